This is an optimization exercise on Yosys and OpenROAD, whose aim is small area, not a production implementation. In this exercise RTL edits were held to simulation tests only and were not proved equivalent to the original. Order is by start time. A run may have started before the one above it ended, and the first run may already hold edits. Not every run is shown, and edits may drop behaviour that the tests do not exercise. Power figures rest on the tool's default switching activity, not on a simulated workload.

==> flow/design.v <==
module twin_77_ad_sign_43(
  input CLK,
  input rst,
  input PSW0,
  output LED0,
  output LED1,
  output LED2,
  output trans1,
  output trans2,
  output trans3,
  output trans4,
  output trans5,
  output trans6,
  output trans7,
  output trans8,
  output trans9,
  output trans10,
  output trans11,
  output trans12,
  output trans13,
  output trans14,
  output trans15,
  output trans16,
  output trans17,
  output trans18,
  output trans19,
  output trans20,
  output trans21,
  output trans22,
  output trans23,
  output trans24,
  output trans25,
  output trans26,
  output trans27,
  output trans28,
  output trans29,
  output trans30,
  output trans31,
  output trans32,
  output trans33,
  output trans34,
  output trans35,
  output trans36,
  output trans37,
  output trans38,
  output trans39,
  output trans40,
  output trans41,
  output trans42,
  output trans43,
  output trans44,
  output trans45,
  output trans46,
  output trans47,
  output trans48,
  output trans49
);
  reg [10:0] base;
  reg        first;
  wire       wrap = base[10] & base[7] & base[6] & base[5] & base[0];  
  always @(posedge CLK) begin
    if (rst) begin
      base  <= 11'd0;
      first <= 1'b1;
    end else begin
      base <= wrap ? 11'd0 : base + 11'd1;
      if (wrap) first <= 1'b0;
    end
  end
  reg [1:0]  psw0_reg;
  reg [19:0] lfsr;
  reg [2:0]  psw0_smp_reg;
  reg        psw0_filt_reg;
  reg [6:0]  sel;
  wire smp_pulse = (lfsr == 20'h36dff);
  wire psw0_filt = (psw0_smp_reg[0] & psw0_smp_reg[1]) | (psw0_smp_reg[0] & psw0_smp_reg[2]) |
                   (psw0_smp_reg[1] & psw0_smp_reg[2]);
  always @(posedge CLK) begin
    if (rst) begin
      psw0_reg      <= 2'd0;
      lfsr          <= 20'h6dbff;
      psw0_smp_reg  <= 3'd0;
      psw0_filt_reg <= 1'b0;
      sel           <= 7'd0;
    end else begin
      psw0_reg <= {psw0_reg[0], PSW0};
      lfsr <= {lfsr[18:0], ~(lfsr[19] ^ lfsr[16]) ^ smp_pulse};
      if (smp_pulse) psw0_smp_reg <= {psw0_smp_reg[1:0], psw0_reg[1]};
      psw0_filt_reg <= psw0_filt;
      if (psw0_filt & ~psw0_filt_reg) sel <= sel + 7'd1;
    end
  end
  wire s0 = (sel == 7'd0);
  wire s1 = (sel == 7'd1);
  wire s2 = (sel == 7'd2);
  wire s3 = ~(s0 | s1 | s2);
  assign LED0 = s0;
  assign LED1 = s1 | (sel == 7'd3);
  assign LED2 = s2;
  wire [4:0] H = base[10:6];
  wire [5:0] L = base[5:0];
  wire heq0 = H == 5'd0;
  wire heq1 = H == 5'd1;
  wire heq2 = H == 5'd2;
  wire heq3 = H == 5'd3;
  wire heq4 = H == 5'd4;
  wire heq5 = H == 5'd5;
  wire heq6 = H == 5'd6;
  wire heq7 = H == 5'd7;
  wire heq8 = H == 5'd8;
  wire heq9 = H == 5'd9;
  wire heq10 = H == 5'd10;
  wire heq11 = H == 5'd11;
  wire heq12 = H == 5'd12;
  wire heq13 = H == 5'd13;
  wire heq14 = H == 5'd14;
  wire heq15 = H == 5'd15;
  wire heq16 = H == 5'd16;
  wire heq17 = H == 5'd17;
  wire heq18 = H == 5'd18;
  wire heq19 = H == 5'd19;
  wire hgt0 = H > 5'd0;
  wire hgt1 = H > 5'd1;
  wire hgt2 = H > 5'd2;
  wire hgt3 = H > 5'd3;
  wire hgt4 = H > 5'd4;
  wire hgt5 = H > 5'd5;
  wire hgt6 = H > 5'd6;
  wire hgt7 = H > 5'd7;
  wire hgt8 = H > 5'd8;
  wire hgt9 = H > 5'd9;
  wire hgt10 = H > 5'd10;
  wire hgt11 = H > 5'd11;
  wire hgt12 = H > 5'd12;
  wire hgt13 = H > 5'd13;
  wire hgt14 = H > 5'd14;
  wire hgt15 = H > 5'd15;
  wire hgt16 = H > 5'd16;
  wire hgt17 = H > 5'd17;
  wire hgt18 = H > 5'd18;
  wire hgt19 = H > 5'd19;
  wire lgt0 = L > 6'd0;
  wire lgt1 = L > 6'd1;
  wire lgt2 = L > 6'd2;
  wire lgt3 = L > 6'd3;
  wire lgt4 = L > 6'd4;
  wire lgt5 = L > 6'd5;
  wire lgt6 = L > 6'd6;
  wire lgt7 = L > 6'd7;
  wire lgt8 = L > 6'd8;
  wire lgt9 = L > 6'd9;
  wire lgt10 = L > 6'd10;
  wire lgt11 = L > 6'd11;
  wire lgt12 = L > 6'd12;
  wire lgt13 = L > 6'd13;
  wire lgt14 = L > 6'd14;
  wire lgt15 = L > 6'd15;
  wire lgt16 = L > 6'd16;
  wire lgt17 = L > 6'd17;
  wire lgt18 = L > 6'd18;
  wire lgt19 = L > 6'd19;
  wire lgt20 = L > 6'd20;
  wire lgt21 = L > 6'd21;
  wire lgt22 = L > 6'd22;
  wire lgt23 = L > 6'd23;
  wire lgt24 = L > 6'd24;
  wire lgt25 = L > 6'd25;
  wire lgt26 = L > 6'd26;
  wire lgt27 = L > 6'd27;
  wire lgt28 = L > 6'd28;
  wire lgt29 = L > 6'd29;
  wire lgt30 = L > 6'd30;
  wire lgt31 = L > 6'd31;
  wire lgt32 = L > 6'd32;
  wire lgt33 = L > 6'd33;
  wire lgt34 = L > 6'd34;
  wire lgt35 = L > 6'd35;
  wire lgt36 = L > 6'd36;
  wire lgt37 = L > 6'd37;
  wire lgt38 = L > 6'd38;
  wire lgt39 = L > 6'd39;
  wire lgt40 = L > 6'd40;
  wire lgt41 = L > 6'd41;
  wire lgt42 = L > 6'd42;
  wire lgt43 = L > 6'd43;
  wire lgt44 = L > 6'd44;
  wire lgt45 = L > 6'd45;
  wire lgt46 = L > 6'd46;
  wire lgt47 = L > 6'd47;
  wire lgt48 = L > 6'd48;
  wire lgt49 = L > 6'd49;
  wire lgt50 = L > 6'd50;
  wire lgt51 = L > 6'd51;
  wire lgt52 = L > 6'd52;
  wire lgt53 = L > 6'd53;
  wire lgt54 = L > 6'd54;
  wire lgt55 = L > 6'd55;
  wire lgt56 = L > 6'd56;
  wire lgt57 = L > 6'd57;
  wire lgt58 = L > 6'd58;
  wire lgt59 = L > 6'd59;
  wire lgt60 = L > 6'd60;
  wire lgt61 = L > 6'd61;
  wire lgt62 = L > 6'd62;
  wire fd170 = first & ~((hgt2 | (heq2 & lgt41)));  
  wire fd185 = first & ~((hgt2 | (heq2 & lgt56)));  
  wire fd197 = first & ~((hgt3 | (heq3 & lgt4)));  
  wire fd205 = first & ~((hgt3 | (heq3 & lgt12)));  
  wire fd220 = first & ~((hgt3 | (heq3 & lgt27)));  
  wire fd237 = first & ~((hgt3 | (heq3 & lgt44)));  
  wire fd264 = first & ~((hgt4 | (heq4 & lgt7)));  
  wire fd319 = first & ~((hgt4 | (heq4 & lgt62)));  
  wire fd362 = first & ~((hgt5 | (heq5 & lgt41)));  
  wire fd463 = first & ~((hgt7 | (heq7 & lgt14)));  
  wire fd624 = first & ~((hgt9 | (heq9 & lgt47)));  
  wire p1_1 = (hgt11 | (heq11 & lgt48)) & ~(hgt15 | (heq15 & lgt56));
  wire p1_2 = (hgt9 | (heq9 & lgt57)) & ~(hgt14 | (heq14 & lgt1));
  wire p1_3 = (hgt4 | (heq4 & lgt56)) & ~(hgt9 | (heq9 & lgt0));
  wire p1_4 = (hgt5 | (heq5 & lgt0)) & ~(hgt9 | (heq9 & lgt8));
  assign trans1 = (s0 ? p1_1 : s1 ? p1_2 : s2 ? p1_3 : p1_4) | fd264;
  wire p2_1 = (hgt2 | (heq2 & lgt0)) & ~(hgt6 | (heq6 & lgt8));
  wire p2_2 = (hgt0 | (heq0 & lgt54)) & ~(hgt4 | (heq4 & lgt62));
  wire p2_3 = (hgt16 | (heq16 & lgt2)) | ~(hgt0 | (heq0 & lgt40));
  wire p2_4 = (hgt13 | (heq13 & lgt41)) & ~(hgt17 | (heq17 & lgt49));
  assign trans2 = (s0 ? p2_1 : s1 ? p2_2 : s2 ? p2_3 : p2_4) | fd264;
  wire p3_1 = (hgt8 | (heq8 & lgt37)) & ~(hgt12 | (heq12 & lgt45));
  wire p3_2 = (hgt8 | (heq8 & lgt18)) & ~(hgt12 | (heq12 & lgt26));
  wire p3_3 = (hgt4 | (heq4 & lgt48)) & ~(hgt8 | (heq8 & lgt56));
  wire p3_4 = (hgt6 | (heq6 & lgt52)) & ~(hgt10 | (heq10 & lgt60));
  assign trans3 = (s0 ? p3_1 : s1 ? p3_2 : s2 ? p3_3 : p3_4) | fd264;
  wire p4_1 = (hgt11 | (heq11 & lgt4)) & ~(hgt16 | (heq16 & lgt3));
  wire p4_2 = (hgt11 | (heq11 & lgt46)) & ~(hgt16 | (heq16 & lgt45));
  wire p4_3 = (hgt9 | (heq9 & lgt8)) & ~(hgt14 | (heq14 & lgt7));
  wire p4_4 = (hgt8 | (heq8 & lgt37)) & ~(hgt13 | (heq13 & lgt36));
  assign trans4 = (s0 ? p4_1 : s1 ? p4_2 : s2 ? p4_3 : p4_4) | fd319;
  wire p5_1 = (hgt0 | (heq0 & lgt0)) & ~(hgt5 | (heq5 & lgt42));
  wire p5_2 = (hgt1 | (heq1 & lgt40)) & ~(hgt7 | (heq7 & lgt18));
  wire p5_3 = (hgt0 | (heq0 & lgt0)) & ~(hgt5 | (heq5 & lgt42));
  wire p5_4 = (hgt2 | (heq2 & lgt48)) & ~(hgt8 | (heq8 & lgt26));
  assign trans5 = (s0 ? p5_1 : s1 ? p5_2 : s2 ? p5_3 : p5_4) | fd362;
  wire p6_1 = (hgt15 | (heq15 & lgt3)) | ~(hgt0 | (heq0 & lgt32));
  wire p6_2 = (hgt17 | (heq17 & lgt39)) | ~(hgt3 | (heq3 & lgt4));
  wire p6_3 = (hgt16 | (heq16 & lgt60)) | ~(hgt2 | (heq2 & lgt25));
  wire p6_4 = (hgt0 | (heq0 & lgt29)) & ~(hgt5 | (heq5 & lgt28));
  assign trans6 = (s0 ? p6_1 : s1 ? p6_2 : s2 ? p6_3 : p6_4) | fd319;
  wire p7_1 = (hgt7 | (heq7 & lgt49)) & ~(hgt10 | (heq10 & lgt54));
  wire p7_2 = (hgt11 | (heq11 & lgt8)) & ~(hgt14 | (heq14 & lgt13));
  wire p7_3 = (hgt11 | (heq11 & lgt21)) & ~(hgt14 | (heq14 & lgt26));
  wire p7_4 = (hgt14 | (heq14 & lgt2)) & ~(hgt17 | (heq17 & lgt7));
  assign trans7 = (s0 ? p7_1 : s1 ? p7_2 : s2 ? p7_3 : p7_4) | fd197;
  wire p8_1 = (hgt1 | (heq1 & lgt19)) & ~(hgt5 | (heq5 & lgt0));
  wire p8_2 = (hgt18 | (heq18 & lgt50)) | ~(hgt2 | (heq2 & lgt61));
  wire p8_3 = (hgt13 | (heq13 & lgt39)) & ~(hgt17 | (heq17 & lgt20));
  wire p8_4 = (hgt9 | (heq9 & lgt57)) & ~(hgt13 | (heq13 & lgt38));
  assign trans8 = (s0 ? p8_1 : s1 ? p8_2 : s2 ? p8_3 : p8_4) | fd237;
  wire p9_1 = (hgt9 | (heq9 & lgt60)) & ~(hgt17 | (heq17 & lgt11));
  wire p9_2 = (hgt8 | (heq8 & lgt41)) & ~(hgt15 | (heq15 & lgt56));
  wire p9_3 = (hgt4 | (heq4 & lgt9)) & ~(hgt11 | (heq11 & lgt24));
  wire p9_4 = (hgt5 | (heq5 & lgt16)) & ~(hgt12 | (heq12 & lgt31));
  assign trans9 = (s0 ? p9_1 : s1 ? p9_2 : s2 ? p9_3 : p9_4) | fd463;
  wire p10_1 = (hgt18 | (heq18 & lgt9)) | ~(hgt3 | (heq3 & lgt38));
  wire p10_2 = (hgt17 | (heq17 & lgt47)) | ~(hgt3 | (heq3 & lgt12));
  wire p10_3 = (hgt14 | (heq14 & lgt6)) & ~(hgt19 | (heq19 & lgt5));
  wire p10_4 = (hgt11 | (heq11 & lgt14)) & ~(hgt16 | (heq16 & lgt13));
  assign trans10 = (s0 ? p10_1 : s1 ? p10_2 : s2 ? p10_3 : p10_4) | fd319;
  wire p11_1 = (hgt2 | (heq2 & lgt42)) & ~(hgt5 | (heq5 & lgt55));
  wire p11_2 = (hgt3 | (heq3 & lgt18)) & ~(hgt6 | (heq6 & lgt31));
  wire p11_3 = (hgt0 | (heq0 & lgt40)) & ~(hgt3 | (heq3 & lgt53));
  wire p11_4 = (hgt1 | (heq1 & lgt39)) & ~(hgt4 | (heq4 & lgt52));
  assign trans11 = (s0 ? p11_1 : s1 ? p11_2 : s2 ? p11_3 : p11_4) | fd205;
  wire p12_1 = (hgt10 | (heq10 & lgt58)) & ~(hgt15 | (heq15 & lgt2));
  wire p12_2 = (hgt12 | (heq12 & lgt38)) & ~(hgt16 | (heq16 & lgt46));
  wire p12_3 = (hgt11 | (heq11 & lgt0)) & ~(hgt15 | (heq15 & lgt8));
  wire p12_4 = (hgt11 | (heq11 & lgt8)) & ~(hgt15 | (heq15 & lgt16));
  assign trans12 = (s0 ? p12_1 : s1 ? p12_2 : s2 ? p12_3 : p12_4) | fd264;
  wire p13_1 = (hgt6 | (heq6 & lgt5)) & ~(hgt9 | (heq9 & lgt33));
  wire p13_2 = (hgt8 | (heq8 & lgt47)) & ~(hgt12 | (heq12 & lgt11));
  wire p13_3 = (hgt8 | (heq8 & lgt12)) & ~(hgt11 | (heq11 & lgt40));
  wire p13_4 = (hgt9 | (heq9 & lgt25)) & ~(hgt12 | (heq12 & lgt53));
  assign trans13 = (s0 ? p13_1 : s1 ? p13_2 : s2 ? p13_3 : p13_4) | fd220;
  wire p14_1 = (hgt16 | (heq16 & lgt0)) | ~(hgt1 | (heq1 & lgt29));
  wire p14_2 = (hgt0 | (heq0 & lgt0)) & ~hgt4;
  wire p14_3 = (hgt0 | (heq0 & lgt21)) & ~(hgt5 | (heq5 & lgt20));
  wire p14_4 = (hgt5 | (heq5 & lgt25)) & ~(hgt10 | (heq10 & lgt24));
  assign trans14 = (s0 ? p14_1 : s1 ? p14_2 : s2 ? p14_3 : p14_4) | fd319;
  wire p15_1 = (hgt7 | (heq7 & lgt1)) & ~(hgt10 | (heq10 & lgt29));
  wire p15_2 = (hgt4 | (heq4 & lgt54)) & ~(hgt8 | (heq8 & lgt18));
  wire p15_3 = (hgt19 | (heq19 & lgt5)) | ~hgt2;
  wire p15_4 = (hgt14 | (heq14 & lgt45)) & ~(hgt18 | (heq18 & lgt9));
  assign trans15 = (s0 ? p15_1 : s1 ? p15_2 : s2 ? p15_3 : p15_4) | fd220;
  wire p16_1 = (hgt18 | (heq18 & lgt0)) | ~(hgt1 | (heq1 & lgt43));
  wire p16_2 = (hgt16 | (heq16 & lgt38)) | ~(hgt0 | (heq0 & lgt17));
  wire p16_3 = hgt11 & ~(hgt15 | (heq15 & lgt12));
  wire p16_4 = (hgt9 | (heq9 & lgt30)) & ~(hgt12 | (heq12 & lgt43));
  assign trans16 = (s0 ? p16_1 : s1 ? p16_2 : s2 ? p16_3 : p16_4) | fd205;
  wire p17_1 = (hgt6 | (heq6 & lgt12)) & ~(hgt8 | (heq8 & lgt54));
  wire p17_2 = (hgt5 | (heq5 & lgt44)) & ~(hgt8 | (heq8 & lgt22));
  wire p17_3 = (hgt1 | (heq1 & lgt62)) & ~(hgt4 | (heq4 & lgt40));
  wire p17_4 = (hgt1 | (heq1 & lgt56)) & ~(hgt4 | (heq4 & lgt34));
  assign trans17 = (s0 ? p17_1 : s1 ? p17_2 : s2 ? p17_3 : p17_4) | fd170;
  wire p18_1 = (hgt9 | (heq9 & lgt8)) & ~(hgt12 | (heq12 & lgt36));
  wire p18_2 = (hgt9 | (heq9 & lgt45)) & ~(hgt13 | (heq13 & lgt9));
  wire p18_3 = (hgt7 | (heq7 & lgt2)) & ~(hgt10 | (heq10 & lgt30));
  wire p18_4 = (hgt7 | (heq7 & lgt17)) & ~(hgt10 | (heq10 & lgt45));
  assign trans18 = (s0 ? p18_1 : s1 ? p18_2 : s2 ? p18_3 : p18_4) | fd220;
  wire p19_1 = (hgt17 | (heq17 & lgt49)) | ~(hgt1 | (heq1 & lgt43));
  wire p19_2 = (hgt19 | (heq19 & lgt30)) | ~(hgt3 | (heq3 & lgt24));
  wire p19_3 = (hgt17 | (heq17 & lgt59)) | ~(hgt1 | (heq1 & lgt53));
  wire p19_4 = (hgt0 | (heq0 & lgt49)) & ~(hgt4 | (heq4 & lgt13));
  assign trans19 = (s0 ? p19_1 : s1 ? p19_2 : s2 ? p19_3 : p19_4) | fd220;
  wire p20_1 = (hgt11 | (heq11 & lgt34)) & ~(hgt16 | (heq16 & lgt33));
  wire p20_2 = (hgt14 | (heq14 & lgt19)) & ~(hgt19 | (heq19 & lgt18));
  wire p20_3 = (hgt13 | (heq13 & lgt52)) & ~(hgt18 | (heq18 & lgt51));
  wire p20_4 = (hgt14 | (heq14 & lgt14)) & ~(hgt19 | (heq19 & lgt13));
  assign trans20 = (s0 ? p20_1 : s1 ? p20_2 : s2 ? p20_3 : p20_4) | fd319;
  wire p21_1 = (hgt2 | (heq2 & lgt61)) & ~(hgt6 | (heq6 & lgt42));
  wire p21_2 = (hgt6 | (heq6 & lgt37)) & ~(hgt10 | (heq10 & lgt18));
  wire p21_3 = (hgt7 | (heq7 & lgt2)) & ~(hgt10 | (heq10 & lgt47));
  wire p21_4 = (hgt9 | (heq9 & lgt17)) & ~(hgt12 | (heq12 & lgt62));
  assign trans21 = (s0 ? p21_1 : s1 ? p21_2 : s2 ? p21_3 : p21_4) | fd237;
  wire p22_1 = (hgt8 | (heq8 & lgt51)) & ~(hgt12 | (heq12 & lgt32));
  wire p22_2 = (hgt6 | (heq6 & lgt38)) & ~(hgt10 | (heq10 & lgt19));
  wire p22_3 = (hgt1 | (heq1 & lgt16)) & ~(hgt4 | (heq4 & lgt61));
  wire p22_4 = (hgt16 | (heq16 & lgt23)) | ~(hgt0 | (heq0 & lgt34));
  assign trans22 = (s0 ? p22_1 : s1 ? p22_2 : s2 ? p22_3 : p22_4) | fd237;
  wire p23_1 = (hgt0 | (heq0 & lgt45)) & ~(hgt3 | (heq3 & lgt38));
  wire p23_2 = (hgt18 | (heq18 & lgt50)) | ~(hgt2 | (heq2 & lgt9));
  wire p23_3 = (hgt14 | (heq14 & lgt8)) & ~(hgt17 | (heq17 & lgt1));
  wire p23_4 = (hgt11 | (heq11 & lgt34)) & ~(hgt14 | (heq14 & lgt27));
  assign trans23 = (s0 ? p23_1 : s1 ? p23_2 : s2 ? p23_3 : p23_4) | fd185;
  wire p24_1 = (hgt8 | (heq8 & lgt0)) & ~(hgt11 | (heq11 & lgt28));
  wire p24_2 = (hgt7 | (heq7 & lgt30)) & ~(hgt10 | (heq10 & lgt58));
  wire p24_3 = (hgt3 | (heq3 & lgt47)) & ~(hgt7 | (heq7 & lgt11));
  wire p24_4 = (hgt5 | (heq5 & lgt13)) & ~(hgt8 | (heq8 & lgt41));
  assign trans24 = (s0 ? p24_1 : s1 ? p24_2 : s2 ? p24_3 : p24_4) | fd220;
  wire p25_1 = (hgt11 | (heq11 & lgt37)) & ~(hgt14 | (heq14 & lgt42));
  wire p25_2 = (hgt12 | (heq12 & lgt10)) & ~(hgt15 | (heq15 & lgt15));
  wire p25_3 = (hgt9 | (heq9 & lgt30)) & ~(hgt12 | (heq12 & lgt35));
  wire p25_4 = (hgt8 | (heq8 & lgt31)) & ~(hgt11 | (heq11 & lgt36));
  assign trans25 = (s0 ? p25_1 : s1 ? p25_2 : s2 ? p25_3 : p25_4) | fd197;
  wire p26_1 = (hgt0 | (heq0 & lgt31)) & ~(hgt3 | (heq3 & lgt59));
  wire p26_2 = (hgt2 | (heq2 & lgt13)) & ~(hgt5 | (heq5 & lgt41));
  wire p26_3 = (hgt0 | (heq0 & lgt42)) & ~(hgt4 | (heq4 & lgt6));
  wire p26_4 = (hgt1 | (heq1 & lgt44)) & ~(hgt5 | (heq5 & lgt8));
  assign trans26 = (s0 ? p26_1 : s1 ? p26_2 : s2 ? p26_3 : p26_4) | fd220;
  wire p27_1 = (hgt13 | (heq13 & lgt44)) & ~(hgt18 | (heq18 & lgt43));
  wire p27_2 = (hgt16 | (heq16 & lgt30)) | ~(hgt1 | (heq1 & lgt59));
  wire p27_3 = (hgt16 | (heq16 & lgt1)) | ~(hgt1 | (heq1 & lgt30));
  wire p27_4 = (hgt0 | (heq0 & lgt0)) & ~hgt4;
  assign trans27 = (s0 ? p27_1 : s1 ? p27_2 : s2 ? p27_3 : p27_4) | fd319;
  wire p28_1 = (hgt4 | (heq4 & lgt19)) & ~(hgt9 | (heq9 & lgt18));
  wire p28_2 = (hgt7 | (heq7 & lgt62)) & ~(hgt12 | (heq12 & lgt61));
  wire p28_3 = (hgt8 | (heq8 & lgt29)) & ~(hgt13 | (heq13 & lgt28));
  wire p28_4 = (hgt10 | (heq10 & lgt44)) & ~(hgt15 | (heq15 & lgt43));
  assign trans28 = (s0 ? p28_1 : s1 ? p28_2 : s2 ? p28_3 : p28_4) | fd319;
  wire p29_1 = (hgt6 | (heq6 & lgt57)) & ~(hgt10 | (heq10 & lgt38));
  wire p29_2 = (hgt4 | (heq4 & lgt46)) & ~(hgt8 | (heq8 & lgt27));
  wire p29_3 = (hgt18 | (heq18 & lgt61)) | ~(hgt3 | (heq3 & lgt8));
  wire p29_4 = (hgt14 | (heq14 & lgt37)) & ~(hgt18 | (heq18 & lgt18));
  assign trans29 = (s0 ? p29_1 : s1 ? p29_2 : s2 ? p29_3 : p29_4) | fd237;
  wire p30_1 = (hgt17 | (heq17 & lgt49)) | ~(hgt1 | (heq1 & lgt60));
  wire p30_2 = (hgt16 | (heq16 & lgt22)) | ~(hgt0 | (heq0 & lgt33));
  wire p30_3 = (hgt11 | (heq11 & lgt48)) & ~(hgt15 | (heq15 & lgt29));
  wire p30_4 = (hgt9 | (heq9 & lgt14)) & ~(hgt12 | (heq12 & lgt59));
  assign trans30 = (s0 ? p30_1 : s1 ? p30_2 : s2 ? p30_3 : p30_4) | fd237;
  wire p31_1 = (hgt6 | (heq6 & lgt4)) & ~(hgt8 | (heq8 & lgt61));
  wire p31_2 = (hgt5 | (heq5 & lgt37)) & ~(hgt8 | (heq8 & lgt30));
  wire p31_3 = (hgt1 | (heq1 & lgt54)) & ~(hgt4 | (heq4 & lgt47));
  wire p31_4 = (hgt1 | (heq1 & lgt49)) & ~(hgt4 | (heq4 & lgt42));
  assign trans31 = (s0 ? p31_1 : s1 ? p31_2 : s2 ? p31_3 : p31_4) | fd185;
  wire p32_1 = (hgt8 | (heq8 & lgt22)) & ~(hgt13 | (heq13 & lgt21));
  wire p32_2 = (hgt8 | (heq8 & lgt60)) & ~(hgt13 | (heq13 & lgt59));
  wire p32_3 = (hgt6 | (heq6 & lgt16)) & ~(hgt11 | (heq11 & lgt15));
  wire p32_4 = (hgt6 | (heq6 & lgt32)) & ~(hgt11 | (heq11 & lgt31));
  assign trans32 = (s0 ? p32_1 : s1 ? p32_2 : s2 ? p32_3 : p32_4) | fd319;
  wire p33_1 = (hgt18 | (heq18 & lgt10)) | ~(hgt1 | (heq1 & lgt18));
  wire p33_2 = (hgt0 | (heq0 & lgt21)) & ~hgt2;
  wire p33_3 = (hgt18 | (heq18 & lgt20)) | ~(hgt1 | (heq1 & lgt28));
  wire p33_4 = (hgt1 | (heq1 & lgt10)) & ~(hgt3 | (heq3 & lgt52));
  assign trans33 = (s0 ? p33_1 : s1 ? p33_2 : s2 ? p33_3 : p33_4) | fd170;
  wire p34_1 = (hgt11 | (heq11 & lgt34)) & ~(hgt16 | (heq16 & lgt33));
  wire p34_2 = (hgt14 | (heq14 & lgt19)) & ~(hgt19 | (heq19 & lgt18));
  wire p34_3 = (hgt13 | (heq13 & lgt52)) & ~(hgt18 | (heq18 & lgt51));
  wire p34_4 = (hgt14 | (heq14 & lgt14)) & ~(hgt19 | (heq19 & lgt13));
  assign trans34 = (s0 ? p34_1 : s1 ? p34_2 : s2 ? p34_3 : p34_4) | fd319;
  wire p35_1 = (hgt2 | (heq2 & lgt47)) & ~(hgt6 | (heq6 & lgt55));
  wire p35_2 = (hgt6 | (heq6 & lgt24)) & ~(hgt10 | (heq10 & lgt32));
  wire p35_3 = (hgt6 | (heq6 & lgt52)) & ~(hgt10 | (heq10 & lgt60));
  wire p35_4 = (hgt9 | (heq9 & lgt4)) & ~(hgt13 | (heq13 & lgt12));
  assign trans35 = (s0 ? p35_1 : s1 ? p35_2 : s2 ? p35_3 : p35_4) | fd264;
  wire p36_1 = (hgt0 | (heq0 & lgt20)) & ~(hgt5 | (heq5 & lgt62));
  wire p36_2 = (hgt17 | (heq17 & lgt52)) | ~(hgt3 | (heq3 & lgt60));
  wire p36_3 = (hgt12 | (heq12 & lgt40)) & ~(hgt18 | (heq18 & lgt18));
  wire p36_4 = (hgt8 | (heq8 & lgt59)) & ~(hgt14 | (heq14 & lgt37));
  assign trans36 = (s0 ? p36_1 : s1 ? p36_2 : s2 ? p36_3 : p36_4) | fd362;
  wire p37_1 = (hgt11 | (heq11 & lgt32)) & ~(hgt15 | (heq15 & lgt40));
  wire p37_2 = (hgt10 | (heq10 & lgt13)) & ~(hgt14 | (heq14 & lgt21));
  wire p37_3 = (hgt5 | (heq5 & lgt45)) & ~(hgt9 | (heq9 & lgt53));
  wire p37_4 = (hgt6 | (heq6 & lgt52)) & ~(hgt10 | (heq10 & lgt60));
  assign trans37 = (s0 ? p37_1 : s1 ? p37_2 : s2 ? p37_3 : p37_4) | fd264;
  wire p38_1 = (hgt18 | (heq18 & lgt51)) | ~(hgt2 | (heq2 & lgt62));
  wire p38_2 = (hgt18 | (heq18 & lgt24)) | ~(hgt2 | (heq2 & lgt35));
  wire p38_3 = (hgt14 | (heq14 & lgt48)) & ~(hgt18 | (heq18 & lgt29));
  wire p38_4 = (hgt11 | (heq11 & lgt55)) & ~(hgt15 | (heq15 & lgt36));
  assign trans38 = (s0 ? p38_1 : s1 ? p38_2 : s2 ? p38_3 : p38_4) | fd237;
  wire p39_1 = (hgt2 | (heq2 & lgt47)) & ~(hgt5 | (heq5 & lgt52));
  wire p39_2 = (hgt3 | (heq3 & lgt22)) & ~(hgt6 | (heq6 & lgt27));
  wire p39_3 = (hgt0 | (heq0 & lgt45)) & ~(hgt3 | (heq3 & lgt50));
  wire p39_4 = (hgt1 | (heq1 & lgt43)) & ~(hgt4 | (heq4 & lgt48));
  assign trans39 = (s0 ? p39_1 : s1 ? p39_2 : s2 ? p39_3 : p39_4) | fd197;
  wire p40_1 = (hgt11 | (heq11 & lgt16)) & ~(hgt14 | (heq14 & lgt44));
  wire p40_2 = (hgt12 | (heq12 & lgt59)) & ~(hgt16 | (heq16 & lgt23));
  wire p40_3 = (hgt11 | (heq11 & lgt22)) & ~(hgt14 | (heq14 & lgt50));
  wire p40_4 = (hgt11 | (heq11 & lgt29)) & ~(hgt14 | (heq14 & lgt57));
  assign trans40 = (s0 ? p40_1 : s1 ? p40_2 : s2 ? p40_3 : p40_4) | fd220;
  wire p41_1 = (hgt6 | (heq6 & lgt12)) & ~(hgt9 | (heq9 & lgt25));
  wire p41_2 = (hgt8 | (heq8 & lgt55)) & ~(hgt12 | (heq12 & lgt4));
  wire p41_3 = (hgt8 | (heq8 & lgt19)) & ~(hgt11 | (heq11 & lgt32));
  wire p41_4 = (hgt9 | (heq9 & lgt33)) & ~(hgt12 | (heq12 & lgt46));
  assign trans41 = (s0 ? p41_1 : s1 ? p41_2 : s2 ? p41_3 : p41_4) | fd205;
  wire p42_1 = (hgt16 | (heq16 & lgt28)) | ~(hgt1 | (heq1 & lgt2));
  wire p42_2 = (hgt0 | (heq0 & lgt28)) & ~(hgt4 | (heq4 & lgt36));
  wire p42_3 = (hgt0 | (heq0 & lgt49)) & ~(hgt4 | (heq4 & lgt57));
  wire p42_4 = (hgt5 | (heq5 & lgt53)) & ~(hgt9 | (heq9 & lgt61));
  assign trans42 = (s0 ? p42_1 : s1 ? p42_2 : s2 ? p42_3 : p42_4) | fd264;
  wire p43_1 = (hgt8 | (heq8 & lgt60)) & ~(hgt18 | (heq18 & lgt44));
  wire p43_2 = (hgt7 | (heq7 & lgt5)) & ~(hgt16 | (heq16 & lgt53));
  wire p43_3 = (hgt2 | (heq2 & lgt4)) & ~(hgt11 | (heq11 & lgt52));
  wire p43_4 = (hgt2 | (heq2 & lgt12)) & ~(hgt11 | (heq11 & lgt60));
  assign trans43 = (s0 ? p43_1 : s1 ? p43_2 : s2 ? p43_3 : p43_4) | fd624;
  wire p44_1 = (hgt2 | (heq2 & lgt29)) & ~(hgt5 | (heq5 & lgt42));
  wire p44_2 = (hgt1 | (heq1 & lgt19)) & ~(hgt4 | (heq4 & lgt32));
  wire p44_3 = (hgt16 | (heq16 & lgt31)) | ~(hgt0 | (heq0 & lgt10));
  wire p44_4 = (hgt14 | (heq14 & lgt6)) & ~(hgt17 | (heq17 & lgt19));
  assign trans44 = (s0 ? p44_1 : s1 ? p44_2 : s2 ? p44_3 : p44_4) | fd205;
  wire p45_1 = (hgt8 | (heq8 & lgt51)) & ~(hgt12 | (heq12 & lgt32));
  wire p45_2 = (hgt8 | (heq8 & lgt31)) & ~(hgt12 | (heq12 & lgt12));
  wire p45_3 = (hgt4 | (heq4 & lgt62)) & ~(hgt8 | (heq8 & lgt43));
  wire p45_4 = (hgt7 | (heq7 & lgt1)) & ~(hgt10 | (heq10 & lgt46));
  assign trans45 = (s0 ? p45_1 : s1 ? p45_2 : s2 ? p45_3 : p45_4) | fd237;
  wire p46_1 = (hgt12 | (heq12 & lgt7)) & ~(hgt15 | (heq15 & lgt0));
  wire p46_2 = (hgt12 | (heq12 & lgt49)) & ~(hgt15 | (heq15 & lgt42));
  wire p46_3 = (hgt10 | (heq10 & lgt11)) & ~(hgt13 | (heq13 & lgt4));
  wire p46_4 = (hgt9 | (heq9 & lgt40)) & ~(hgt12 | (heq12 & lgt33));
  assign trans46 = (s0 ? p46_1 : s1 ? p46_2 : s2 ? p46_3 : p46_4) | fd185;
  wire p47_1 = (hgt1 | (heq1 & lgt7)) & ~(hgt4 | (heq4 & lgt35));
  wire p47_2 = (hgt2 | (heq2 & lgt46)) & ~(hgt6 | (heq6 & lgt10));
  wire p47_3 = (hgt1 | (heq1 & lgt7)) & ~(hgt4 | (heq4 & lgt35));
  wire p47_4 = (hgt3 | (heq3 & lgt54)) & ~(hgt7 | (heq7 & lgt18));
  assign trans47 = (s0 ? p47_1 : s1 ? p47_2 : s2 ? p47_3 : p47_4) | fd220;
  wire p48_1 = (hgt15 | (heq15 & lgt53)) & ~(hgt19 | (heq19 & lgt17));
  wire p48_2 = (hgt18 | (heq18 & lgt24)) | ~(hgt2 | (heq2 & lgt18));
  wire p48_3 = (hgt17 | (heq17 & lgt46)) | ~(hgt1 | (heq1 & lgt40));
  wire p48_4 = (hgt1 | (heq1 & lgt14)) & ~(hgt4 | (heq4 & lgt42));
  assign trans48 = (s0 ? p48_1 : s1 ? p48_2 : s2 ? p48_3 : p48_4) | fd220;
  wire p49_1 = (hgt7 | (heq7 & lgt37)) & ~(hgt11 | (heq11 & lgt1));
  wire p49_2 = (hgt10 | (heq10 & lgt60)) & ~(hgt14 | (heq14 & lgt24));
  wire p49_3 = (hgt11 | (heq11 & lgt9)) & ~(hgt14 | (heq14 & lgt37));
  wire p49_4 = (hgt13 | (heq13 & lgt54)) & ~(hgt17 | (heq17 & lgt18));
  assign trans49 = (s0 ? p49_1 : s1 ? p49_2 : s2 ? p49_3 : p49_4) | fd220;
endmodule
==> flow/flow/area.script <==
strash
&get -n
&st
&deepsyn -T 60
&dch -f
&nf -R 1000
&put
==> flow/flow/reabc.ys <==
# Re-map the combinational logic of the standard synthesis netlist with an area-oriented
# ABC script. Flip-flop cells are kept as they are (same instances, names and cell types).
read_liberty -ignore_miss_func {LIB}
read_verilog {IN}
hierarchy -top {TOP}
setattr -mod -set keep_hierarchy 1 sky130_fd_sc_hd__df* sky130_fd_sc_hd__sdf* sky130_fd_sc_hd__edf*
flatten
rename -hide w:*.*
opt -purge
tee -o {OUTDIR}/reabc_before.txt stat -liberty {LIB}
abc -script {SCRIPT} -liberty {LIB} -dont_use *probe* -dont_use *lpflow*
setundef -zero
splitnets
opt_clean -purge
hilomap -singleton -hicell sky130_fd_sc_hd__conb_1 HI -locell sky130_fd_sc_hd__conb_1 LO
insbuf -buf sky130_fd_sc_hd__buf_4 A X
opt_clean -purge
check
blackbox sky130_fd_sc_hd__*
tee -o {OUTDIR}/reabc_after.txt stat -liberty {LIB}

write_verilog -noattr -nohex -nodec {OUT}
==> flow/standard.sh <==
#!/bin/bash
# synth_recipe.tcl (not shown) runs the flow's synth.tcl, then flattens the netlist and writes it again
# the make line also repeats each setting of config.mk as NAME=value (left out here)
make -C /OpenROAD-flow-scripts/flow DESIGN_CONFIG=/design/flow/config.mk WORK_HOME=/design/flow/orfs CLKGATE_MAP_FILE= SYNTH_SCRIPT=/design/flow/synth_recipe.tcl "${@:-finish}"
==> flow/constraint.sdc <==
create_clock -name core_clock -period 10.0 [get_ports {CLK}]
set_input_delay 2.0000 -clock core_clock [delete_from_list [all_inputs] [get_ports {CLK}]]
set_output_delay 2.0000 -clock core_clock [all_outputs]
set_load 0.01 [all_outputs]
==> flow/config.mk <==
export PLATFORM = sky130hd
export DESIGN_NAME = twin_77_ad_sign_43
export DESIGN_NICKNAME = twin_77_ad_sign_43
export VERILOG_FILES = /design/flow/design.v
export SDC_FILE = /design/flow/constraint.sdc
export NUM_CORES = 4
export LEC_CHECK = 0
export CAP_MARGIN = 20
export CORE_MARGIN = 2
export CORE_UTILIZATION = 60
export SLEW_MARGIN = 20
==> flow/flow/run.sh <==
#!/bin/bash
# Standard synthesis, then an area-oriented ABC re-mapping of its combinational logic (the
# registers stay exactly as the standard synthesis made them), then the standard layout steps.
set -euo pipefail
W=$(pwd)
R=$W/orfs/results/$FLOW_PLATFORM/twin_77_ad_sign_43/base
LIB=$FLOW_HOME/platforms/$FLOW_PLATFORM/lib/sky130_fd_sc_hd__tt_025C_1v80.lib

bash standard.sh synth > $W/log_1_standard_synth.txt 2>&1

cp $R/1_2_yosys.v $W/std_1_2_yosys.v
sed -e "s#{LIB}#$LIB#g" -e "s#{IN}#$W/std_1_2_yosys.v#g" -e "s#{TOP}#$FLOW_TOP#g" \
    -e "s#{SCRIPT}#$W/flow/area.script#g" -e "s#{OUT}#$W/reabc.v#g" -e "s#{OUTDIR}#$W#g" \
    flow/reabc.ys > $W/reabc_run.ys
yosys -s $W/reabc_run.ys > $W/log_2_reabc.txt 2>&1

cp $W/reabc.v $R/1_2_yosys.v
rm -f $R/1_synth.odb
touch $R/1_2_yosys.v

export BUFFER_PORTS_ARGS="-buffer_cell sky130_fd_sc_hd__buf_1"
export CTS_ARGS="-sink_clustering_enable -repair_clock_nets -dont_use_dummy_load"
bash standard.sh finish > $W/log_3_layout.txt 2>&1
==> results of run 1 <==
per-layer routing:
layer	GRT overflow	track usage (%)
met1	0	81.4
met2	3	90.0
met3	0	74.3
met4	3	73.6
met5	0	46.7
through the flow:
stage / total power, mW / hold WS, ps / util, % / setup WS, ps / area (µm²)
floorplan: 0.204 / 414 / - / 4680 / 5320
global placement: 0.215 / 431 / 67.3 / 4280 / 5840
CTS: 0.319 / 408 / 68.1 / 3910 / 5910
detailed placement: 0.215 / 433 / 67.3 / 4230 / 5840
worst min path at each step:
stage	startpoint	to	slack, ps
3_5_place_dp	lfsr[3]$_SDFF_PP1_	lfsr[4]$_SDFF_PP1_	430
2_1_floorplan	psw0_reg[0]$_SDFF_PP0_	psw0_reg[1]$_SDFF_PP0_	410
4_1_cts	lfsr[0]$_SDFF_PP1_	lfsr[1]$_SDFF_PP1_	410
3_3_place_gp	lfsr[3]$_SDFF_PP1_	lfsr[4]$_SDFF_PP1_	430
power groups by stage:
stage          combinational (mW)  sequential [mW]  clock [mW]
4_1_cts                    0.0231            0.188       0.109
2_1_floorplan              0.0138            0.190           0
3_3_place_gp               0.0231            0.192           0
3_5_place_dp               0.0230            0.192           0
==> results.cfg, run 1 <==
[die]
fp.dieH_um = 98.1
pin_count = 55
dieWidth_um = 98.1
initial_core_util_pct = 61.3
rows = 34

[clocking]
post_cts_buffers = 0
cts_hold_buf = 0
cts_root_buffer = clkbuf_8
clk_path_buf_depth = 2
numCtsBuffers = 5
cts_resized = 0
htreeDepth = 2

[global_route]
grt_use_total_pct = 80.2
grt_pass1_vias = 9683
grt_max_degree = 49
gr-total-overflow = 6
grt_pass1_wl_um = 59000

[placement]
placed_cells = 1063
numPortBuffers = 54
place_congestion = 1.64
dp_hpwl_um = 22800

[yosys]
ys_warn_count = 1
synth_cells = 876
syn_nets = 879
netlist_area_mm2 = 0.00532
post_synth.cell_area_avg_um2 = 6.07

[outcome]
status = did not finish
error_message = [ERROR GRT-0116] Global routing finished with congestion. Check the congestion regions in the DRC Viewer.
flow.stopped_at = global routing
==> inputs of run 2 (changes only) <==
--- a/flow/config.mk
+++ b/flow/config.mk
@@ -8,4 +8,7 @@
 export CAP_MARGIN = 20
+export CELL_PAD_IN_SITES_DETAIL_PLACEMENT = 2
+export CELL_PAD_IN_SITES_GLOBAL_PLACEMENT = 4
 export CORE_MARGIN = 2
-export CORE_UTILIZATION = 60
+export CORE_UTILIZATION = 25
+export PLACE_DENSITY = 0.3
 export SLEW_MARGIN = 20
==> results.cfg, run 2 <==
[cells_and_area]
final_cell_mix = 160 x nand2_1, 123 x nor2_1, 106 x a21oi_1, 100 x o21ai_0, 54 x buf_1
reg.largest.list = lfsr x20, base x11, sel x7
largest_reg_flops = 20
nNetsFinal = 993
layout-drive-gt1-share_pct = 5.67
final_common_cell = nand2_1
design_area_mm2 = 0.00637
fin_cells = 1268
top_register = lfsr
area_growth_pct = 19.7

[global_route]
grt_pass1_vias = 9501
grt_max_degree = 52
grt_pass1_wl_um = 72300
gr-total-overflow = 0
antenna_found_initial = 2
grt_use_total_pct = 45.6

[worst_setup_path]
rr_startpoint = base[10]$_SDFF_PP0_
r2r_cells = 4
crit_chain = buf_4 -> and2_0 -> nor2_1 -> nand2_1 -> a21oi_1 -> buf_4 -> a21oi_1 -> a311oi_1 -> o21ai_0 -> o311ai_0 -> buf_1
cp-start-kind = flop
crit_type = reg -> out
cp.arrival_ps = 4930
cp-end-kind = primary output
slowest_delay_ps = 1020
critPathMaxFanout = 43
crit_slowest_cell = nor2_1
cp_data_required_time_ps = 8000
r2r_setup_slack_ps = 6890
setup.worst_path.end = trans24
reg2reg_to = base[6]$_SDFF_PP0_
cp-startpoint = base[8]$_SDFF_PP0_

[die]
core-area_mm2 = 0.0210
rows = 53
die_area_mm2 = 0.0225
dieWidth_um = 150
initial_core_util_pct = 25.4
fp.dieH_um = 150
pin_count = 55

[clocking]
cts_hold_buf = 0
clock_sinks = 45
worstSkewPairLatency_ps = 310
cts_resized = 0
htreeDepth = 2
numCtsBuffers = 5
clk_path_buf_depth = 2
post_cts_buffers = 0
cts_tree = built
cts_root_buffer = clkbuf_16
cts.clk_slew.worst_paths_ps = 50

[route]
drc = 0
drtAntennaViolNets = 0
drt_wl_total_um = 52000
routedWlPerCell_um = 41.0
initialDrtViolationCount = 1596
drt_pass1_iterations = 6
via_per_inst = 7.52
num_vias = 9537

[yosys]
post_synth.cell_area_avg_um2 = 6.03
synth_cells = 883
netlist_area_mm2 = 0.00532
syn_nets = 886
ys_warn_count = 1

[timing]
slew_headroom_pct = 21.9
fin_skew_ps = 18.2
layout_worst_path_cycle_share_pct = 69.3
rsz0062_at_grt = false
fin_setup_tns_ps = 0
maxSlewViolCount = 0
tightest_slew_ps = 1170
max_freq_mhz = 144
setup_viol = 0
period_needed_ps = 6930
hold_viol = 0

[worst_hold_path]
min_path_type = reg -> reg

[outcome]
status = finished clean

[job]
max-cap-violations = 0

[placement]
dp_hpwl_um = 38600
numPortBuffers = 54
place_area_mm2 = 0.00622
place_congestion = 1.08
placed_cells = 1258

[power_and_ir_drop]
power_density_mw_per_mm2 = 59.9
total_leakage_power_nw = 1.97
vdd_drop_max_mv = 0.0574
## run 2: cell type report
cell class	count	area, µm²
multi-input cells	829	4400
well taps	275	344
flip-flops and latches	45	902
diodes	5	12.5
clock buffers	5	125
inverters	8	30.0
fillers	2670	14600
repair buffers	101	556
## run 2: per-stage QoR
| step | utilization (%) | hold slack [ps] | setup slack, ps | total power [mW] |
|---|---|---|---|---|
| after CTS | 30.3 | 457 | 3420 | 0.380 |
| after detailed placement | 29.7 | 443 | 3730 | 0.221 |
| after global routing | 30.3 | 470 | 3130 | 0.388 |
| final | 30.4 | 457 | 3070 | 0.381 |
| after global placement | 29.7 | 429 | 3560 | 0.220 |
| after floorplan | - | 414 | 4680 | 0.204 |
## run 2: critical path: cells and delay by family, from the launching register on
family / cells / cell delay (ps)
buffers and inverters: 3 / 840
AO/OA/AOI/OAI: 5 / 1440
AND/OR/NAND/NOR: 3 / 2040
flip-flops: 1 / 290
## run 2: worst min path at each step
stage	start	endpoint	slack, ps	cells after the start
3_3_place_gp	lfsr[13]$_SDFF_PP0_	lfsr[14]$_SDFF_PP1_	430	1
4_1_cts	lfsr[1]$_SDFF_PP1_	lfsr[2]$_SDFF_PP1_	460	1
5_1_grt	psw0_reg[0]$_SDFF_PP0_	psw0_reg[1]$_SDFF_PP0_	470	1
6_report	psw0_reg[0]$_SDFF_PP0_	psw0_reg[1]$_SDFF_PP0_	460	1
2_1_floorplan	psw0_reg[0]$_SDFF_PP0_	psw0_reg[1]$_SDFF_PP0_	410	1
3_5_place_dp	lfsr[14]$_SDFF_PP1_	lfsr[15]$_SDFF_PP1_	440	1
## run 2: where the power goes
| part | internal, mW | total (mW) | leakage (nW) | switching [mW] |
|---|---|---|---|---|
| clock network | 0.0887 | 0.161 | 0.0616 | 0.0727 |
| logic | 0.00649 | 0.0322 | 1.54 | 0.0257 |
| registers | 0.184 | 0.188 | 0.368 | 0.00397 |
## run 2: metal layers
layer,track usage (%),wire length (µm),vias to the layer above
li1,-,-,3595
met1,55.7,19200,4632
met2,63.7,20200,970
met3,17.9,7520,336
met4,34.6,4980,4
met5,0,49,-
==> inputs of run 3 (changes only) <==
--- a/flow/flow/run.sh
+++ b/flow/flow/run.sh
@@ -21,3 +21,6 @@
 export BUFFER_PORTS_ARGS="-buffer_cell sky130_fd_sc_hd__buf_1"
-export CTS_ARGS="-sink_clustering_enable -repair_clock_nets -dont_use_dummy_load"
+CTS_ARGS="-sink_clustering_enable -repair_clock_nets -dont_use_dummy_load"
+CBL=$(sed -n "s/^export CTS_BUF_LIST = //p" config.mk)
+if [[ -n "$CBL" ]]; then CTS_ARGS="$CTS_ARGS -buf_list {$CBL}"; fi
+export CTS_ARGS
 bash standard.sh finish > $W/log_3_layout.txt 2>&1
--- a/flow/config.mk
+++ b/flow/config.mk
@@ -7,3 +7,3 @@
 export LEC_CHECK = 0
-export CAP_MARGIN = 20
+export CAP_MARGIN = 0
 export CELL_PAD_IN_SITES_DETAIL_PLACEMENT = 2
@@ -12,3 +12,5 @@
 export CORE_UTILIZATION = 25
+export CTS_BUF_LIST = sky130_fd_sc_hd__clkbuf_8
+export GPL_TIMING_DRIVEN = 0
 export PLACE_DENSITY = 0.3
-export SLEW_MARGIN = 20
+export SLEW_MARGIN = 0
==> results.cfg, run 3 <==
[timing]
max_freq_mhz = 127
tightest_slew_ps = 1510
fin_setup_tns_ps = 0
period_needed_ps = 7850
hold_viol = 0
rsz0062_at_grt = false
slew_headroom_pct = -1.52
maxSlewViolCount = 47
layout_worst_path_cycle_share_pct = 78.5
setup_viol = 0
fin_skew_ps = 33.4

[die]
dieWidth_um = 150
rows = 53
die_area_mm2 = 0.0225
fp.dieH_um = 150
initial_core_util_pct = 25.4
pin_count = 55
core-area_mm2 = 0.0210

[route]
routed.top_layer = met5
drc = 0
wl_met1_um = 19100
routedWlPerCell_um = 41.1
drt_pass1_iterations = 5
initialDrtViolationCount = 1410
via_per_inst = 7.43
wl_met2_um = 20400
drt_wl_total_um = 50600
num_vias = 9140
dr_wl_met3_um = 6820
drtAntennaViolNets = 0

[outcome]
so.violations = capacitance limit, slew limit
status = finished with violations

[cells_and_area]
top_register = lfsr
fill_cells = 2668
reg.largest.list = lfsr x20, base x11, sel x7
largest_reg_flops = 20
nNetsFinal = 958
area_growth_pct = 15.3
final_common_cell = nand2_1
final_cell_mix = 160 x nand2_1, 118 x nor2_1, 106 x a21oi_1, 99 x o21ai_0, 53 x buf_1
layout-drive-gt1-share_pct = 3.04

[placement]
dp_hpwl_um = 37800
numPortBuffers = 54
place_congestion = 1.07

[worst_setup_path]
cp_data_required_time_ps = 8000
cp-start-kind = flop
cp.arrival_ps = 5850
crit_type = reg -> out
critPathMaxFanout = 32
r2r_setup_slack_ps = 5220
cp-end-kind = primary output
cp-startpoint = base[4]$_SDFF_PP0_
reg2reg_to = base[7]$_SDFF_PP0_
rr_startpoint = base[4]$_SDFF_PP0_
r2r_cells = 5

[clocking]
clk_path_buf_depth = 2
worstSkewPairLatency_ps = 310
cts_tree = built
clock_sinks = 45
cts_resized = 0
cts_hold_buf = 0
cts.clk_slew.worst_paths_ps = 100
htreeDepth = 2
cts_root_buffer = clkbuf_8
post_cts_buffers = 0
numCtsBuffers = 5

[worst_hold_path]
min_path_type = reg -> reg
min_to = lfsr[7]$_SDFF_PP1_
worstHoldStart = lfsr[6]$_SDFF_PP1_
worstHoldPathCells = 1

[power_and_ir_drop]
power_mw = 0.322
power_density_mw_per_mm2 = 52.6
vdd_drop_max_mv = 0.0582
total_leakage_power_nw = 1.80

[global_route]
grt_use_total_pct = 44.2
grt_pass1_vias = 9134
grt_max_degree = 44
gr-total-overflow = 0
antenna_found_initial = 3
grt_pass1_wl_um = 69900

[yosys]
synth_cells = 883
ys_warn_count = 1
post_synth.cell_area_avg_um2 = 6.03
netlist_area_mm2 = 0.00532
syn_nets = 886

[job]
max-cap-violations = 3
run 3: worst max-delay path: stages, from the launching register on:
cell and delay [ps]:
dfxtp_1 1330, and2_0 1060, nand2_1 550, nor2_1 940, a21oi_1 450, nand2_1 580
o21ai_0 190, a211o_1 310, buf_1 130
run 3: worst max-delay path by stage:
| stage | endpoint | slack [ps] | depth (start not counted) |
|---|---|---|---|
| finish | trans14 | 2150 | 8 |
| global route | trans14 | 2160 | 8 |
| CTS | trans14 | 2500 | 8 |
| detailed placement | trans14 | 2850 | 8 |
| global placement | trans16 | 1220 | 10 |
| floorplan | trans41 | 4680 | 10 |
run 3: cell type report:
cell class	instances	area [µm²]	area share (%)
buffer	1	7.51	0.122
tap	275	344	5.61
antenna	2	5.00	0.0816
inverter	8	30.0	0.489
multi-input combinational	829	4410	71.8
clock buffer	5	68.8	1.12
sequential	45	906	14.8
timing repair buffer	65	369	6.02
run 3: per-layer routing:
metal | vias up | global-route usage (%)
met3 | 250 | 15.5
li1 | 3545 | -
met2 | 853 | 64.0
met1 | 4488 | 54.9
met5 | - | 0
met4 | 4 | 29.4
run 3: per-stage QoR:
step	utilization, %	std cells	setup slack (ps)	hold slack, ps	instance area (µm²)
floorplan	-	883	4680	414	5320
global placement	28.0	1212	1220	432	5870
detailed placement	28.9	1222	2850	438	6050
CTS	29.2	1227	2500	437	6120
global route	29.3	1228	2160	448	6130
finish	29.3	1230	2150	431	6140
run 3: power by group:
group | switching [mW] | internal (mW)
sequential | 0.00566 | 0.184
clock | 0.0573 | 0.0451
combinational | 0.0246 | 0.00599
total | 0.0876 | 0.235
==> inputs of run 4 (changes only) <==
--- a/flow/config.mk
+++ b/flow/config.mk
@@ -7,3 +7,3 @@
 export LEC_CHECK = 0
-export CAP_MARGIN = 0
+export CAP_MARGIN = 20
 export CELL_PAD_IN_SITES_DETAIL_PLACEMENT = 2
@@ -15,2 +15,2 @@
 export PLACE_DENSITY = 0.3
-export SLEW_MARGIN = 0
+export SLEW_MARGIN = 20
==> results.cfg, run 4 <==
[cells_and_area]
final_common_cell = nand2_1
multi_input_area_mm2 = 0.00444
fill_cells = 2700
final_cell_mix = 159 x nand2_1, 116 x nor2_1, 103 x a21oi_1, 98 x o21ai_0, 53 x buf_1
top_register = lfsr
nNetsFinal = 961
area_growth_pct = 16.5
reg.largest.list = lfsr x20, base x11, sel x7
fin_cells = 1233
largest_reg_flops = 20
seq_area_um2 = 908
layout-drive-gt1-share_pct = 4.39

[worst_setup_path]
crit_type = reg -> out
critPathMaxFanout = 22
cp-startpoint = sel[0]$_SDFFE_PP0P_
cp_data_required_time_ps = 8000
cp-start-kind = flop
cp-end-kind = primary output
r2r_setup_slack_ps = 5640
reg2reg_to = base[7]$_SDFF_PP0_
r2r_cells = 5
cp.arrival_ps = 5530
setup.worst_path.end = trans2
critical-path-top-delay-family = simple AND/OR/NAND/NOR gates
crit_slowest_cell = clkinv_1
rr_startpoint = base[4]$_SDFF_PP0_
crit_chain = nor2_2 -> nand2_1 -> clkinv_1 -> nand2_1 -> o2111ai_1 -> a21oi_1 -> o21ai_0 -> nand2_1 -> buf_1
crit_buf_inv = 2
cp.depth = 9
slowest_delay_ps = 1220
cp_common_cell = nand2_1

[timing]
maxSlewViolCount = 0
slew_headroom_pct = 13.1
fin_skew_ps = 28.0
tightest_slew_ps = 1300
max_freq_mhz = 133
layout_worst_path_cycle_share_pct = 75.3
setup_viol = 0
fin_setup_tns_ps = 0
fin_hold_ws_ps = 449
rsz0062_at_grt = false
hold_viol = 0
period_needed_ps = 7530

[power_and_ir_drop]
total_leakage_power_nw = 1.82
power_density_mw_per_mm2 = 51.9
vdd_drop_max_mv = 0.0692

[route]
routedWlPerCell_um = 40.9
drc = 0
via_per_inst = 7.36
drt_pass1_iterations = 5
num_vias = 9076
drtAntennaViolNets = 0
drt_wl_total_um = 50400
initialDrtViolationCount = 1666

[job]
max-cap-violations = 0

[global_route]
gr-total-overflow = 0
grt_use_total_pct = 44.5
grt_pass1_wl_um = 70500
antenna_found_initial = 2
grt_pass1_vias = 9160
grt_max_degree = 35

[die]
core-area_mm2 = 0.0210
rows = 53
dieWidth_um = 150
initial_core_util_pct = 25.4
fp.dieH_um = 150
die_area_mm2 = 0.0225
pin_count = 55

[outcome]
status = finished clean

[clocking]
post_cts_buffers = 0
cts_root_buffer = clkbuf_8
worstSkewPairLatency_ps = 310
cts_tree = built
numCtsBuffers = 5
clk_path_buf_depth = 2
cts_hold_buf = 0
cts_resized = 0
htreeDepth = 2
clock_sinks = 45
cts.clk_slew.worst_paths_ps = 90

[yosys]
ys_warn_count = 1
synth_cells = 883
syn_nets = 886
netlist_area_mm2 = 0.00532
post_synth.cell_area_avg_um2 = 6.03

[placement]
dp_hpwl_um = 37900
place_congestion = 1.07
placed_cells = 1226
numPortBuffers = 54

[worst_hold_path]
min_path_type = reg -> reg
[run 4: per-stage QoR]
stage | util (%) | worst slack, ps | cell area (µm²) | power [mW]
2_1_floorplan | - | 4680 | 5320 | 0.204
6_report | 29.6 | 2470 | 6200 | 0.321
3_5_place_dp | 29.2 | 3210 | 6120 | 0.222
3_3_place_gp | 28.0 | 1220 | 5870 | 0.221
4_1_cts | 29.5 | 2850 | 6190 | 0.324
5_1_grt | 29.6 | 2560 | 6190 | 0.334
[run 4: worst min path at each step]
stage                                      start                      to  slack [ps]  cells after the start
after floorplan           psw0_reg[0]$_SDFF_PP0_  psw0_reg[1]$_SDFF_PP0_         410                      1
after global placement    psw0_reg[0]$_SDFF_PP0_  psw0_reg[1]$_SDFF_PP0_         430                      1
after detailed placement      lfsr[6]$_SDFF_PP1_      lfsr[7]$_SDFF_PP1_         430                      1
after CTS                     lfsr[7]$_SDFF_PP1_      lfsr[8]$_SDFF_PP1_         430                      1
after global routing          lfsr[7]$_SDFF_PP1_      lfsr[8]$_SDFF_PP1_         470                      1
final                         lfsr[7]$_SDFF_PP1_      lfsr[8]$_SDFF_PP1_         450                      1
[run 4: power breakdown]
part,total (mW),switching [mW],internal (mW)
combinational,0.0307,0.0247,0.00600
sequential,0.189,0.00557,0.184
clock,0.101,0.0564,0.0451
[run 4: final cells by class]
class | count | area share [%]
Buffer | 1 | 0.121
Tap cell | 275 | 5.55
Timing Repair Buffer | 68 | 6.34
Sequential cell | 45 | 14.7
Multi-Input combinational cell | 829 | 71.7
Clock buffer | 5 | 1.11
Inverter | 8 | 0.485
Antenna cell | 2 | 0.0808
[run 4: layer usage]
layer	GRT usage [%]	vias to the layer above	wire [µm]
met3	15.4	250	6620
met2	62.9	831	20100
li1	-	3550	-
met4	31.6	0	4500
met5	1.36	-	0
met1	55.9	4445	19200
[run 4: worst reg2reg max path, stage by stage (launching register included)]
cell	delay, ps
dfxtp_2	840
and2_0	1100
nand2_1	580
nor2_1	950
nor2_1	370
nor4b_1	390
==> inputs of run 5 (changes only) <==
--- a/flow/config.mk
+++ b/flow/config.mk
@@ -7,3 +7,3 @@
 export LEC_CHECK = 0
-export CAP_MARGIN = 20
+export CAP_MARGIN = 10
 export CELL_PAD_IN_SITES_DETAIL_PLACEMENT = 2
@@ -15,2 +15,2 @@
 export PLACE_DENSITY = 0.3
-export SLEW_MARGIN = 20
+export SLEW_MARGIN = 10
==> results.cfg, run 5 <==
[clocking]
cts_root_buffer = clkbuf_8
post_cts_buffers = 0
cts_resized = 0
cts_tree = built
cts_hold_buf = 0
clk_path_buf_depth = 2
numCtsBuffers = 5
worstSkewPairLatency_ps = 320
htreeDepth = 2
clock_sinks = 45
cts.clk_slew.worst_paths_ps = 100

[worst_setup_path]
critical-path-top-delay-family = simple AND/OR/NAND/NOR gates
reg2reg_to = base[7]$_SDFF_PP0_
crit_slowest_cell = clkinv_1
slowest_delay_ps = 1260
cp.arrival_ps = 5570
cp-end-kind = primary output
r2r_cells = 5
cp-startpoint = sel[0]$_SDFFE_PP0P_
critPathMaxFanout = 22
cp_common_cell = nand2_1
r2r_setup_slack_ps = 5580
crit_buf_inv = 2
cp_data_required_time_ps = 8000
cp-start-kind = flop
crit_chain = nor2_2 -> nand2_1 -> clkinv_1 -> nand2_1 -> o2111ai_1 -> a21oi_1 -> o21ai_0 -> nand2_1 -> buf_1
rr_startpoint = base[4]$_SDFF_PP0_
crit_type = reg -> out

[route]
initialDrtViolationCount = 1426
dr_wl_met3_um = 7020
drt_wl_total_um = 50100
drtAntennaViolNets = 0
routed.top_layer = met5
num_vias = 9142
via_per_inst = 7.43
wl_met1_um = 18600
wl_met2_um = 20300
drt_pass1_iterations = 6
routedWlPerCell_um = 40.8
drc = 0

[worst_hold_path]
min_to = lfsr[18]$_SDFF_PP1_
worstHoldStart = lfsr[17]$_SDFF_PP1_
worstHoldPathCells = 1
min_path_type = reg -> reg

[timing]
fin_setup_tns_ps = 0
hold_viol = 0
layout_worst_path_cycle_share_pct = 75.7
rsz0062_at_grt = false
setup_viol = 0
maxSlewViolCount = 0
period_needed_ps = 7570
slew_headroom_pct = 4.15
max_freq_mhz = 132
tightest_slew_ps = 1420
fin_skew_ps = 34.5

[yosys]
post_synth.cell_area_avg_um2 = 6.03
ys_warn_count = 1
netlist_area_mm2 = 0.00532
synth_cells = 883
syn_nets = 886

[cells_and_area]
reg.largest.list = lfsr x20, base x11, sel x7
final_cell_mix = 160 x nand2_1, 117 x nor2_1, 104 x a21oi_1, 99 x o21ai_0, 53 x buf_1
largest_reg_flops = 20
final_common_cell = nand2_1
design_area_mm2 = 0.00615
area_growth_pct = 15.6
fin_cells = 1230
fin_util_pct = 29.4
fill_cells = 2669
nNetsFinal = 959
layout-drive-gt1-share_pct = 3.67
top_register = lfsr

[placement]
place_area_mm2 = 0.00608
place_congestion = 1.07
dp_hpwl_um = 37600
placed_cells = 1224
numPortBuffers = 54

[die]
fp.dieH_um = 150
pin_count = 55
die_area_mm2 = 0.0225
core-area_mm2 = 0.0210
initial_core_util_pct = 25.4
rows = 53
dieWidth_um = 150

[global_route]
antenna_found_initial = 4
grt_max_degree = 41
grt_use_total_pct = 44.0
grt_pass1_vias = 9121
grt_pass1_wl_um = 69500
gr-total-overflow = 0

[power_and_ir_drop]
total_leakage_power_nw = 1.81
power_density_mw_per_mm2 = 52.7
vdd_drop_max_mv = 0.0630

[job]
max-cap-violations = 0

[outcome]
status = finished clean
run 5: cell count changes in the layout (fill, tap and decap cells not counted), sizes merged:
| cell | delta |
|---|---|
| diode | -1 |
| buf | -2 |
run 5: final cells by class:
type / count / area, µm² / share of cell area (%)
diodes: 1 / 2.50 / 0.0407
plain buffers: 1 / 7.51 / 0.122
clock buffers: 5 / 68.8 / 1.12
inverters: 8 / 30.0 / 0.488
multi-input cells: 829 / 4420 / 71.8
flip-flops and latches: 45 / 907 / 14.7
well taps: 275 / 344 / 5.59
repair buffers: 66 / 373 / 6.06
run 5: metrics by stage:
stage	setup WS, ps	hold WS, ps	power (mW)
after detailed placement	3130	437	0.222
after global placement	1220	432	0.221
final	2430	445	0.324
after floorplan	4680	414	0.204
after CTS	2780	449	0.325
after global routing	2570	472	0.336
run 5: report_power, final:
group | leakage [nW] | internal (mW) | switching, mW
registers | 0.370 | 0.184 | 0.00565
clock network | 0.0360 | 0.0452 | 0.0586
logic | 1.40 | 0.00600 | 0.0250
run 5: how the worst max path moves through the flow:
| stage | end | slack (ps) | cells after the start |
|---|---|---|---|
| after detailed placement | trans2 | 3130 | 9 |
| after CTS | trans2 | 2780 | 9 |
| after floorplan | trans41 | 4680 | 10 |
| after global routing | trans2 | 2570 | 9 |
| after global placement | trans16 | 1220 | 10 |
| final | trans2 | 2430 | 9 |
run 5: per-layer routing:
metal	GRT usage [%]	vias up
met3	15.0	259
li1	-	3539
met2	63.9	921
met5	0	-
met4	29.1	2
met1	54.8	4421
==> inputs of run 6 (changes only) <==
--- a/flow/flow/run.sh
+++ b/flow/flow/run.sh
@@ -21,5 +21,8 @@
 export BUFFER_PORTS_ARGS="-buffer_cell sky130_fd_sc_hd__buf_1"
+# the standard CTS options (as cts.tcl builds them from config.mk), without dummy loads
+cfg() { sed -n "s/^export $1 = //p" config.mk; }
 CTS_ARGS="-sink_clustering_enable -repair_clock_nets -dont_use_dummy_load"
-CBL=$(sed -n "s/^export CTS_BUF_LIST = //p" config.mk)
-if [[ -n "$CBL" ]]; then CTS_ARGS="$CTS_ARGS -buf_list {$CBL}"; fi
+if [[ -n "$(cfg CTS_BUF_LIST)" ]]; then CTS_ARGS="$CTS_ARGS -buf_list {$(cfg CTS_BUF_LIST)}"; fi
+if [[ -n "$(cfg CTS_CLUSTER_SIZE)" ]]; then CTS_ARGS="$CTS_ARGS -sink_clustering_size $(cfg CTS_CLUSTER_SIZE)"; fi
+if [[ -n "$(cfg CTS_CLUSTER_DIAMETER)" ]]; then CTS_ARGS="$CTS_ARGS -sink_clustering_max_diameter $(cfg CTS_CLUSTER_DIAMETER)"; fi
 export CTS_ARGS
--- a/flow/config.mk
+++ b/flow/config.mk
@@ -11,6 +11,8 @@
 export CORE_MARGIN = 2
-export CORE_UTILIZATION = 25
+export CORE_UTILIZATION = 35
 export CTS_BUF_LIST = sky130_fd_sc_hd__clkbuf_8
+export CTS_CLUSTER_DIAMETER = 500
+export CTS_CLUSTER_SIZE = 50
 export GPL_TIMING_DRIVEN = 0
-export PLACE_DENSITY = 0.3
+export PLACE_DENSITY = 0.4
 export SLEW_MARGIN = 10
==> results.cfg, run 6 <==
[yosys]
post_synth.cell_area_avg_um2 = 6.03
syn_nets = 886
synth_cells = 883
ys_warn_count = 1
netlist_area_mm2 = 0.00532

[die]
fp.dieH_um = 127
dieWidth_um = 127
rows = 45
initial_core_util_pct = 35.4

[outcome]
flow.stopped_at = global placement without I/O
error_message = [ERROR GPL-0301] Utilization 101.222 % exceeds 100%.
status = did not finish
==> inputs of run 7 (changes only) <==
--- a/flow/config.mk
+++ b/flow/config.mk
@@ -11,3 +11,3 @@
 export CORE_MARGIN = 2
-export CORE_UTILIZATION = 35
+export CORE_UTILIZATION = 25
 export CTS_BUF_LIST = sky130_fd_sc_hd__clkbuf_8
@@ -16,3 +16,3 @@
 export GPL_TIMING_DRIVEN = 0
-export PLACE_DENSITY = 0.4
+export PLACE_DENSITY = 0.3
 export SLEW_MARGIN = 10
==> results.cfg, run 7 <==
[route]
drt_pass1_iterations = 6
initialDrtViolationCount = 1426
drt_wl_total_um = 50100
drtAntennaViolNets = 0
drc = 0
routedWlPerCell_um = 40.8
via_per_inst = 7.43
num_vias = 9142

[clocking]
cts_resized = 0
cts_tree = built
worstSkewPairLatency_ps = 320
numCtsBuffers = 5
cts_root_buffer = clkbuf_8
cts.clk_slew.worst_paths_ps = 100
clk_path_buf_depth = 2
post_cts_buffers = 0
clock_sinks = 45
cts_hold_buf = 0
htreeDepth = 2

[worst_setup_path]
crit_slowest_cell = clkinv_1
crit_chain = nor2_2 -> nand2_1 -> clkinv_1 -> nand2_1 -> o2111ai_1 -> a21oi_1 -> o21ai_0 -> nand2_1 -> buf_1
r2r_cells = 5
cp-end-kind = primary output
slowest_delay_ps = 1260
r2r_setup_slack_ps = 5580
crit_type = reg -> out
cp_common_cell = nand2_1
critPathMaxFanout = 22
cp-start-kind = flop
cp.arrival_ps = 5570
rr_startpoint = base[4]$_SDFF_PP0_
cp_data_required_time_ps = 8000
reg2reg_to = base[7]$_SDFF_PP0_

[die]
core-area_mm2 = 0.0210
pin_count = 55
fp.dieH_um = 150
initial_core_util_pct = 25.4
rows = 53
die_area_mm2 = 0.0225
dieWidth_um = 150

[cells_and_area]
area_growth_pct = 15.6
largest_reg_flops = 20
reg.largest.list = lfsr x20, base x11, sel x7
final_common_cell = nand2_1
top_register = lfsr
nNetsFinal = 959
layout-drive-gt1-share_pct = 3.67
final_cell_mix = 160 x nand2_1, 117 x nor2_1, 104 x a21oi_1, 99 x o21ai_0, 53 x buf_1
fin_cells = 1230

[worst_hold_path]
worstHoldStart = lfsr[17]$_SDFF_PP1_
min_to = lfsr[18]$_SDFF_PP1_
worstHoldPathCells = 1
min_path_type = reg -> reg

[timing]
hold_viol = 0
period_needed_ps = 7570
tightest_slew_ps = 1420
slew_headroom_pct = 4.15
max_freq_mhz = 132
maxSlewViolCount = 0
layout_worst_path_cycle_share_pct = 75.7
fin_setup_tns_ps = 0
setup_viol = 0
rsz0062_at_grt = false
fin_skew_ps = 34.5

[placement]
numPortBuffers = 54
placed_cells = 1224
dp_hpwl_um = 37600
place_congestion = 1.07

[outcome]
status = finished clean

[yosys]
netlist_area_mm2 = 0.00532
syn_nets = 886
ys_warn_count = 1
post_synth.cell_area_avg_um2 = 6.03
synth_cells = 883

[power_and_ir_drop]
vdd_drop_max_mv = 0.0630
total_leakage_power_nw = 1.81
power_density_mw_per_mm2 = 52.7

[job]
max-cap-violations = 0

[global_route]
grt_max_degree = 41
gr-total-overflow = 0
antenna_found_initial = 4
grt_use_total_pct = 44.0
grt_pass1_vias = 9121
grt_pass1_wl_um = 69500
-- run 7: layer usage --
layer  vias up  global-route usage (%)  wire, µm
li1       3539                       -         -
met1      4421                    54.8     18600
met2       921                    63.9     20300
met3       259                    15.0      7020
met4         2                    29.1      4220
met5         -                       0        16
-- run 7: how the worst max path moves through the flow --
stage | start | to | slack (ps)
after floorplan | base[8]$_SDFF_PP0_ | trans41 | 4680
after global routing | sel[0]$_SDFFE_PP0P_ | trans2 | 2570
after detailed placement | sel[0]$_SDFFE_PP0P_ | trans2 | 3130
after CTS | sel[0]$_SDFFE_PP0P_ | trans2 | 2780
final | sel[0]$_SDFFE_PP0P_ | trans2 | 2430
after global placement | base[8]$_SDFF_PP0_ | trans16 | 1220
-- run 7: critical path: cells and delay by family (launching register included) --
family | cells | cell delay [ps]
simple gates | 4 | 1970
buf+inv | 2 | 1410
compound gates | 3 | 1000
flops | 1 | 860
-- run 7: power by group --
group | leakage, nW | internal [mW] | switching, mW
Clock | 0.0360 | 0.0452 | 0.0586
Combinational | 1.40 | 0.00600 | 0.0250
Sequential | 0.370 | 0.184 | 0.00565
-- run 7: final cells by class --
type / instances / area, µm²
fillers: 2669 / 14800
multi-input cells: 829 / 4420
flip-flops and latches: 45 / 907
repair buffers: 66 / 373
well taps: 275 / 344
clock buffers: 5 / 68.8
inverters: 8 / 30.0
plain buffers: 1 / 7.51
diodes: 1 / 2.50
-- run 7: through the flow --
stage	power, mW	setup WS [ps]	utilization (%)	cell area (µm²)	hold WS (ps)
after floorplan	0.204	4680	-	5320	414
after CTS	0.325	2780	29.3	6140	449
after global placement	0.221	1220	28.0	5870	432
final	0.324	2430	29.4	6150	445
after detailed placement	0.222	3130	29.0	6080	437
after global routing	0.336	2570	29.3	6150	472
==> inputs of run 8 (changes only) <==
==> flow/config.mk (replaced) <==
export PLATFORM = sky130hd
export DESIGN_NAME = twin_77_ad_sign_43
export DESIGN_NICKNAME = twin_77_ad_sign_43
export VERILOG_FILES = /design/flow/design.v
export SDC_FILE = /design/flow/constraint.sdc
export NUM_CORES = 4
export LEC_CHECK = 0
export CAP_MARGIN = 5
export CELL_PAD_IN_SITES_DETAIL_PLACEMENT = 2
export CELL_PAD_IN_SITES_GLOBAL_PLACEMENT = 3
export CORE_MARGIN = 2
export CORE_UTILIZATION = 30
export CTS_BUF_LIST = sky130_fd_sc_hd__clkbuf_8
export GPL_TIMING_DRIVEN = 0
export PLACE_DENSITY = 0.35
export SLEW_MARGIN = 5
==> results.cfg, run 8 <==
[placement]
dp_hpwl_um = 34200
placed_cells = 1162
numPortBuffers = 54
place_area_mm2 = 0.00591
dp_slack_ps = 2790
place_congestion = 1.18

[timing]
period_needed_ps = 8100
max_freq_mhz = 123
layout_setup_ws_ps = 1900
fin_hold_ws_ps = 450
layout_worst_path_cycle_share_pct = 81.0
maxSlewViolCount = 2
fin_setup_tns_ps = 0
slew_headroom_pct = -5.10
tightest_slew_ps = 1540
rsz0062_at_grt = false
hold_viol = 0
fin_skew_ps = 43.6
setup_viol = 0

[clocking]
worstSkewPairLatency_ps = 330
post_cts_buffers = 0
clk_path_buf_depth = 2
cts_root_buffer = clkbuf_8
htreeDepth = 2
cts.clk_slew.worst_paths_ps = 110
numCtsBuffers = 5
cts_resized = 0
clock_sinks = 45
cts_tree = built
cts_hold_buf = 0

[power_and_ir_drop]
power_density_mw_per_mm2 = 53.5
vdd_drop_max_mv = 0.109
power_mw = 0.321
total_leakage_power_nw = 1.85

[cells_and_area]
final_common_cell = nand2_1
final_cell_mix = 142 x nand2_1, 125 x nor2_1, 100 x a21oi_1, 100 x o21ai_0, 54 x buf_1
area_growth_pct = 12.9
design_area_mm2 = 0.00601
layout-drive-gt1-share_pct = 2.44
fin_util_pct = 34.7
nNetsFinal = 949
reg.largest.list = lfsr x20, base x11, sel x7
top_register = lfsr
largest_reg_flops = 20
fin_cells = 1170

[worst_setup_path]
cp.arrival_ps = 6100
cp-end-kind = primary output
crit_type = reg -> out
cp_data_required_time_ps = 8000
r2r_cells = 5
cp-start-kind = flop
critPathMaxFanout = 27

[yosys]
synth_cells = 876
ys_warn_count = 1
post_synth.cell_area_avg_um2 = 6.07
netlist_area_mm2 = 0.00532
syn_nets = 879

[job]
max-cap-violations = 1

[route]
num_vias = 9166
routedWlPerCell_um = 40.4
drt_wl_total_um = 47200
initialDrtViolationCount = 1628
drt_pass1_iterations = 7
drtAntennaViolNets = 0
via_per_inst = 7.83
drc = 0

[global_route]
grt_max_degree = 44
grt_pass1_vias = 9089
grt_pass1_wl_um = 66000
antenna_found_initial = 3
gr-total-overflow = 0
grt_use_total_pct = 50.1

[worst_hold_path]
worstHoldPathCells = 1
min_path_type = reg -> reg

[outcome]
status = finished with violations
so.violations = capacitance limit, slew limit

[die]
core-area_mm2 = 0.0173
die_area_mm2 = 0.0188
rows = 48
dieWidth_um = 137
initial_core_util_pct = 30.7
fp.dieH_um = 137
pin_count = 55
run 8: routing by layer:
metal | wire, µm | part of all wire (%) | GRT usage [%]
met1 | 16400 | 35 | 59.5
met2 | 18700 | 40 | 72.1
met3 | 7350 | 16 | 20.6
met5 | 29 | 0.061 | 0
met4 | 4760 | 10 | 36.9
run 8: worst paths after layout:
| check | slack [ps] | startpoint | end |
|---|---|---|---|
| max | 1900 | sel[4]$_SDFFE_PP0P_ | trans6 |
| max reg2reg | 6060 | base[6]$_SDFF_PP0_ | base[6]$_SDFF_PP0_ |
| min | 450 | lfsr[5]$_SDFF_PP1_ | lfsr[6]$_SDFF_PP1_ |
| min reg2reg | 450 | lfsr[5]$_SDFF_PP1_ | lfsr[6]$_SDFF_PP1_ |
run 8: final cells by class:
type	count	area [µm²]
Sequential cell	45	906
Clock buffer	5	68.8
Inverter	10	37.5
Tap cell	225	282
Antenna cell	1	2.50
Buffer	1	7.51
Fill cell	2199	11300
Multi-Input combinational cell	820	4390
Timing Repair Buffer	63	317
run 8: where the power goes:
group	switching, mW	internal [mW]	total (mW)
Sequential	0.00537	0.184	0.189
Combinational	0.0223	0.00631	0.0286
Clock	0.0584	0.0451	0.103
run 8: worst max-delay path: stages (launching register included):
cell,delay [ps]
dfxtp_1,420
nor2_1,90
nand2_1,130
nor2_1,270
nand2_1,980
clkinv_1,1400
a2111oi_0,1630
o22ai_1,290
o221ai_1,260
o211ai_1,130
buf_1,170

-- static timing again, ports no longer ideal --
How much do the figures lean on ideal ports? The routed layouts below were timed once more, with nothing changed but the port constraints.
Step 1 (the two cells are an assumption about what drives the block):
set clk [get_ports {CLK}]
set_driving_cell -lib_cell sky130_fd_sc_hd__clkbuf_16 $clk
set_driving_cell -lib_cell sky130_fd_sc_hd__buf_2 [delete_from_list [all_inputs] $clk]
Step 2 moves the port delays by t, midway between the first and last clock arrival at a register: inputs arrive t later, outputs are due t later. That takes back most of the time a late clock gives input paths.
Three values: ideal, step 1, step 2; two values: the first two.
run	shift t [ns]	setup WS [ns]	worst setup path at the end	latest minus earliest clock arrival (ns)	cell pins on the clock port's net
run 2	0.341	3.073 / 3.027 / 3.368	register to output	0.021 / 0.021	1
run 3	0.332	2.145 / 2.111 / 2.443	register to output	0.033 / 0.033	1
run 4	0.331	2.475 / 2.440 / 2.770	register to output	0.029 / 0.029	1
run 5	0.334	2.425 / 2.392 / 2.726	register to output	0.035 / 0.035	1
run 7	0.334	2.425 / 2.392 / 2.726	register to output	0.035 / 0.035	1
run 8	0.338	1.895 / 1.862 / 2.199	register to output	0.044 / 0.043	1
